From an optimization exercise on the open Yosys and OpenROAD flow, aimed at small area, a short achievable clock period and few clock cycles; shortcuts taken in it are not production practice.
Function was checked by simulation only, so behaviour that the tests miss may differ from the original.
Runs are listed by start time; runs that overlapped did not see each other's results, and the first one shown may already differ from the original design.
Not every run is shown, and edits may drop behaviour that the tests do not exercise.

File: run.sh
#!/bin/bash
# synth_recipe.tcl (not shown) runs the flow's synth.tcl, then flattens the netlist and writes it again
# the make line also repeats each setting of config.mk as NAME=value (left out here)
make -C /OpenROAD-flow-scripts/flow DESIGN_CONFIG=/design/flow/config.mk WORK_HOME=/design/flow/orfs CLKGATE_MAP_FILE= SYNTH_SCRIPT=/design/flow/synth_recipe.tcl finish
File: config.mk
export PLATFORM = sky130hd
export DESIGN_NAME = y86_cpu
export DESIGN_NICKNAME = y86_cpu
export VERILOG_FILES = /design/flow/design.v
export SDC_FILE = /design/flow/constraint.sdc
export NUM_CORES = 4
export LEC_CHECK = 0
export CAP_MARGIN = 20
export CORE_MARGIN = 2
export CORE_UTILIZATION = 40
export PLACE_DENSITY = 0.6
export SLEW_MARGIN = 20
File: constraint.sdc
create_clock -name core_clock -period 60.0 [get_ports {clk}]
set_input_delay 12.0000 -clock core_clock [delete_from_list [all_inputs] [get_ports {clk}]]
set_output_delay 12.0000 -clock core_clock [all_outputs]
set_load 0.01 [all_outputs]
File: design.v
module halfadder(input a,input b, output sum,output carry);  
xor xor1(sum,a,b); 
and and1(carry,a,b); 
endmodule
module full_adder(output sum, output cout, input a, b, c_in);
wire w1;
wire w2;
halfadder h1(a, b, w1, w2);
wire w3;
halfadder h2(w1, c_in, sum, w3);
or o1(cout, w2, w3);
endmodule
module add64(S,overflow,A,B,control);
output signed [63:0] S;
input [1:0] control;
input signed [63:0] A;
input signed [63:0] B;
output overflow;
wire signed [63:0] tempA;
wire signed [63:0] tempB;
wire signed [63:0] tempS;
wire tempC;
wire x;
wire y;
reg temp;
xor(x,A[63],B[63]);
wire carry[64:0];
assign carry[0]=1'b0;
genvar i;
for(i=0;i<64;i=i+1)
begin
    assign tempA[i] = A[i];
    assign tempB[i] = B[i];
    full_adder f(tempS[i], carry[i+1],tempA[i] ,tempB[i],carry[i]);
    assign S[i] = tempS[i];
end
xor(y,A[63],S[63]);
always@(*)
begin
    if (x==1'b0)
    begin
        if(y==1'b1)
         temp = 1'b1; 
        else 
        temp = 1'b0; 
    end 
    else
      temp = 1'b0;
end 
assign overflow = temp;
endmodule
module sub64(S,overflow,A,B,control);
output signed [63:0] S;
output overflow;
input [1:0] control;
input signed [63:0] A;
input signed [63:0] B;
wire signed [63:0] tempA;
wire signed [63:0] tempB;
wire signed [63:0] tempS;
wire signed [63:0] Bnot;
wire tempC;
wire x;
xor(x,A[63],B[63]);
wire y;
reg temp;
wire [64:0] carry;
assign carry[0]=1'b1;
genvar k;
generate for(k=0;k<64;k=k+1)
        begin
            not(Bnot[k],B[k]);
        end
endgenerate
genvar i;
for(i=0;i<64;i=i+1)
begin
    assign tempA[i] = A[i];
    assign tempB[i] = Bnot[i];
    full_adder f(tempS[i], carry[i+1],tempA[i] ,tempB[i],carry[i]);
    assign S[i] = tempS[i];
end
xor(y,B[63],S[63]);
always@(*)
begin
    if (x==1'b1)
    begin
        if (y==1'b0)
            temp = 1'b1;
        else 
            temp = 1'b0;
    end
    else 
        temp = 1'b0;
end
assign overflow = temp;
endmodule
module and64(output signed [63:0] C ,output overflow ,input signed [63:0] A,input signed [63:0] B,input [1:0] control);
    genvar i;
    for(i = 0; i < 64; i = i + 1) begin
        and(C[i], A[i], B[i]);
    end
    assign overflow = 1'b0;
endmodule
module xor64(output signed [63:0] C ,output overflow,input signed [63:0] A,input signed [63:0] B,input [1:0] control);
    genvar i;
    for(i=0; i<64; i=i+1) begin
        xor(C[i], A[i], B[i]);
    end
    assign overflow = 1'b0;
endmodule
module ALU(control,A,B,C,overflow);
input [1:0] control;
input signed [63:0] A;
input signed [63:0] B;
output signed [63:0] C;
reg signed [63:0] tempC;
wire overflow1;
wire overflow2;
wire overflow3;
wire overflow4;
reg OF1;
output overflow;
wire signed [63:0] out1;
wire signed [63:0] out2;
wire signed [63:0] out3;
wire signed [63:0] out4;
wire signed [63:0] tempA;
wire signed [63:0] tempB;
assign tempA = A;
assign tempB = B;
add64 a(out1,overflow1,tempA,tempB,control);
sub64 s(out2,overflow2,tempA,tempB,control);
and64 a1(out3,overflow3,tempA,tempB,control);
xor64 x(out4,overflow4,tempA,tempB,control);
always@(*)
begin
    case (control)
    2'b00: begin tempC = out1; OF1 = overflow1; end
    2'b01: begin tempC = out2; OF1 = overflow2; end
    2'b10: begin tempC = out3; OF1 = overflow3; end
    default: begin tempC = out4; OF1 = overflow4; end
    endcase
end
assign C = tempC;
assign overflow = OF1;
endmodule
module y86_cpu (
    input             clk,
    input             rst,
    output     [63:0] imem_addr,
    input      [79:0] imem_rdata,
    output     [63:0] dmem_addr,
    output            dmem_we,
    output     [63:0] dmem_wdata,
    input      [63:0] dmem_rdata,
    output     [1:0]  stat,
    input      [3:0]  dbg_reg,
    output     [63:0] dbg_val
);
    localparam S_FETCH = 2'd0, S_EXEC = 2'd1, S_MEM = 2'd2, S_HALT = 2'd3;
    localparam I_HALT = 4'h0, I_NOP = 4'h1, I_RRMOVQ = 4'h2, I_IRMOVQ = 4'h3,
               I_RMMOVQ = 4'h4, I_MRMOVQ = 4'h5, I_OPQ = 4'h6, I_JXX = 4'h7,
               I_CALL = 4'h8, I_RET = 4'h9, I_PUSHQ = 4'hA, I_POPQ = 4'hB;
    localparam RSP = 4'd4, RNONE = 4'hF;
    reg [1:0]  state;
    reg [63:0] pc;
    reg [1:0]  stat_r;
    reg        zf, sf, of;
    reg [63:0] regs [0:14];
    reg [3:0]  m_dst;       
    reg        m_ret;       
    wire [3:0]  icode = imem_rdata[79:76];
    wire [3:0]  ifun  = imem_rdata[75:72];
    wire [3:0]  rA    = imem_rdata[71:68];
    wire [3:0]  rB    = imem_rdata[67:64];
    wire [63:0] valC_r  = imem_rdata[63:0];      
    wire [63:0] valC_j  = imem_rdata[71:8];      
    wire is_rrmov = icode == I_RRMOVQ;
    wire is_irmov = icode == I_IRMOVQ;
    wire is_rmmov = icode == I_RMMOVQ;
    wire is_mrmov = icode == I_MRMOVQ;
    wire is_op    = icode == I_OPQ;
    wire is_jxx   = icode == I_JXX;
    wire is_call  = icode == I_CALL;
    wire is_ret   = icode == I_RET;
    wire is_push  = icode == I_PUSHQ;
    wire is_pop   = icode == I_POPQ;
    wire is_halt  = icode == I_HALT;
    wire instr_valid = (icode <= 4'hB) &&
                       !((is_rrmov || is_jxx) && ifun > 4'd6) &&
                       !(is_op && ifun > 4'd3);
    reg [3:0] ilen;
    always @(*) begin
        case (icode)
            I_RRMOVQ, I_OPQ, I_PUSHQ, I_POPQ: ilen = 4'd2;
            I_IRMOVQ, I_RMMOVQ, I_MRMOVQ:     ilen = 4'd10;
            I_JXX, I_CALL:                    ilen = 4'd9;
            default:                          ilen = 4'd1;
        endcase
    end
    wire [63:0] valP = pc + {60'd0, ilen};
    wire stack_op = is_push || is_pop || is_call || is_ret;
    wire [3:0] srcA = (is_pop || is_ret) ? RSP : rA;
    wire [3:0] srcB = stack_op ? RSP : rB;
    wire [63:0] valA = (srcA == RNONE) ? 64'd0 : regs[srcA];
    wire [63:0] valB = (srcB == RNONE) ? 64'd0 : regs[srcB];
    reg cnd;
    always @(*) begin
        case (ifun)
            4'd0:    cnd = 1'b1;
            4'd1:    cnd = (sf ^ of) | zf;
            4'd2:    cnd = sf ^ of;
            4'd3:    cnd = zf;
            4'd4:    cnd = ~zf;
            4'd5:    cnd = ~(sf ^ of);
            4'd6:    cnd = ~(sf ^ of) & ~zf;
            default: cnd = 1'b0;
        endcase
    end
    reg [1:0]  alu_ctl;
    reg [63:0] alu_a, alu_b;
    always @(*) begin
        alu_a   = valB;
        alu_b   = valA;
        alu_ctl = 2'b00;
        if (is_op) begin
            alu_ctl = ifun[1:0];
        end else if (is_rmmov || is_mrmov) begin
            alu_b = valC_r;
        end else if (is_push || is_call) begin
            alu_b   = 64'd8;
            alu_ctl = 2'b01;
        end else if (is_pop || is_ret) begin
            alu_b = 64'd8;
        end
    end
    wire [63:0] alu_out;
    wire        alu_of;
    ALU alu (alu_ctl, alu_a, alu_b, alu_out, alu_of);
    wire [63:0] valE = is_irmov ? valC_r : is_rrmov ? valA : alu_out;
    reg [3:0] dstE;
    always @(*) begin
        if (is_rrmov)      dstE = cnd ? rB : RNONE;
        else if (is_irmov || is_op) dstE = rB;
        else if (stack_op) dstE = RSP;
        else               dstE = RNONE;
    end
    wire exec = state == S_EXEC;
    assign dmem_addr  = (is_pop || is_ret) ? valA : alu_out;
    assign dmem_we    = exec && instr_valid && (is_rmmov || is_push || is_call);
    assign dmem_wdata = is_call ? valP : valA;
    reg        rf_we;
    reg [3:0]  rf_wa;
    reg [63:0] rf_wd;
    always @(*) begin
        rf_we = 1'b0;
        rf_wa = dstE;
        rf_wd = valE;
        if (exec && instr_valid && !is_halt && dstE != RNONE)
            rf_we = 1'b1;
        if (state == S_MEM && !m_ret && m_dst != RNONE) begin
            rf_we = 1'b1;
            rf_wa = m_dst;
            rf_wd = dmem_rdata;
        end
    end
    integer i;
    always @(posedge clk) begin
        if (rst) begin
            for (i = 0; i < 15; i = i + 1)
                regs[i] <= 64'd0;
        end else if (rf_we) begin
            regs[rf_wa] <= rf_wd;
        end
    end
    always @(posedge clk) begin
        if (rst) begin
            state  <= S_FETCH;
            pc     <= 64'd0;
            stat_r <= 2'd0;
            zf     <= 1'b1;
            sf     <= 1'b0;
            of     <= 1'b0;
            m_dst  <= RNONE;
            m_ret  <= 1'b0;
        end else begin
            case (state)
                S_FETCH: state <= S_EXEC;
                S_EXEC: begin
                    if (!instr_valid) begin
                        state  <= S_HALT;
                        stat_r <= 2'd2;
                    end else if (is_halt) begin
                        state  <= S_HALT;
                        stat_r <= 2'd1;
                    end else begin
                        if (is_op) begin
                            zf <= alu_out == 64'd0;
                            sf <= alu_out[63];
                            of <= alu_of;
                        end
                        if (is_jxx)
                            pc <= cnd ? valC_j : valP;
                        else if (is_call)
                            pc <= valC_j;
                        else
                            pc <= valP;
                        if (is_mrmov || is_pop || is_ret) begin
                            state <= S_MEM;
                            m_dst <= is_ret ? RNONE : rA;
                            m_ret <= is_ret;
                        end else begin
                            state <= S_FETCH;
                        end
                    end
                end
                S_MEM: begin
                    if (m_ret)
                        pc <= dmem_rdata;
                    state <= S_FETCH;
                end
                default: state <= S_HALT;
            endcase
        end
    end
    assign imem_addr = pc;
    assign stat      = stat_r;
    assign dbg_val   = (dbg_reg == RNONE) ? 64'd0 : regs[dbg_reg];
endmodule
==> out/metrics.json, run 1 <==
{
  "run_status": "complete, no violations",
  "synthMostInstantiatedCell": "edfxtp_1",
  "grt_start_max_net_pins": 107,
  "ys_warn_count": 4,
  "clock_tree.root_cell": "clkbuf_16",
  "synth.lib_cells_used.distinct": 92,
  "wirelength_mm": 430.7,
  "netlist_top_cells_area": "edfxtp_1, mux4_2, nor3_1",
  "critical_path.most_common_cell": "fa_1",
  "synth_area_leader_cell": "edfxtp_1",
  "required_ns": 48.00,
  "max_cap_viol_count": 0,
  "placementRows": 163,
  "share_of_flip_flops_with_an_asynchronous_set_or_reset_pct": 0,
  "worst_hold_path.num_cells": 2,
  "post-route-cell-area_mm2": 0.09078,
  "cts-htree-levels": 4,
  "drc": 0,
  "timing_hold_violations_final": 0,
  "syn_avg_cell_area_um2": 10.27,
  "wl_per_cell_um": 40.63,
  "tightestPinTransition_ns": 1.391,
  "achievable-frequency_ghz": 0.01704,
  "ant_nets": 0,
  "overflow": 0,
  "core_area_mm2": 0.1976,
  "grt_pass1_vias": 73200,
  "maxSlewViolCount": 0,
  "drt_first_pass_iters": 8,
  "slew_headroom_pct": 7.297,
  "area_delta_synth_final_pct": 13.95,
  "ctsHoldBuffers": 0,
  "vias_per_cell": 7.367,
  "critical_path.reg2reg.startpoint": "regs[5][0]",
  "design.final.nets": 8174,
  "period_utilization_post_route_pct": 97.81,
  "critical_path.max_stage_delay_ns": 0.83,
  "start_util_pct": 40.31,
  "tritoncts": "built",
  "synth-edff-count": 1024,
  "die_height_um": 450.3,
  "hpwl_mm": 279.7,
  "post_route_cells_drive_above_1_share_pct": 15.81,
  "cp_data_arrival_time_ns": 46.69,
  "timing.critical_path.slowest_stage_cell": "clkdlybuf4s50_1",
  "floorplan.io_pins": 409,
  "cp-start-kind": "input port",
  "crit_start": "imem_rdata[78]",
  "groute.usage.overall_pct": 41.26,
  "cts.repair.resized": 0,
  "tritoncts.num_buffers": 130,
  "worst_clock_skew_ns": 0.06046,
  "first_iter_violations": 15600,
  "synthCells": 7754,
  "place.port_buffers": 408,
  "hp_class": "reg2reg",
  "criticalPathCategory": "in2out",
  "synth.cells.most_frequent": "edfxtp_1, nor2_1, nor3_1",
  "placed_cell_area_mm2": 0.08653,
  "critical_path.endpoint_type": "output pin",
  "rsz0062_at_grt": "false",
  "synthDominantCellAreaShare_pct": 38.60,
  "clock_sinks": 1100,
  "share_of_synthesized_area_occupied_by_flip_flops_and_latches_pct": 40.51,
  "synthesis.area_mm2": 0.07966,
  "floorplan.die_area_mm2": 0.2027,
  "hold_path.startpoint": "stat_r[1]",
  "grt_pass1_wl_mm": 591.4,
  "vias": 78100,
  "antenna_violations_before_repair": 34,
  "max-clock-path-buffers": 3,
  "worstPathMaxFanout": 22,
  "layout_min_cycle_time_ns": 58.69,
  "holdWs_ns": 0.4972,
  "finalSetupViolCount": 0,
  "ys_dominant_reg_cell": "edfxtp_1",
  "place.gp.congestion": 1.014,
  "worst_skew_pair.late_latency_ns": 0.86,
  "cts_setup_buffers": 0,
  "die_width_um": 450.3,
  "ff2ff_path_depth": 79,
  "timing.setup.tns_ns": 0,
  "ys_seq_elements": 1100,
  "cts.reportedPaths.clkPinSlew_ns": 0.06
}
## sequential cells by signal, indices dropped and copies added, names as in the netlist
signal  count
m_ret       1
regs     1024
state       2
pc         64
sf          1
of          1
zf          1
stat_r      2
m_dst       4
## final cells by class
class,count,area [um^2]
Tap cell,2640,3303
Timing Repair Buffer,695,6394
Clock inverter,67,609.3
Multi-Input combinational cell,5674,43830
Inverter,230,865.8
Clock buffer,161,3422
Fill cell,18380,106800
Sequential cell,1100,32270
Antenna cell,34,85.08
## critical path: cells and delay by family
kind,cells,cell delay [ns]
adder cells (fa/ha/maj),62,29.39
buffers and inverters,5,2.40
AND/OR/NAND/NOR,4,1.55
AO/OA/AOI/OAI,4,1.11
multiplexers,1,0.15
## cell families (layout without fill, tap and decap cells)
kind of cell | Yosys count | count (layout) | synth area share [%]
DFF | 1100 | 1100 | 40.51
buffers and inverters | 1043 | 1153 | 5.489
AOI/OAI and AO/OA | 1863 | 1863 | 16.10
xor gates and xnor gates | 66 | 66 | 0.7256
and+or+nand+nor | 2629 | 2629 | 15.33
adders and majority gates | 193 | 193 | 4.209
muxes | 859 | 859 | 17.64
other | 1 | 98 | 0.004707
## layout by cell type (no fill, tap or decap), types with 47 or more instances in the layout
cell type	Yosys	routed
conb_1	1	64
mux4_2	417	417
fa_1	125	125
o21ai_1	57	57
nand3_1	285	281
nor3_1	673	667
a22o_1	67	67
nand2_1	502	491
inv_1	226	226
mux2i_1	255	255
a31oi_1	100	97
a311oi_1	93	93
a22oi_1	47	47
a21oi_1	267	261
a211oi_1	163	163
dfxtp_1	76	76
buf_4	32	277
clkbuf_16	0	132
nor2_1	798	793
o22ai_1	94	94
o211ai_1	70	70
nor2b_1	129	125
ha_1	68	68
clkdlybuf4s50_1	0	397
o21ai_0	441	441
edfxtp_1	1024	1024
o221ai_1	47	47
mux2_2	187	187
a221o_1	72	72
o21a_1	64	64
## layer usage
layer  global-route usage [%]  routed length (um)
met5                        0                  72
met4                    37.35               48130
met3                    14.60               65070
met2                    57.38              176200
met1                    49.93              141200
## worst paths after layout
check	endpoint	slack, ns
setup / recovery	dmem_addr[63]	1.31
hold / removal	stat_r[1]	0.50
setup reg to reg	regs[4][63]	26.68
hold reg to reg	stat_r[1]	0.50
## stage by stage
step	setup WS (ns)	instances	utilization, %
floorplan	5.016	7817	-
global placement	1.327	10330	43.77
detailed placement	1.472	10330	43.79
CTS	1.368	10560	45.83
global route	0.4986	10580	45.91
finish	1.314	10600	45.93
Testbench counts, summed over its fixed seeds: cycles 44,355.
Power of run 1 is not shown: the default activity estimate is doubtful for this run.
==> inputs of run 2 (changes only) <==
==> design.v (replaced) <==
module add64 (
    input  [63:0] a,
    input  [63:0] b,
    input         ci,
    output [63:0] s
);
    reg [63:0] G, P, c;
    integer l, i;
    always @(*) begin
        P = a ^ b;
        G = a & b;
        G[0] = G[0] | (P[0] & ci);
        for (l = 0; l < 6; l = l + 1)
            for (i = 0; i < 64; i = i + 1)
                if (((i + 1) % (2 << l)) == 0) begin
                    G[i] = G[i] | (P[i] & G[i - (1 << l)]);
                    P[i] = P[i] & P[i - (1 << l)];
                end
        for (l = 4; l >= 0; l = l - 1)
            for (i = 0; i < 64; i = i + 1)
                if (((i + 1) % (2 << l)) == (1 << l) && i > (1 << l)) begin
                    G[i] = G[i] | (P[i] & G[i - (1 << l)]);
                    P[i] = P[i] & P[i - (1 << l)];
                end
        c = {G[62:0], ci};
    end
    assign s = a ^ b ^ c;
endmodule
module inc60 (
    input  [59:0] a,
    output [59:0] s
);
    reg [63:0] P;
    integer l, i;
    always @(*) begin
        P = {4'b0, a};
        for (l = 0; l < 6; l = l + 1)
            for (i = 0; i < 64; i = i + 1)
                if (((i + 1) % (2 << l)) == 0)
                    P[i] = P[i] & P[i - (1 << l)];
        for (l = 4; l >= 0; l = l - 1)
            for (i = 0; i < 64; i = i + 1)
                if (((i + 1) % (2 << l)) == (1 << l) && i > (1 << l))
                    P[i] = P[i] & P[i - (1 << l)];
    end
    assign s = a ^ {P[58:0], 1'b1};
endmodule
module y86_cpu (
    input             clk,
    input             rst,
    output     [63:0] imem_addr,
    input      [79:0] imem_rdata,
    output     [63:0] dmem_addr,
    output            dmem_we,
    output     [63:0] dmem_wdata,
    input      [63:0] dmem_rdata,
    output     [1:0]  stat,
    input      [3:0]  dbg_reg,
    output     [63:0] dbg_val
);
    localparam I_HALT = 4'h0, I_NOP = 4'h1, I_RRMOVQ = 4'h2, I_IRMOVQ = 4'h3,
               I_RMMOVQ = 4'h4, I_MRMOVQ = 4'h5, I_OPQ = 4'h6, I_JXX = 4'h7,
               I_CALL = 4'h8, I_RET = 4'h9, I_PUSHQ = 4'hA, I_POPQ = 4'hB;
    localparam RSP = 4'd4, RNONE = 4'hF;
    reg [1:0]  stat_r;
    reg        zf, sf, of;
    reg        boot;           
    reg [63:0] fpc;            
    reg        f_valid;        
    reg        e_valid;
    reg [3:0]  e_icode, e_ifun;
    reg [3:0]  e_srcA, e_srcB, e_rA, e_rB;
    reg        e_bad;          
    reg [63:0] e_valC;         
    reg        w_we;           
    reg        w_load;         
    reg [3:0]  w_dst;
    reg [63:0] w_val;
    reg        w_ret;          
    wire halted = stat_r != 2'd0;
    wire [63:0] rf [0:15];
    assign rf[15] = 64'd0;
    wire [63:0] w_data = w_load ? dmem_rdata : w_val;
    wire        sp_we;         
    wire [63:0] sp_new;
    genvar g;
    generate
        for (g = 0; g < 15; g = g + 1) begin : R
            reg [63:0] q;
            assign rf[g] = q;
            if (g == 4) begin : SP
                always @(posedge clk)
                    if (rst)                       q <= 64'd0;
                    else if (sp_we)                q <= sp_new;
                    else if (w_we && w_dst == g)   q <= w_data;
            end else begin : GP
                always @(posedge clk)
                    if (rst)                       q <= 64'd0;
                    else if (w_we && w_dst == g)   q <= w_data;
            end
        end
    endgenerate
    wire [3:0]  rb_addr = halted ? dbg_reg : e_srcB;
    wire [63:0] rb_raw  = rf[rb_addr];
    wire [63:0] ra_raw  = rf[e_srcA];
    assign dbg_val = rb_raw;
    wire bypA = w_we && !w_load && w_dst == e_srcA;
    wire bypB = w_we && !w_load && w_dst == e_srcB;
    wire [63:0] valA = bypA ? w_val : ra_raw;
    wire [63:0] valB = bypB ? w_val : rb_raw;
    wire e_rrmov = e_icode == I_RRMOVQ;
    wire e_irmov = e_icode == I_IRMOVQ;
    wire e_rmmov = e_icode == I_RMMOVQ;
    wire e_mrmov = e_icode == I_MRMOVQ;
    wire e_op    = e_icode == I_OPQ;
    wire e_call  = e_icode == I_CALL;
    wire e_ret   = e_icode == I_RET;
    wire e_push  = e_icode == I_PUSHQ;
    wire e_pop   = e_icode == I_POPQ;
    wire e_halt  = e_icode == I_HALT;
    wire stall = e_valid && w_we && w_load &&
                 (w_dst == e_srcA || w_dst == e_srcB);
    wire e_live = e_valid && !halted;
    wire e_go   = e_live && !stall && !e_bad && !e_halt;
    reg e_cnd;
    always @(*) begin
        case (e_ifun)
            4'd0:    e_cnd = 1'b1;
            4'd1:    e_cnd = (sf ^ of) | zf;
            4'd2:    e_cnd = sf ^ of;
            4'd3:    e_cnd = zf;
            4'd4:    e_cnd = ~zf;
            4'd5:    e_cnd = ~(sf ^ of);
            4'd6:    e_cnd = ~(sf ^ of) & ~zf;
            default: e_cnd = 1'b0;
        endcase
    end
    wire        e_sub = e_op && e_ifun[1:0] == 2'd1;
    wire [63:0] opB   = e_op ? valA :
                        (e_rmmov || e_mrmov) ? e_valC :
                        (e_push || e_call) ? 64'hFFFF_FFFF_FFFF_FFF8 :
                        64'd8;
    wire [63:0] sum;
    add64 adder (.a(valB), .b(e_sub ? ~opB : opB), .ci(e_sub), .s(sum));
    reg  [63:0] alu_out;
    always @(*) begin
        case (e_ifun[1:0])
            2'd2:    alu_out = valB & valA;
            2'd3:    alu_out = valB ^ valA;
            default: alu_out = sum;
        endcase
        if (!e_op) alu_out = sum;
    end
    wire alu_of = (e_ifun[1:0] == 2'd0) ? (valA[63] == valB[63]) && (sum[63] != valB[63]) :
                  (e_ifun[1:0] == 2'd1) ? (valA[63] != valB[63]) && (sum[63] != valB[63]) :
                  1'b0;
    wire alu_zf = alu_out == 64'd0;
    wire alu_sf = alu_out[63];
    wire n_zf = (e_go && e_op) ? alu_zf : zf;
    wire n_sf = (e_go && e_op) ? alu_sf : sf;
    wire n_of = (e_go && e_op) ? alu_of : of;
    assign sp_we  = e_go && (e_push || e_pop || e_call || e_ret);
    assign sp_new = sum;
    assign dmem_addr  = (e_pop || e_ret) ? valB : sum;
    assign dmem_we    = e_go && (e_rmmov || e_push || e_call);
    assign dmem_wdata = e_call ? e_valC : valA;
    wire [3:0] e_dst = (e_op || e_irmov)    ? e_rB :
                       e_rrmov              ? (e_cnd ? e_rB : RNONE) :
                       (e_mrmov || e_pop)   ? e_rA :
                       RNONE;
    wire [63:0] e_res = e_irmov ? e_valC : e_rrmov ? valA : alu_out;
    wire [3:0]  f_icode = imem_rdata[79:76];
    wire [3:0]  f_ifun  = imem_rdata[75:72];
    wire [3:0]  f_rA    = imem_rdata[71:68];
    wire [3:0]  f_rB    = imem_rdata[67:64];
    wire [63:0] f_valC  = imem_rdata[63:0];
    wire [63:0] f_dest  = imem_rdata[71:8];
    wire f_jxx  = f_icode == I_JXX;
    wire f_call = f_icode == I_CALL;
    wire f_ret  = f_icode == I_RET;
    wire [4:0]  lo1  = {1'b0, fpc[3:0]} + 5'd1;
    wire [4:0]  lo2  = {1'b0, fpc[3:0]} + 5'd2;
    wire [4:0]  lo9  = {1'b0, fpc[3:0]} + 5'd9;
    wire [4:0]  lo10 = {1'b0, fpc[3:0]} + 5'd10;
    reg  [4:0]  f_lo;
    always @(*) begin
        case (f_icode)
            I_RRMOVQ, I_OPQ, I_PUSHQ, I_POPQ: f_lo = lo2;
            I_IRMOVQ, I_RMMOVQ, I_MRMOVQ:     f_lo = lo10;
            I_JXX, I_CALL:                    f_lo = lo9;
            default:                          f_lo = lo1;
        endcase
    end
    wire [59:0] fpc_hi1;
    inc60 pcinc (.a(fpc[63:4]), .s(fpc_hi1));
    wire [63:0] f_valP  = {f_lo[4] ? fpc_hi1 : fpc[63:4], f_lo[3:0]};
    reg f_cnd;
    always @(*) begin
        case (f_ifun)
            4'd0:    f_cnd = 1'b1;
            4'd1:    f_cnd = (n_sf ^ n_of) | n_zf;
            4'd2:    f_cnd = n_sf ^ n_of;
            4'd3:    f_cnd = n_zf;
            4'd4:    f_cnd = ~n_zf;
            4'd5:    f_cnd = ~(n_sf ^ n_of);
            4'd6:    f_cnd = ~(n_sf ^ n_of) & ~n_zf;
            default: f_cnd = 1'b0;
        endcase
    end
    wire f_bad = (f_icode > 4'hB) ||
                 ((f_icode == I_RRMOVQ || f_jxx) && f_ifun > 4'd6) ||
                 (f_icode == I_OPQ && f_ifun > 4'd3);
    reg [3:0] f_srcA, f_srcB;
    always @(*) begin
        f_srcA = RNONE;
        f_srcB = RNONE;
        case (f_icode)
            I_RRMOVQ:          f_srcA = f_rA;
            I_RMMOVQ, I_OPQ: begin f_srcA = f_rA; f_srcB = f_rB; end
            I_MRMOVQ:          f_srcB = f_rB;
            I_PUSHQ: begin     f_srcA = f_rA; f_srcB = RSP; end
            I_POPQ, I_CALL, I_RET: f_srcB = RSP;
            default: ;
        endcase
    end
    reg [63:0] next_pc;
    always @(*) begin
        if (w_ret)
            next_pc = dmem_rdata;
        else if (stall || !f_valid)
            next_pc = fpc;
        else if (f_call || (f_jxx && f_cnd))
            next_pc = f_dest;
        else
            next_pc = f_valP;
    end
    assign imem_addr = next_pc;
    always @(posedge clk) begin
        if (rst) begin
            stat_r  <= 2'd0;
            zf      <= 1'b1;
            sf      <= 1'b0;
            of      <= 1'b0;
            boot    <= 1'b1;
            fpc     <= 64'd0;
            f_valid <= 1'b0;
            e_valid <= 1'b0;
            w_we    <= 1'b0;
            w_load  <= 1'b0;
            w_ret   <= 1'b0;
        end else begin
            boot <= 1'b0;
            fpc  <= next_pc;
            if (boot || w_ret)
                f_valid <= 1'b1;
            else if (!stall && f_valid && f_ret)
                f_valid <= 1'b0;
            if (!stall) begin
                e_valid <= f_valid && !boot && !w_ret;
                e_icode <= f_icode;
                e_ifun  <= f_ifun;
                e_rA    <= f_rA;
                e_rB    <= f_rB;
                e_srcA  <= f_srcA;
                e_srcB  <= f_srcB;
                e_bad   <= f_bad;
                e_valC  <= f_call ? f_valP : f_valC;
            end
            if (e_live && !stall && e_bad)
                stat_r <= 2'd2;
            else if (e_live && !stall && e_halt)
                stat_r <= 2'd1;
            if (e_go && e_op) begin
                zf <= alu_zf;
                sf <= alu_sf;
                of <= alu_of;
            end
            w_we   <= e_go && e_dst != RNONE;
            w_load <= e_mrmov || e_pop;
            w_dst  <= e_dst;
            w_val  <= e_res;
            w_ret  <= e_go && e_ret;
        end
    end
    assign stat = stat_r;
endmodule
==> out/metrics.json, run 2 <==
{
  "tritoncts": "built",
  "synth-edff-count": 157,
  "clock_sinks": 1192,
  "netlist_top_cells_area": "dfxtp_1, a211oi_1, nor2_1",
  "critical_path.reg2reg.startpoint": "e_srcA[0]",
  "slew_headroom_pct": 10.40,
  "cts_setup_buffers": 0,
  "max_cap_viol_count": 0,
  "post_route_cells_drive_above_1_share_pct": 7.993,
  "rsz0062_at_grt": "false",
  "worst_hold_path.endpoint": "f_valid",
  "worst_skew_pair.late_latency_ns": 0.82,
  "wl_per_cell_um": 33.88,
  "critical_path.endpoint_type": "output pin",
  "synthCells": 8017,
  "ctsHoldBuffers": 0,
  "die_width_um": 411.8,
  "vias_per_cell": 6.869,
  "critical_path.n_buffers_inverters": 6,
  "ys_warn_count": 3,
  "first_iter_violations": 11490,
  "timing.setup.tns_ns": 0,
  "worst_hold_path.num_cells": 2,
  "cts.repair.resized": 0,
  "ys_seq_elements": 1192,
  "cp_data_arrival_time_ns": 25.59,
  "synth_area_leader_cell": "dfxtp_1",
  "critical_path.max_stage_delay_ns": 1.05,
  "wirelength_mm": 347.5,
  "share_of_flip_flops_with_an_asynchronous_set_or_reset_pct": 0,
  "reg2reg_to": "fpc[23]",
  "grt_start_max_net_pins": 207,
  "timing.critical_path.slowest_stage_cell": "a311oi_1",
  "commonest_cells_after_routing_fill_and_taps_aside": "nor2_1, a211oi_1, dfxtp_1, nand2_1, a21oi_1",
  "largest-register": "R.q",
  "design.final.nets": 8288,
  "grt_pass1_wl_mm": 483.2,
  "criticalPathCategory": "in2out",
  "maxSlewViolCount": 0,
  "synthMostInstantiatedCell": "nor2_1",
  "synth.cells.most_frequent": "nor2_1, a211oi_1, dfxtp_1",
  "cts-htree-levels": 4,
  "cp-start-kind": "input port",
  "reg2reg_setup_slack_ns": 46.14,
  "grt_pass1_vias": 64020,
  "layout_min_cycle_time_ns": 37.59,
  "clock_tree.root_cell": "clkbuf_16",
  "worst_clock_skew_ns": 0.03053,
  "cpLargestDelayFamily": "compound AO/OA/AOI/OAI gates",
  "start_util_pct": 40.32,
  "synthDominantCellAreaShare_pct": 31.14,
  "core_area_mm2": 0.1650,
  "place.gp.congestion": 1.009,
  "largest_reg_flops": 960,
  "hpwl_mm": 231.2,
  "syn_avg_cell_area_um2": 8.299,
  "synth.lib_cells_used.distinct": 87,
  "die_height_um": 411.8,
  "drt_first_pass_iters": 14,
  "tritoncts.num_buffers": 135,
  "timing_hold_violations_final": 0,
  "placementRows": 149,
  "layout_commonest_cell": "nor2_1",
  "floorplan.io_pins": 409,
  "place.port_buffers": 408,
  "overflow": 0,
  "vias": 70460,
  "ys_dominant_reg_cell": "dfxtp_1",
  "antenna_violations_before_repair": 26,
  "cts.reportedPaths.clkPinSlew_ns": 0.06,
  "max-clock-path-buffers": 3,
  "drc": 0,
  "area_delta_synth_final_pct": 15.81,
  "synthesis.area_mm2": 0.06653,
  "floorplan.die_area_mm2": 0.1696,
  "ant_nets": 0,
  "hp_class": "reg2reg",
  "required_ns": 48.00,
  "worstPathMaxFanout": 62,
  "ff2ff_path_depth": 41,
  "tightestPinTransition_ns": 1.339,
  "run_status": "complete, no violations",
  "finalSetupViolCount": 0,
  "period_utilization_post_route_pct": 62.65,
  "hold_path.startpoint": "boot",
  "achievable-frequency_ghz": 0.02660,
  "groute.usage.overall_pct": 39.18,
  "share_of_synthesized_area_occupied_by_flip_flops_and_latches_pct": 38.23,
  "layout.filler_cells": 16000,
  "crit_start": "dbg_reg[0]"
}
run 2: changes by cell type after synthesis, sizes merged, moves of 241 or more:
cell and delta:
nor3 -665, a22oi +344, o21ai -264, mux4 -417
edfxtp -867, buf -241, dfxtp +959, a211oi +853
clkbuf +264, nor2 +602
run 2: kinds of logic (layout without fill, tap and decap cells):
logic type,Yosys count,after routing,synth area share (%)
adder cells (fa/ha/maj),191,191,3.949
XOR/XNOR,76,76,1.001
multiplexers,269,269,4.250
other,0,12,0
AO/OA/AOI/OAI,2999,2999,32.26
buffers and inverters,931,971,5.318
AND/OR/NAND/NOR,2359,2359,14.99
flip-flops,1192,1192,38.23
run 2: layout make-up:
| type | count | area (um^2) | area share (%) |
|---|---|---|---|
| Multi-Input combinational cell | 5894 | 38090 | 49.44 |
| Timing Repair Buffer | 630 | 5922 | 7.686 |
| Clock inverter | 50 | 523.0 | 0.6788 |
| Inverter | 95 | 357.8 | 0.4645 |
| Sequential cell | 1192 | 25440 | 33.02 |
| Tap cell | 2189 | 2739 | 3.555 |
| Clock buffer | 196 | 3944 | 5.119 |
| Antenna cell | 12 | 30.03 | 0.03897 |
run 2: worst max-delay path by stage:
stage | to | slack, ns | cells after the start
after floorplan | imem_addr[2] | 27.40 | 41
after global placement | imem_addr[20] | 23.18 | 43
after detailed placement | imem_addr[14] | 23.15 | 43
after CTS | imem_addr[14] | 23.09 | 43
after global routing | imem_addr[14] | 22.30 | 43
final | imem_addr[14] | 22.41 | 43
run 2: routing by layer:
| metal | GRT usage [%] | vias to the layer above | share of wire, % |
|---|---|---|---|
| li1 | - | 30290 | - |
| met1 | 50.97 | 33440 | 39 |
| met2 | 54.83 | 5501 | 40 |
| met3 | 15.01 | 1221 | 15 |
| met4 | 22.54 | 14 | 6.7 |
| met5 | 0 | - | 0.025 |
run 2: stage by stage:
| stage | hold WS, ns | worst slack (ns) | utilization, % | std cells | area, um^2 |
|---|---|---|---|---|---|
| finish | 0.4908 | 22.41 | 46.70 | 10260 | 77050 |
| global route | 0.5236 | 22.30 | 46.68 | 10250 | 77020 |
| CTS | 0.4922 | 23.09 | 46.63 | 10240 | 76940 |
| detailed placement | 0.4771 | 23.15 | 43.93 | 9996 | 72470 |
| global placement | 0.4735 | 23.18 | 43.92 | 9996 | 72460 |
| floorplan | 0.4564 | 27.40 | - | 8017 | 66530 |
run 2: tightest hold or removal path, cell delays in order (launching register included):
cell     delay [ns]
dfxtp_1        0.30
nor2_1         0.05
a21oi_1        0.10
Testbench counts for the RTL of run 2, summed over its fixed seeds: cycles 22,423.
Power of run 2 is not shown: the default activity estimate is doubtful for this run.
==> inputs of run 3 (changes only) <==
--- a/design.v
+++ b/design.v
@@ -74,2 +74,3 @@
     reg [63:0] e_valC;         
+    reg [63:0] opA;            
     reg        w_we;           
@@ -80,4 +81,6 @@
     wire halted = stat_r != 2'd0;
+    reg  [3:0] f_srcA, f_srcB;
     wire [63:0] rf [0:15];
     assign rf[15] = 64'd0;
+    wire [15:0] rv = {1'b0, rvalid};
     wire [63:0] w_data = w_load ? dmem_rdata : w_val;
@@ -85,2 +88,3 @@
     wire [63:0] sp_new;
+    reg [14:0] rvalid;
     genvar g;
@@ -89,2 +93,3 @@
             reg [63:0] q;
+            wire wr_w = w_we && w_dst == g;
             assign rf[g] = q;
@@ -92,9 +97,13 @@
                 always @(posedge clk)
-                    if (rst)                       q <= 64'd0;
-                    else if (sp_we)                q <= sp_new;
-                    else if (w_we && w_dst == g)   q <= w_data;
+                    if (sp_we)      q <= sp_new;
+                    else if (wr_w)  q <= w_data;
+                always @(posedge clk)
+                    if (rst)                 rvalid[g] <= 1'b0;
+                    else if (sp_we || wr_w)  rvalid[g] <= 1'b1;
             end else begin : GP
                 always @(posedge clk)
-                    if (rst)                       q <= 64'd0;
-                    else if (w_we && w_dst == g)   q <= w_data;
+                    if (wr_w)       q <= w_data;
+                always @(posedge clk)
+                    if (rst)        rvalid[g] <= 1'b0;
+                    else if (wr_w)  rvalid[g] <= 1'b1;
             end
@@ -102,9 +111,8 @@
     endgenerate
-    wire [3:0]  rb_addr = halted ? dbg_reg : e_srcB;
-    wire [63:0] rb_raw  = rf[rb_addr];
-    wire [63:0] ra_raw  = rf[e_srcA];
-    assign dbg_val = rb_raw;
-    wire bypA = w_we && !w_load && w_dst == e_srcA;
+    wire [3:0]  ra_addr = halted ? dbg_reg : f_srcA;
+    wire [63:0] ra_raw  = rf[ra_addr] & {64{rv[ra_addr]}};
+    assign dbg_val = ra_raw;
+    wire [63:0] rb_raw  = rf[e_srcB] & {64{rv[e_srcB]}};
     wire bypB = w_we && !w_load && w_dst == e_srcB;
-    wire [63:0] valA = bypA ? w_val : ra_raw;
+    wire [63:0] valA = opA;
     wire [63:0] valB = bypB ? w_val : rb_raw;
@@ -212,3 +220,2 @@
                  (f_icode == I_OPQ && f_ifun > 4'd3);
-    reg [3:0] f_srcA, f_srcB;
     always @(*) begin
@@ -225,2 +232,9 @@
     end
+    wire e_wr_dst = e_go && e_dst != RNONE && e_dst == f_srcA;
+    wire e_wr_sp  = e_go && (e_push || e_pop || e_call || e_ret) && f_srcA == RSP;
+    wire w_wr_a   = w_we && w_dst == f_srcA;
+    wire [63:0] f_opA = e_wr_dst ? e_res :
+                        e_wr_sp  ? sum :
+                        w_wr_a   ? w_data :
+                        ra_raw;
     reg [63:0] next_pc;
@@ -267,2 +281,5 @@
                 e_valC  <= f_call ? f_valP : f_valC;
+                opA     <= f_opA;
+            end else if (w_dst == e_srcA) begin
+                opA     <= dmem_rdata;
             end
==> out/metrics.json, run 3 <==
{
  "tritoncts.num_buffers": 139,
  "worst_hold_path.num_cells": 2,
  "wirelength_mm": 336.7,
  "period_utilization_post_route_pct": 50.33,
  "synth-edff-count": 1181,
  "synthCells": 6375,
  "critical_path.max_stage_delay_ns": 0.91,
  "place.gp.congestion": 1.008,
  "synthDominantCellAreaShare_pct": 51.07,
  "wl_per_cell_um": 37.33,
  "ctsHoldBuffers": 0,
  "grt_start_max_net_pins": 129,
  "drt_first_pass_iters": 13,
  "design.final.nets": 6927,
  "worstPathMaxFanout": 42,
  "ys_dominant_reg_cell": "edfxtp_1",
  "layout_min_cycle_time_ns": 30.20,
  "cts.repair.resized": 0,
  "post-route-util_pct": 47.02,
  "synth.lib_cells_used.distinct": 93,
  "share_of_flip_flops_with_an_asynchronous_set_or_reset_pct": 0,
  "syn_avg_cell_area_um2": 10.89,
  "cts-htree-levels": 4,
  "tritoncts": "built",
  "worst_clock_skew_ns": 0.03474,
  "die_height_um": 420.6,
  "synth.cells.most_frequent": "edfxtp_1, a22oi_1, nand2_1",
  "worst_skew_pair.late_latency_ns": 0.83,
  "clock_tree.root_cell": "clkbuf_16",
  "floorplan.io_pins": 409,
  "run_status": "complete, no violations",
  "cp-start-kind": "input port",
  "post-route-cell-area_mm2": 0.08093,
  "synthesis.area_mm2": 0.06944,
  "ys_seq_elements": 1271,
  "timing.setup.tns_ns": 0,
  "area_delta_synth_final_pct": 16.55,
  "vias": 63590,
  "criticalPathCategory": "in2out",
  "slew_headroom_pct": 17.90,
  "achievable-frequency_ghz": 0.03312,
  "synth_area_leader_cell": "edfxtp_1",
  "max-clock-path-buffers": 3,
  "antenna_violations_before_repair": 9,
  "layout_commonest_cell": "edfxtp_1",
  "timing_hold_violations_final": 0,
  "ys_warn_count": 3,
  "placementRows": 152,
  "critical_path.n_buffers_inverters": 4,
  "core_area_mm2": 0.1721,
  "share_of_synthesized_area_occupied_by_flip_flops_and_latches_pct": 53.67,
  "first_iter_violations": 12180,
  "path_cells": "clkdlybuf4s50_1, nand2b_1, a211oi_2, inv_2, o21ai_1, and3_2, buf_4, a22oi_1, nand3_1, nor3_1, nor3_1, clkdlybuf4s50_1",
  "timing.critical_path.depth": 12,
  "groute.usage.overall_pct": 37.01,
  "vias_per_cell": 7.050,
  "clock_sinks": 1271,
  "overflow": 0,
  "netlist_top_cells_area": "edfxtp_1, a22oi_1, nand2_1",
  "maxSlewViolCount": 0,
  "commonest_cells_after_routing_fill_and_taps_aside": "edfxtp_1, a22oi_1, nand2_1, clkdlybuf4s50_1, a21oi_1",
  "start_util_pct": 40.34,
  "cts.reportedPaths.clkPinSlew_ns": 0.06,
  "place.port_buffers": 408,
  "grt_pass1_vias": 59820,
  "rsz0062_at_grt": "false",
  "hpwl_mm": 223.8,
  "max_cap_viol_count": 0,
  "synthMostInstantiatedCell": "edfxtp_1",
  "grt_pass1_wl_mm": 462.2,
  "ant_nets": 0,
  "finalSetupViolCount": 0,
  "placed_cell_area_mm2": 0.07630,
  "critical_path.endpoint_type": "output pin",
  "cpLargestDelayFamily": "buffers and inverters",
  "hp_class": "reg2reg",
  "largest_reg_flops": 960,
  "ff2ff_path_depth": 34,
  "required_ns": 48.00,
  "drc": 0,
  "tightestPinTransition_ns": 1.220,
  "floorplan.die_area_mm2": 0.1769,
  "post_route_cells_drive_above_1_share_pct": 10.33,
  "cts_setup_buffers": 0,
  "timing.critical_path.slowest_stage_cell": "nor3_1",
  "die_width_um": 420.6,
  "largest-register": "R.q",
  "cp_data_arrival_time_ns": 18.20
}
run 3: changes by cell type after synthesis, moves of 84 or more:
| cell | delta |
|---|---|
| a31oi_1 | -84 |
| o31ai_1 | +117 |
| nor2_1 | -1041 |
| a211oi_1 | -915 |
| mux2i_1 | -86 |
| clkbuf_1 | -319 |
| nand2_1 | +106 |
| a22o_1 | -123 |
| o21ai_0 | +97 |
| edfxtp_1 | +1024 |
| dfxtp_1 | -945 |
| a221oi_1 | -208 |
| a22oi_1 | +248 |
run 3: worst reg2reg max path: cells and delay by family, from the launching register on:
kind            cells  cell delay (ns)
simple gates       12             5.71
compound gates     16             5.36
buf+inv             4             1.81
fa+ha+maj           2             0.76
flops               1             0.39
run 3: final timing paths:
path / slack (ns) / start / to
worst max register to register: 45.82 / e_srcB[1] / fpc[16]
worst max-delay path: 29.80 / imem_rdata[78] / dbg_val[57]
worst min register to register: 0.47 / sf / sf
worst min-delay path: 0.47 / sf / sf
run 3: layout make-up:
cell class	count	area, um^2
Antenna cell	10	25.02
Sequential cell	1271	37270
Inverter	107	402.9
Tap cell	2310	2890
Clock inverter	87	890.9
Timing Repair Buffer	612	5672
Fill cell	15700	91190
Multi-Input combinational cell	4456	30110
Clock buffer	167	3667
run 3: per-stage QoR:
stage / cells / setup slack [ns] / hold WS (ns)
floorplan: 6375 / 32.92 / 0.4403
global route: 9010 / 29.92 / 0.5030
detailed placement: 8755 / 30.21 / 0.4581
global placement: 8754 / 30.25 / 0.4522
CTS: 9009 / 30.20 / 0.4660
finish: 9020 / 29.80 / 0.4660
run 3: logic make-up (layout without fill, tap and decap cells):
logic type,Yosys count,count (layout),share of synthesized area (%)
compound gates,2209,2209,22.04
xor+xnor,111,111,1.420
fa+ha+maj,192,192,3.800
buf+inv,648,973,3.672
flops,1271,1271,53.67
mux,193,193,3.076
other cells,0,10,0
simple gates,1751,1751,12.32
run 3: metal layers:
metal | GRT usage, % | routed length (um) | vias to the layer above
met5 | 0 | 98 | -
met4 | 23.02 | 25770 | 10
met3 | 14.20 | 54510 | 1352
met2 | 52.63 | 137400 | 5948
met1 | 47.16 | 118900 | 30620
li1 | - | - | 25660
Testbench counts for the RTL of run 3, summed over its fixed seeds: cycles 22,423.
Power of run 3 is not shown: the default activity estimate is doubtful for this run.
==> inputs of run 4 (changes only) <==
--- a/design.v
+++ b/design.v
@@ -111,3 +111,3 @@
     endgenerate
-    wire [3:0]  ra_addr = halted ? dbg_reg : f_srcA;
+    wire [3:0]  ra_addr = halted ? dbg_reg : imem_rdata[71:68];
     wire [63:0] ra_raw  = rf[ra_addr] & {64{rv[ra_addr]}};
@@ -188,18 +188,20 @@
     wire f_ret  = f_icode == I_RET;
-    wire [4:0]  lo1  = {1'b0, fpc[3:0]} + 5'd1;
-    wire [4:0]  lo2  = {1'b0, fpc[3:0]} + 5'd2;
-    wire [4:0]  lo9  = {1'b0, fpc[3:0]} + 5'd9;
-    wire [4:0]  lo10 = {1'b0, fpc[3:0]} + 5'd10;
-    reg  [4:0]  f_lo;
-    always @(*) begin
-        case (f_icode)
-            I_RRMOVQ, I_OPQ, I_PUSHQ, I_POPQ: f_lo = lo2;
-            I_IRMOVQ, I_RMMOVQ, I_MRMOVQ:     f_lo = lo10;
-            I_JXX, I_CALL:                    f_lo = lo9;
-            default:                          f_lo = lo1;
-        endcase
-    end
+    wire [3:0] x = fpc[3:0];
+    wire [3:0] lo1  = {x[3] ^ (x[2] & x[1] & x[0]), x[2] ^ (x[1] & x[0]), x[1] ^ x[0], ~x[0]};
+    wire [3:0] lo2  = {x[3] ^ (x[2] & x[1]), x[2] ^ x[1], ~x[1], x[0]};
+    wire [3:0] lo9  = {~lo1[3], lo1[2:0]};
+    wire [3:0] lo10 = {~lo2[3], lo2[2:0]};
+    wire k1  = &x;
+    wire k2  = x[3] & x[2] & x[1];
+    wire k9  = x[3] | (x[2] & x[1] & x[0]);
+    wire k10 = x[3] | (x[2] & x[1]);
+    wire c2  = f_icode == I_RRMOVQ || f_icode == I_OPQ || f_icode == I_PUSHQ || f_icode == I_POPQ;
+    wire c10 = f_icode == I_IRMOVQ || f_icode == I_RMMOVQ || f_icode == I_MRMOVQ;
+    wire c9  = f_jxx || f_call;
+    wire c1  = !(c2 || c10 || c9);
+    wire [3:0] f_lo = ({4{c1}} & lo1) | ({4{c2}} & lo2) | ({4{c9}} & lo9) | ({4{c10}} & lo10);
+    wire f_carry = (c1 & k1) | (c2 & k2) | (c9 & k9) | (c10 & k10);
     wire [59:0] fpc_hi1;
     inc60 pcinc (.a(fpc[63:4]), .s(fpc_hi1));
-    wire [63:0] f_valP  = {f_lo[4] ? fpc_hi1 : fpc[63:4], f_lo[3:0]};
+    wire [63:0] f_valP  = {f_carry ? fpc_hi1 : fpc[63:4], f_lo};
     reg f_cnd;
@@ -239,13 +241,12 @@
                         ra_raw;
-    reg [63:0] next_pc;
-    always @(*) begin
-        if (w_ret)
-            next_pc = dmem_rdata;
-        else if (stall || !f_valid)
-            next_pc = fpc;
-        else if (f_call || (f_jxx && f_cnd))
-            next_pc = f_dest;
-        else
-            next_pc = f_valP;
-    end
+    wire hold  = stall || !f_valid;        
+    wire f_tgt = f_call || (f_jxx && f_cnd);
+    wire s_ret = w_ret;
+    wire s_fpc = !w_ret && hold;
+    wire s_tgt = !hold && f_tgt;
+    wire s_seq = !hold && !f_tgt;
+    wire [63:0] next_pc = ({64{s_ret}} & dmem_rdata) |
+                          ({64{s_fpc}} & fpc) |
+                          ({64{s_tgt}} & f_dest) |
+                          ({64{s_seq}} & f_valP);
     assign imem_addr = next_pc;
==> out/metrics.json, run 4 <==
{
  "layout_min_cycle_time_ns": 29.04,
  "grt_pass1_vias": 59220,
  "placementRows": 153,
  "grt.met3_usage_pct": 16.14,
  "layout_commonest_cell": "edfxtp_1",
  "ys_warn_count": 3,
  "worstPathMaxFanout": 35,
  "layout.filler_cells": 15650,
  "use_met2_pct": 51.90,
  "synthMostInstantiatedCell": "edfxtp_1",
  "synth_area_leader_cell": "edfxtp_1",
  "period_utilization_post_route_pct": 48.40,
  "synth-edff-count": 1181,
  "floorplan.io_pins": 409,
  "timing_hold_violations_final": 0,
  "synth.cells.most_frequent": "edfxtp_1, a22oi_1, a21oi_1",
  "run_status": "complete, no violations",
  "synthCells": 6182,
  "largest_reg_flops": 960,
  "die_width_um": 422.0,
  "clock_sinks": 1271,
  "grtUsageMet1_pct": 46.39,
  "start_util_pct": 40.24,
  "die_height_um": 422.0,
  "cts.reportedPaths.clkPinSlew_ns": 0.06,
  "synthesis.area_mm2": 0.06988,
  "criticalPathCategory": "in2out",
  "required_ns": 48.00,
  "synth.lib_cells_used.distinct": 95,
  "design.final.nets": 6727,
  "groute.usage.overall_pct": 36.90,
  "antenna_violations_before_repair": 14,
  "drt_first_pass_iters": 14,
  "ys_dominant_reg_cell": "edfxtp_1",
  "critical_path.endpoint_type": "output pin",
  "share_of_synthesized_area_occupied_by_flip_flops_and_latches_pct": 53.33,
  "max-clock-path-buffers": 3,
  "cts-htree-levels": 4,
  "max_cap_viol_count": 0,
  "timing.setup.tns_ns": 0,
  "multi_input_comb_area_mm2": 0.03062,
  "largest-register": "R.q",
  "overflow": 0,
  "synthDominantCellAreaShare_pct": 50.75,
  "cp-start-kind": "input port",
  "hp_class": "reg2reg",
  "slew_headroom_pct": 8.918,
  "place.gp.congestion": 1.027,
  "floorplan.die_area_mm2": 0.1781,
  "share_of_flip_flops_with_an_asynchronous_set_or_reset_pct": 0,
  "holdWs_ns": 0.4848,
  "vias_per_cell": 7.130,
  "global_route.peak_usage_layer": "met2",
  "drc": 0,
  "syn_avg_cell_area_um2": 11.30,
  "post_route_cells_drive_above_1_share_pct": 11.60,
  "commonest_cells_after_routing_fill_and_taps_aside": "edfxtp_1, a22oi_1, a21oi_1, nand2_1, clkdlybuf4s50_1",
  "grt_pass1_wl_mm": 467.8,
  "place.port_buffers": 408,
  "achievable-frequency_ghz": 0.03443,
  "synthSimpleGateAreaFrac_pct": 10.50,
  "worst_skew_pair.late_latency_ns": 0.83,
  "register_area_mm2": 0.03727,
  "ys_seq_elements": 1271,
  "synth_mux_area_share_pct": 5.950,
  "worst_clock_skew_ns": 0.03271,
  "reg2reg_setup_slack_ns": 46.79,
  "ctsHoldBuffers": 0,
  "cp_data_arrival_time_ns": 17.04,
  "synthXorXnorAreaFrac_pct": 1.266,
  "final_instance_count_without_filler_cells": 8838,
  "tightestPinTransition_ns": 1.328,
  "ant_nets": 0,
  "finalSetupViolCount": 0,
  "synth_top_family_by_area": "compound AO/OA/AOI/OAI gates",
  "hpwl_mm": 220.9,
  "wl_per_cell_um": 38.55,
  "vias": 63010,
  "tritoncts": "built",
  "cts_setup_buffers": 0,
  "tritoncts.num_buffers": 140,
  "clock_tree.root_cell": "clkbuf_16",
  "core_area_mm2": 0.1736,
  "maxSlewViolCount": 0,
  "first_iter_violations": 12140,
  "synth_fa_ha_area_share_pct": 3.746,
  "placed_cells": 8568,
  "area_delta_synth_final_pct": 16.23,
  "rsz0062_at_grt": "false",
  "wirelength_mm": 340.7,
  "cts.repair.resized": 0,
  "grt_start_max_net_pins": 97,
  "netlist_top_cells_area": "edfxtp_1, a22oi_1, mux2i_1",
  "synth_compound_gate_area_share_pct": 21.72
}
==> run 4: cell count changes in the layout (fill, tap and decap cells not counted), sizes merged, moves of 55 or more <==
cell,previous run,this run
o221a,0,63
nand4,110,178
a21oi,377,432
a22o,3,77
or4,9,73
o31ai,125,65
nand2,614,421
o21ai,357,265
mux2i,75,232
==> run 4: cells by family (layout without fill, tap and decap cells) <==
kind of cell	count (synthesis)	after routing
fa+ha+maj	190	190
xor+xnor	101	101
buf+inv	595	919
compound gates	2143	2143
flops	1271	1271
simple gates	1494	1494
mux	388	388
other cells	0	7
==> run 4: worst paths after layout <==
kind / to / from / cells after the start
setup / recovery: dbg_val[16] / imem_rdata[71] / 10
hold reg to reg: rvalid[13] / rvalid[13] / 2
setup reg to reg: fpc[25] / e_srcB[1] / 32
hold / removal: rvalid[13] / rvalid[13] / 2
==> run 4: worst max-delay path, stage by stage <==
cell	delay (ns)
clkdlybuf4s50_1	0.78
or3b_2	0.55
a221oi_2	0.24
buf_4	0.32
and2_2	0.91
buf_4	0.82
a22oi_1	0.17
nand4_1	0.16
o221a_2	0.40
clkdlybuf4s50_1	0.61
==> run 4: layout make-up <==
type | count | area share [%]
Timing Repair Buffer | 589 | 6.775
Multi-Input combinational cell | 4316 | 37.70
Tap cell | 2325 | 3.582
Clock buffer | 170 | 4.591
Inverter | 69 | 0.3204
Clock inverter | 91 | 1.123
Sequential cell | 1271 | 45.89
Antenna cell | 7 | 0.02157
==> run 4: stage by stage <==
step           cell area (um^2)  setup slack, ns  utilization (%)
5_1_grt                   81210            31.06            46.77
3_3_place_gp              76550            31.29            44.09
4_1_cts                   81190            31.26            46.76
2_1_floorplan             69880            33.47                -
3_5_place_dp              76550            31.26            44.09
6_report                  81220            30.96            46.78
==> run 4: metal layers <==
layer / share of wire [%] / vias to the layer above / wire (um)
li1: - / 25220 / -
met1: 35 / 30480 / 119500
met2: 40 / 5957 / 137700
met3: 17 / 1342 / 57250
met4: 7.6 / 14 / 26040
met5: 0.075 / - / 256
Testbench counts for the RTL of run 4, summed over its fixed seeds: cycles 22,423.
Power of run 4 is not shown: the default activity estimate is doubtful for this run.
==> inputs of run 5 (changes only) <==
--- a/design.v
+++ b/design.v
@@ -80,2 +80,8 @@
     reg        w_ret;          
+    reg        w_pred;         
+    reg [63:0] ras;            
+    reg        ras_v;
+    reg        e_pred;         
+    wire mis      = w_ret && w_pred && (dmem_rdata != ras);
+    wire redirect = w_ret && (!w_pred || mis);
     wire halted = stat_r != 2'd0;
@@ -128,2 +134,3 @@
     wire e_halt  = e_icode == I_HALT;
+    wire e_store = e_rmmov || e_push || e_call;
     wire stall = e_valid && w_we && w_load &&
@@ -132,2 +139,3 @@
     wire e_go   = e_live && !stall && !e_bad && !e_halt;
+    wire e_commit = e_go && !mis;
     reg e_cnd;
@@ -169,6 +177,6 @@
     wire n_of = (e_go && e_op) ? alu_of : of;
-    assign sp_we  = e_go && (e_push || e_pop || e_call || e_ret);
+    assign sp_we  = e_commit && (e_push || e_pop || e_call || e_ret);
     assign sp_new = sum;
     assign dmem_addr  = (e_pop || e_ret) ? valB : sum;
-    assign dmem_we    = e_go && (e_rmmov || e_push || e_call);
+    assign dmem_we    = e_commit && e_store;
     assign dmem_wdata = e_call ? e_valC : valA;
@@ -241,10 +249,13 @@
                         ra_raw;
-    wire hold  = stall || !f_valid;        
+    wire hold  = stall || !f_valid;
     wire f_tgt = f_call || (f_jxx && f_cnd);
-    wire s_ret = w_ret;
-    wire s_fpc = !w_ret && hold;
-    wire s_tgt = !hold && f_tgt;
-    wire s_seq = !hold && !f_tgt;
+    wire f_pret = f_ret && ras_v;          
+    wire s_ret = redirect;
+    wire s_fpc = !redirect && hold;
+    wire s_ras = !redirect && !hold && f_pret;
+    wire s_tgt = !redirect && !hold && f_tgt;
+    wire s_seq = !redirect && !hold && !f_tgt && !f_pret;
     wire [63:0] next_pc = ({64{s_ret}} & dmem_rdata) |
                           ({64{s_fpc}} & fpc) |
+                          ({64{s_ras}} & ras) |
                           ({64{s_tgt}} & f_dest) |
@@ -265,2 +276,5 @@
             w_ret   <= 1'b0;
+            w_pred  <= 1'b0;
+            ras_v   <= 1'b0;
+            e_pred  <= 1'b0;
         end else begin
@@ -268,8 +282,17 @@
             fpc  <= next_pc;
-            if (boot || w_ret)
+            if (boot || redirect)
                 f_valid <= 1'b1;
-            else if (!stall && f_valid && f_ret)
+            else if (!stall && f_valid && f_ret && !ras_v)
                 f_valid <= 1'b0;
+            if (f_valid && !stall && !redirect) begin
+                if (f_call && !(e_valid && e_ret && e_pred)) begin
+                    ras   <= f_valP;
+                    ras_v <= 1'b1;
+                end else if (f_pret) begin
+                    ras_v <= 1'b0;
+                end
+            end
             if (!stall) begin
-                e_valid <= f_valid && !boot && !w_ret;
+                e_valid <= f_valid && !boot && !redirect;
+                e_pred  <= f_pret;
                 e_icode <= f_icode;
@@ -283,10 +306,12 @@
                 opA     <= f_opA;
-            end else if (w_dst == e_srcA) begin
+            end else if (w_we && w_load && w_dst == e_srcA) begin
                 opA     <= dmem_rdata;
             end
-            if (e_live && !stall && e_bad)
+            if (mis)
+                e_valid <= 1'b0;
+            if (e_live && !stall && !mis && e_bad)
                 stat_r <= 2'd2;
-            else if (e_live && !stall && e_halt)
+            else if (e_live && !stall && !mis && e_halt)
                 stat_r <= 2'd1;
-            if (e_go && e_op) begin
+            if (e_commit && e_op) begin
                 zf <= alu_zf;
@@ -295,3 +320,3 @@
             end
-            w_we   <= e_go && e_dst != RNONE;
+            w_we   <= e_commit && e_dst != RNONE;
             w_load <= e_mrmov || e_pop;
@@ -299,3 +324,4 @@
             w_val  <= e_res;
-            w_ret  <= e_go && e_ret;
+            w_ret  <= e_commit && e_ret;
+            w_pred <= e_pred;
         end
==> flow/run.sh (new file) <==
#!/bin/bash
# The standard layout (standard.sh: standard synthesis, floorplan,
# power grid, placement, CTS, routing), with one change: the buffers that
# placement puts on every input and output port are sky130_fd_sc_hd__buf_1
# instead of the cell buffer_ports picks by default.
set -uo pipefail
bash standard.sh "BUFFER_PORTS_ARGS=-buffer_cell sky130_fd_sc_hd__buf_1" finish > make_finish.log 2>&1
rc=$?
tail -40 make_finish.log
exit $rc
==> standard.sh (new file) <==
#!/bin/bash
# synth_recipe.tcl (not shown) runs the flow's synth.tcl, then flattens the netlist and writes it again
# the make line also repeats each setting of config.mk as NAME=value (left out here)
make -C /OpenROAD-flow-scripts/flow DESIGN_CONFIG=/design/flow/config.mk WORK_HOME=/design/flow/orfs CLKGATE_MAP_FILE= SYNTH_SCRIPT=/design/flow/synth_recipe.tcl "${@:-finish}"
removed: run.sh
==> out/metrics.json, run 5 <==
{
  "wl_per_cell_um": 40.88,
  "groute.usage.overall_pct": 39.62,
  "synthesis.area_mm2": 0.07269,
  "vias": 66720,
  "synth_area_leader_cell": "edfxtp_1",
  "period_utilization_post_route_pct": 47.42,
  "placed_cell_area_mm2": 0.07716,
  "worst_clock_skew_ns": 0.03122,
  "clock_sinks": 1338,
  "synth.cells.most_frequent": "edfxtp_1, a22oi_1, nand2_1",
  "design.final.nets": 7156,
  "layout_min_cycle_time_ns": 28.45,
  "post-route-cell-area_mm2": 0.08197,
  "commonest_cells_after_routing_fill_and_taps_aside": "edfxtp_1, a22oi_1, nand2_1, o21ai_0, buf_1",
  "placementRows": 156,
  "register_area_mm2": 0.03925,
  "drc": 0,
  "floorplan.die_area_mm2": 0.1852,
  "overflow": 0,
  "cp_data_arrival_time_ns": 16.45,
  "ys_warn_count": 3,
  "achievable-frequency_ghz": 0.03515,
  "run_status": "complete, no violations",
  "post_route_cells_drive_above_1_share_pct": 11.17,
  "grt_pass1_vias": 61630,
  "holdWs_ns": 0.4776,
  "vias_per_cell": 7.162,
  "cts_setup_buffers": 0,
  "largest_reg_flops": 960,
  "ys_dominant_reg_cell": "edfxtp_1",
  "cts-htree-levels": 4,
  "cts.reportedPaths.clkPinSlew_ns": 0.06,
  "largest-register": "R.q",
  "clock_tree.root_cell": "clkbuf_16",
  "synthMostInstantiatedCell": "edfxtp_1",
  "rsz0062_at_grt": "false",
  "floorplan.io_pins": 409,
  "grt.met3_usage_pct": 13.73,
  "share_of_synthesized_area_occupied_by_flip_flops_and_latches_pct": 53.99,
  "synthCells": 6602,
  "global_route.peak_usage_layer": "met2",
  "synthDominantCellAreaShare_pct": 51.43,
  "grt_pass1_wl_mm": 512.7,
  "reg2reg_setup_slack_ns": 48.03,
  "start_util_pct": 40.22,
  "tritoncts": "built",
  "antenna_violations_before_repair": 27,
  "synth-edff-count": 1245,
  "tightestPinTransition_ns": 1.370,
  "required_ns": 48.00,
  "place.gp.congestion": 1.032,
  "die_height_um": 430.3,
  "max-clock-path-buffers": 3,
  "drt_first_pass_iters": 10,
  "core_area_mm2": 0.1807,
  "grtUsageMet1_pct": 50.00,
  "share_of_flip_flops_with_an_asynchronous_set_or_reset_pct": 0,
  "slew_headroom_pct": 7.692,
  "first_iter_violations": 13880,
  "syn_avg_cell_area_um2": 11.01,
  "finalSetupViolCount": 0,
  "worstPathMaxFanout": 33,
  "cts.repair.resized": 0,
  "hp_class": "reg2reg",
  "criticalPathCategory": "in2out",
  "netlist_top_cells_area": "edfxtp_1, a22oi_1, o21ai_0",
  "dpl_worst_slack_ns": 31.85,
  "ys_seq_elements": 1338,
  "cp-start-kind": "input port",
  "wirelength_mm": 380.8,
  "ant_nets": 0,
  "grt_start_max_net_pins": 88,
  "ctsHoldBuffers": 0,
  "place.port_buffers": 408,
  "multi_input_comb_area_mm2": 0.03112,
  "critical_path.endpoint_type": "output pin",
  "timing.setup.tns_ns": 0,
  "worst_setup_slack_final_ns": 31.55,
  "die_width_um": 430.3,
  "area_delta_synth_final_pct": 12.76,
  "worst_skew_pair.late_latency_ns": 0.86,
  "maxSlewViolCount": 0,
  "max_cap_viol_count": 0,
  "tritoncts.num_buffers": 146,
  "layout_commonest_cell": "edfxtp_1",
  "synth.lib_cells_used.distinct": 89,
  "layout.filler_cells": 16770,
  "use_met2_pct": 57.14,
  "hpwl_mm": 250.0,
  "timing_hold_violations_final": 0
}
==> run 5: changes by cell type in the layout (fill, tap and decap cells not counted), sizes merged, moves of 64 or more <==
cell	previous run	this run
or4	73	7
o21ai	265	457
o2111ai	1	67
xor2	51	119
edfxtp	1181	1245
nand2	421	498
buf	181	610
mux2i	232	113
inv	79	184
clkdlybuf4s50	407	0
==> run 5: worst paths after layout <==
check | from | cells after the start | endpoint
worst min-delay path | e_pred | 2 | e_pred
worst min register to register | e_pred | 2 | e_pred
worst max register to register | e_srcB[2] | 34 | fpc[40]
worst max-delay path | imem_rdata[70] | 11 | dbg_val[42]
==> run 5: area by class of cell <==
cell class	instances	area share [%]
sequential	1338	47.89
multi-input combinational	4544	37.97
clock buffer	184	4.757
timing repair buffer	611	3.870
tap	2370	3.618
clock inverter	79	1.052
inverter	175	0.8060
antenna	15	0.04579
==> run 5: cells by family (layout without fill, tap and decap cells) <==
logic type | after synthesis | count (layout) | synth area share [%]
fa+ha+maj | 190 | 190 | 3.601
xor+xnor | 210 | 210 | 2.530
simple gates | 1548 | 1548 | 10.01
buf+inv | 720 | 1049 | 3.864
other cells | 0 | 15 | 0
flops | 1338 | 1338 | 53.99
compound gates | 2299 | 2299 | 21.48
mux | 297 | 297 | 4.515
==> run 5: critical path, cell delays in order <==
cell and delay (ns):
buf_1 0.08, buf_4 0.19, or4b_2 0.68, o21ai_1 0.65, and2_4 0.81, buf_4 0.69
a22oi_1 0.19, nand4_1 0.17, o22ai_1 0.13, nor2_1 0.59, buf_1 0.23
==> run 5: stage by stage <==
stage / util, % / instances
global placement: 42.67 / 9036
detailed placement: 42.69 / 9037
CTS: 45.32 / 9300
floorplan: - / 6602
global route: 45.33 / 9302
finish: 45.35 / 9316
==> run 5: layer usage <==
| layer | part of all wire (%) | vias up |
|---|---|---|
| met5 | 0.084 | - |
| met4 | 8.8 | 18 |
| met3 | 15 | 1415 |
| met2 | 41 | 6529 |
| met1 | 35 | 32350 |
| li1 | - | 26410 |
Testbench counts for the RTL of run 5, summed over its fixed seeds: cycles 21,099.
Power of run 5 is not shown: the default activity estimate is doubtful for this run.
==> inputs of run 6 (changes only) <==
--- a/design.v
+++ b/design.v
@@ -84,4 +84,5 @@
     reg        e_pred;         
+    reg        mis_r;          
     wire mis      = w_ret && w_pred && (dmem_rdata != ras);
-    wire redirect = w_ret && (!w_pred || mis);
+    wire redirect = w_ret && !w_pred;
     wire halted = stat_r != 2'd0;
@@ -139,3 +140,3 @@
     wire e_go   = e_live && !stall && !e_bad && !e_halt;
-    wire e_commit = e_go && !mis;
+    wire e_commit = e_go && !mis && !mis_r;
     reg e_cnd;
@@ -252,7 +253,8 @@
     wire f_pret = f_ret && ras_v;          
+    wire jump  = redirect || mis_r;
     wire s_ret = redirect;
-    wire s_fpc = !redirect && hold;
-    wire s_ras = !redirect && !hold && f_pret;
-    wire s_tgt = !redirect && !hold && f_tgt;
-    wire s_seq = !redirect && !hold && !f_tgt && !f_pret;
+    wire s_fpc = !jump && hold && !boot;    
+    wire s_ras = mis_r || (!jump && !hold && f_pret);
+    wire s_tgt = !jump && !hold && f_tgt;
+    wire s_seq = !jump && !hold && !f_tgt && !f_pret;
     wire [63:0] next_pc = ({64{s_ret}} & dmem_rdata) |
@@ -270,3 +272,2 @@
             boot    <= 1'b1;
-            fpc     <= 64'd0;
             f_valid <= 1'b0;
@@ -274,11 +275,9 @@
             w_we    <= 1'b0;
-            w_load  <= 1'b0;
             w_ret   <= 1'b0;
-            w_pred  <= 1'b0;
             ras_v   <= 1'b0;
-            e_pred  <= 1'b0;
+            mis_r   <= 1'b0;
         end else begin
-            boot <= 1'b0;
-            fpc  <= next_pc;
-            if (boot || redirect)
+            boot  <= 1'b0;
+            mis_r <= mis;
+            if (boot || jump)
                 f_valid <= 1'b1;
@@ -286,30 +285,15 @@
                 f_valid <= 1'b0;
-            if (f_valid && !stall && !redirect) begin
-                if (f_call && !(e_valid && e_ret && e_pred)) begin
-                    ras   <= f_valP;
+            if (!mis && f_valid && !stall && !jump) begin
+                if (f_call && !(e_valid && e_ret && e_pred))
                     ras_v <= 1'b1;
-                end else if (f_pret) begin
+                else if (f_pret)
                     ras_v <= 1'b0;
-                end
             end
-            if (!stall) begin
-                e_valid <= f_valid && !boot && !redirect;
-                e_pred  <= f_pret;
-                e_icode <= f_icode;
-                e_ifun  <= f_ifun;
-                e_rA    <= f_rA;
-                e_rB    <= f_rB;
-                e_srcA  <= f_srcA;
-                e_srcB  <= f_srcB;
-                e_bad   <= f_bad;
-                e_valC  <= f_call ? f_valP : f_valC;
-                opA     <= f_opA;
-            end else if (w_we && w_load && w_dst == e_srcA) begin
-                opA     <= dmem_rdata;
-            end
-            if (mis)
+            if (!stall)
+                e_valid <= f_valid && !boot && !jump;
+            if (mis_r)
                 e_valid <= 1'b0;
-            if (e_live && !stall && !mis && e_bad)
+            if (e_live && !stall && !mis && !mis_r && e_bad)
                 stat_r <= 2'd2;
-            else if (e_live && !stall && !mis && e_halt)
+            else if (e_live && !stall && !mis && !mis_r && e_halt)
                 stat_r <= 2'd1;
@@ -320,9 +304,30 @@
             end
-            w_we   <= e_commit && e_dst != RNONE;
-            w_load <= e_mrmov || e_pop;
-            w_dst  <= e_dst;
-            w_val  <= e_res;
-            w_ret  <= e_commit && e_ret;
-            w_pred <= e_pred;
+            w_we  <= e_commit && e_dst != RNONE;
+            w_ret <= e_commit && e_ret;
+        end
+    end
+    always @(posedge clk) begin
+        fpc <= next_pc;
+        if (mis)
+            ras <= dmem_rdata;
+        else if (f_valid && !stall && !jump && f_call && !(e_valid && e_ret && e_pred))
+            ras <= f_valP;
+        if (!stall) begin
+            e_pred  <= f_pret;
+            e_icode <= f_icode;
+            e_ifun  <= f_ifun;
+            e_rA    <= f_rA;
+            e_rB    <= f_rB;
+            e_srcA  <= f_srcA;
+            e_srcB  <= f_srcB;
+            e_bad   <= f_bad;
+            e_valC  <= f_call ? f_valP : f_valC;
+            opA     <= f_opA;
+        end else if (w_we && w_load && w_dst == e_srcA) begin
+            opA     <= dmem_rdata;
         end
+        w_load <= e_mrmov || e_pop;
+        w_dst  <= e_dst;
+        w_val  <= e_res;
+        w_pred <= e_pred;
     end
==> flow/run.sh (replaced) <==
#!/bin/bash
# The standard layout (standard.sh: standard synthesis, floorplan,
# power grid, placement, CTS, routing) with two changes:
#  - the buffers that placement puts on every input and output port are
#    sky130_fd_sc_hd__buf_1 instead of the cell buffer_ports picks;
#  - repair_timing aims for 33 ns of setup slack instead of 0, so that it
#    also works on the input-to-output paths that set the achieved period.
# The clock period and all constraints are the design's, unchanged.
set -uo pipefail
bash standard.sh "BUFFER_PORTS_ARGS=-buffer_cell sky130_fd_sc_hd__buf_1" \
    SETUP_SLACK_MARGIN=33 finish > make_finish.log 2>&1
rc=$?
tail -40 make_finish.log
exit $rc
==> out/metrics.json, run 6 <==
{
  "criticalPathCategory": "in2out",
  "largest_reg_flops": 960,
  "cts-htree-levels": 4,
  "synthMostInstantiatedCell": "edfxtp_1",
  "cts.reportedPaths.clkPinSlew_ns": 0.06,
  "antenna_violations_before_repair": 14,
  "hpwl_mm": 224.6,
  "netlist_top_cells_area": "edfxtp_1, a22oi_1, mux2i_1",
  "area_delta_synth_final_pct": 14.78,
  "floorplan.io_pins": 409,
  "worst_setup_slack_final_ns": 32.91,
  "tritoncts.num_buffers": 144,
  "rsz0062_at_grt": "true",
  "wl_per_cell_um": 37.64,
  "timing.setup.tns_ns": 0,
  "ys_seq_elements": 1339,
  "achievable-frequency_ghz": 0.03692,
  "ys_warn_count": 3,
  "place.port_buffers": 408,
  "vias_per_cell": 6.963,
  "synth-edff-count": 1178,
  "timing_hold_violations_final": 0,
  "groute.usage.overall_pct": 36.80,
  "grt_pass1_vias": 61370,
  "slew_headroom_pct": 14.56,
  "ys_dominant_reg_cell": "edfxtp_1",
  "maxSlewViolCount": 0,
  "first_iter_violations": 12600,
  "holdWs_ns": 0.3983,
  "cp_data_arrival_time_ns": 15.09,
  "design.final.nets": 7249,
  "max-clock-path-buffers": 3,
  "wirelength_mm": 357.7,
  "worstPathMaxFanout": 20,
  "use_met2_pct": 52.94,
  "synth.lib_cells_used.distinct": 93,
  "period_utilization_post_route_pct": 45.15,
  "vias": 66160,
  "ant_nets": 0,
  "cp-start-kind": "input port",
  "core_area_mm2": 0.1829,
  "clock_sinks": 1339,
  "die_height_um": 432.6,
  "place.gp.congestion": 1.014,
  "synthDominantCellAreaShare_pct": 48.13,
  "synth.cells.most_frequent": "edfxtp_1, nand2_1, a22oi_1",
  "share_of_flip_flops_with_an_asynchronous_set_or_reset_pct": 0,
  "hp_class": "reg2reg",
  "grtUsageMet1_pct": 45.62,
  "global_route.peak_usage_layer": "met2",
  "placed_cells": 9183,
  "commonest_cells_after_routing_fill_and_taps_aside": "edfxtp_1, nand2_1, a22oi_1, a21oi_1, buf_1",
  "largest-register": "R.q",
  "layout_commonest_cell": "edfxtp_1",
  "placementRows": 157,
  "grt.met3_usage_pct": 13.47,
  "tightestPinTransition_ns": 1.246,
  "synth_area_leader_cell": "edfxtp_1",
  "drc": 0,
  "worst_clock_skew_ns": 0.02957,
  "post_route_cells_drive_above_1_share_pct": 11.49,
  "start_util_pct": 40.19,
  "run_status": "complete, no violations",
  "drt_first_pass_iters": 13,
  "finalSetupViolCount": 0,
  "worst_skew_pair.late_latency_ns": 0.83,
  "clock_tree.root_cell": "clkbuf_16",
  "critical_path.endpoint_type": "output pin",
  "tritoncts": "built",
  "synthCells": 6665,
  "grt_start_max_net_pins": 102,
  "layout_min_cycle_time_ns": 27.09,
  "floorplan.die_area_mm2": 0.1872,
  "overflow": 0,
  "max_cap_viol_count": 0,
  "grt_pass1_wl_mm": 485.8,
  "syn_avg_cell_area_um2": 11.03,
  "die_width_um": 432.6,
  "layout.filler_cells": 16790,
  "required_ns": 48.00,
  "ctsHoldBuffers": 0,
  "dpl_worst_slack_ns": 31.63,
  "final_instance_count_without_filler_cells": 9501,
  "share_of_synthesized_area_occupied_by_flip_flops_and_latches_pct": 52.52,
  "synthesis.area_mm2": 0.07349
}
run 6: layout make-up:
type	instances	area, um^2	area share, %
flip-flops and latches	1339	38600	45.76
multi-input cells	4650	33250	39.41
repair buffers	633	4001	4.744
clock buffers	172	3835	4.546
well taps	2464	3083	3.655
clock inverters	91	1022	1.212
inverters	141	536.8	0.6363
diodes	11	27.53	0.03263
run 6: cells by family (layout without fill, tap and decap cells):
| kind of cell | after synthesis | in the layout | share of synthesized area, % |
|---|---|---|---|
| adders and majority gates | 190 | 190 | 3.562 |
| AOI/OAI and AO/OA | 1990 | 1991 | 19.02 |
| other | 0 | 11 | 0 |
| xor gates and xnor gates | 218 | 218 | 2.598 |
| muxes | 526 | 526 | 7.564 |
| buffers and inverters | 681 | 1037 | 3.604 |
| and+or+nand+nor | 1721 | 1725 | 11.14 |
| DFF | 1339 | 1339 | 52.52 |
run 6: critical path, stage by stage:
cell	delay (ns)
buf_1	0.07
buf_4	0.19
or4b_2	0.73
o21ai_4	0.19
buf_12	0.23
and2_4	0.24
buf_4	0.19
clkbuf_16	0.26
a222oi_1	0.12
nand3_1	0.09
o22a_1	0.37
and2_1	0.19
buf_1	0.15
run 6: layer usage:
layer  routed length (um)  vias up  share of wire [%]
met2               148300     6223                 41
met5                  142        -              0.040
met3                55100     1358                 15
met1               122700    31920                 34
li1                     -    26650                  -
met4                31440       12                8.8
run 6: worst paths after layout:
check	to	slack (ns)	startpoint	cells past startpoint
min	w_pred	0.40	e_pred	0
max reg2reg	fpc[4]	47.51	e_srcB[0]	30
min reg2reg	w_pred	0.40	e_pred	0
max	dbg_val[23]	32.91	imem_rdata[70]	13
run 6: per-stage QoR:
stage                     utilization [%]  area [um^2]
after floorplan                         -        73490
after global placement              42.67        78040
after detailed placement            42.67        78040
after CTS                           45.89        83920
after global routing                46.11        84330
final                               46.12        84350
run 6: repair_timing:
item	4_1_cts	5_1_grt
endpoints found under the setup margin	129	99
hold endpoints to repair	0	0
resized for setup	142	41
setup buffers	18	10
pin swaps	7	2
gates cloned	12	4
Testbench counts for the RTL of run 6, summed over its fixed seeds: cycles 21,099.
Power of run 6 is not shown: the default activity estimate is doubtful for this run.
==> inputs of run 7 (changes only) <==
--- a/design.v
+++ b/design.v
@@ -155,4 +155,4 @@
     wire        e_sub = e_op && e_ifun[1:0] == 2'd1;
-    wire [63:0] opB   = e_op ? valA :
-                        (e_rmmov || e_mrmov) ? e_valC :
+    wire [63:0] opB   = (e_op || e_rrmov) ? valA :
+                        (e_rmmov || e_mrmov || e_irmov) ? e_valC :
                         (e_push || e_call) ? 64'hFFFF_FFFF_FFFF_FFF8 :
@@ -182,3 +182,3 @@
     assign dmem_we    = e_commit && e_store;
-    assign dmem_wdata = e_call ? e_valC : valA;
+    assign dmem_wdata = valA;           
     wire [3:0] e_dst = (e_op || e_irmov)    ? e_rB :
@@ -187,3 +187,3 @@
                        RNONE;
-    wire [63:0] e_res = e_irmov ? e_valC : e_rrmov ? valA : alu_out;
+    wire [63:0] e_res = alu_out;
     wire [3:0]  f_icode = imem_rdata[79:76];
@@ -246,3 +246,4 @@
     wire w_wr_a   = w_we && w_dst == f_srcA;
-    wire [63:0] f_opA = e_wr_dst ? e_res :
+    wire [63:0] f_opA = f_call   ? f_valP :
+                        e_wr_dst ? e_res :
                         e_wr_sp  ? sum :
@@ -323,3 +324,3 @@
             e_bad   <= f_bad;
-            e_valC  <= f_call ? f_valP : f_valC;
+            e_valC  <= f_valC;
             opA     <= f_opA;
==> flow/run.sh (replaced) <==
#!/bin/bash
# The standard layout (standard.sh: standard synthesis, floorplan,
# power grid, placement, CTS, routing) with these changes:
#  - the buffers that placement puts on every input and output port are
#    sky130_fd_sc_hd__buf_1 instead of the cell buffer_ports picks;
#  - repair_timing aims for 33 ns of setup slack instead of 0, so that it
#    also works on the input-to-output paths that set the achieved period;
#  - the clock tree is built from sky130_fd_sc_hd__clkbuf_8.
# The clock period and all constraints are the design's, unchanged.
set -uo pipefail
bash standard.sh "BUFFER_PORTS_ARGS=-buffer_cell sky130_fd_sc_hd__buf_1" \
    SETUP_SLACK_MARGIN=33 CTS_BUF_LIST=sky130_fd_sc_hd__clkbuf_8 \
    finish > make_finish.log 2>&1
rc=$?
tail -40 make_finish.log
exit $rc
==> out/metrics.json, run 7 <==
{
  "wl_per_cell_um": 39.01,
  "post-route-util_pct": 46.61,
  "synth_area_leader_cell": "edfxtp_1",
  "vias": 61180,
  "grt.met3_usage_pct": 13.76,
  "synthDominantCellAreaShare_pct": 51.38,
  "grt_pass1_wl_mm": 461.8,
  "area_delta_synth_final_pct": 16.02,
  "synthesis.area_mm2": 0.06885,
  "ys_dominant_reg_cell": "edfxtp_1",
  "tightestPinTransition_ns": 1.249,
  "vias_per_cell": 6.962,
  "criticalPathCategory": "in2out",
  "placementRows": 152,
  "timing_hold_violations_final": 0,
  "grt_start_max_net_pins": 108,
  "ys_seq_elements": 1339,
  "critical_path.most_common_cell": "buf_4",
  "ant_nets": 0,
  "global_route.peak_usage_layer": "met2",
  "wirelength_mm": 342.8,
  "synth.lib_cells_used.distinct": 81,
  "die_height_um": 418.9,
  "worst_clock_skew_ns": 0.08799,
  "synthMostInstantiatedCell": "edfxtp_1",
  "tritoncts": "built",
  "largest-register": "R.q",
  "timing.critical_path.slowest_stage_cell": "or3b_2",
  "netlist_top_cells_area": "edfxtp_1, a22oi_1, dfxtp_1",
  "cp_data_arrival_time_ns": 15.06,
  "share_of_flip_flops_with_an_asynchronous_set_or_reset_pct": 0,
  "hp_class": "reg2reg",
  "cts-htree-levels": 4,
  "cp-start-kind": "input port",
  "rsz0062_at_grt": "false",
  "layout_min_cycle_time_ns": 27.06,
  "clock_tree.root_cell": "clkbuf_8",
  "place.gp.congestion": 1.013,
  "synth-edff-count": 1178,
  "layout_commonest_cell": "edfxtp_1",
  "slew_headroom_pct": 15.83,
  "worstPathMaxFanout": 35,
  "period_utilization_post_route_pct": 45.10,
  "floorplan.io_pins": 409,
  "tritoncts.num_buffers": 216,
  "max-clock-path-buffers": 3,
  "antenna_violations_before_repair": 24,
  "syn_avg_cell_area_um2": 11.75,
  "die_width_um": 418.9,
  "drc": 0,
  "overflow": 0,
  "drt_first_pass_iters": 15,
  "use_met2_pct": 54.02,
  "cts.reportedPaths.clkPinSlew_ns": 0.06,
  "first_iter_violations": 12820,
  "floorplan.die_area_mm2": 0.1754,
  "commonest_cells_after_routing_fill_and_taps_aside": "edfxtp_1, nand2_1, a22oi_1, buf_1, nor2_1",
  "ys_warn_count": 3,
  "finalSetupViolCount": 0,
  "clock_sinks": 1339,
  "hpwl_mm": 224.5,
  "critical_path.endpoint_type": "output pin",
  "required_ns": 48.00,
  "run_status": "complete, no violations",
  "achievable-frequency_ghz": 0.03696,
  "layout.filler_cells": 15570,
  "synth.cells.most_frequent": "edfxtp_1, nand2_1, a22oi_1",
  "post_route_cells_drive_above_1_share_pct": 15.09,
  "reg2reg_setup_slack_ns": 47.10,
  "start_util_pct": 40.18,
  "maxSlewViolCount": 0,
  "grt_pass1_vias": 56390,
  "groute.usage.overall_pct": 37.76,
  "share_of_synthesized_area_occupied_by_flip_flops_and_latches_pct": 56.06,
  "worst_skew_pair.late_latency_ns": 1.05,
  "synthCells": 5859,
  "timing.setup.tns_ns": 0,
  "largest_reg_flops": 960,
  "max_cap_viol_count": 0,
  "core_area_mm2": 0.1714,
  "grtUsageMet1_pct": 47.59,
  "place.port_buffers": 408,
  "design.final.nets": 6618,
  "path_cells": "buf_1, buf_4, or3b_2, a22oi_1, buf_4, and2_4, buf_12, a221o_1, a221oi_1, and3_1, a211oi_1, buf_2",
  "critical_path.max_stage_delay_ns": 0.48
}
==> run 7: cell types whose count changed after synthesis, sizes merged, moves of 48 or more <==
| cell | previous run | this run |
|---|---|---|
| nand4 | 183 | 120 |
| a31oi | 62 | 14 |
| nor2 | 357 | 307 |
| mux2i | 345 | 61 |
| nand3 | 199 | 122 |
| o22a | 55 | 0 |
| a221o | 7 | 122 |
| clkbuf | 424 | 350 |
| and3 | 53 | 112 |
| a22oi | 545 | 430 |
| a21oi | 481 | 235 |
| a222oi | 177 | 244 |
| nand2 | 624 | 489 |
==> run 7: worst paths after layout <==
path	endpoint	cells after the start	from
worst max-delay path	dbg_val[22]	12	imem_rdata[70]
worst min-delay path	w_pred	0	e_pred
worst max register to register	fpc[8]	35	e_srcB[0]
worst min register to register	w_pred	0	e_pred
==> run 7: cell families after synthesis <==
| group | count (synthesis) | synth area share (%) |
|---|---|---|
| AOI/OAI and AO/OA | 1788 | 19.46 |
| muxes | 246 | 4.044 |
| xor gates and xnor gates | 218 | 2.773 |
| and+or+nand+nor | 1431 | 10.07 |
| DFF | 1339 | 56.06 |
| adders and majority gates | 190 | 3.802 |
| buffers and inverters | 647 | 3.789 |
==> run 7: area by class of cell <==
cell class	count	area, um^2	area share (%)
clock inverter	178	1315	1.646
antenna	7	17.52	0.02193
clock buffer	232	3193	3.998
sequential	1339	38600	48.33
tap	2310	2890	3.619
inverter	174	666.9	0.8349
multi-input combinational	3883	28850	36.12
timing repair buffer	664	4340	5.434
==> run 7: through the flow <==
step           worst slack (ns)  cell area, um^2  hold slack, ns  std cells
2_1_floorplan             33.48            68850          0.3484       5859
3_3_place_gp              31.36            73270          0.3637       8287
3_5_place_dp              31.28            73270          0.3587       8287
4_1_cts                   32.99            79360          0.3732       8753
5_1_grt                   32.98            79860          0.3921       8781
6_report                  32.94            79870          0.3761       8787
==> run 7: worst max-delay path: cells and delay by family <==
| family | cells | cell delay [ns] |
|---|---|---|
| AO/OA/AOI/OAI | 4 | 0.84 |
| buffers and inverters | 5 | 1.24 |
| AND/OR/NAND/NOR | 3 | 0.91 |
==> run 7: timing repair <==
action | in CTS | in global routing
setup endpoints to repair | 126 | 82
gates resized for setup | 192 | 59
hold buffers | 0 | 0
pin swaps | 16 | 13
gates cloned | 18 | 3
setup buffers | 38 | 24
==> run 7: per-layer routing <==
metal | routed length, um | vias to the layer above
met5 | 145 | -
met4 | 30190 | 22
met3 | 52780 | 1349
met2 | 139700 | 5934
met1 | 120000 | 29580
li1 | - | 24300
Testbench counts for the RTL of run 7, summed over its fixed seeds: cycles 21,099.
Power of run 7 is not shown: the default activity estimate is doubtful for this run.
==> inputs of run 8 (changes only) <==
--- a/config.mk
+++ b/config.mk
@@ -9,4 +9,4 @@
 export CORE_MARGIN = 2
-export CORE_UTILIZATION = 40
-export PLACE_DENSITY = 0.6
+export CORE_UTILIZATION = 50
+export PLACE_DENSITY = 0.65
 export SLEW_MARGIN = 20
==> out/metrics.json, run 8 <==
{
  "run_status": "complete, no violations",
  "grt_start_max_net_pins": 95,
  "groute.usage.overall_pct": 44.64,
  "timing_hold_violations_final": 0,
  "drt_first_pass_iters": 17,
  "synthCells": 5859,
  "worst_skew_pair.late_latency_ns": 1.01,
  "ant_nets": 0,
  "achievable-frequency_ghz": 0.03694,
  "criticalPathCategory": "in2out",
  "clock_tree.root_cell": "clkbuf_8",
  "required_ns": 48.00,
  "cts-htree-levels": 4,
  "cts.reportedPaths.clkPinSlew_ns": 0.06,
  "critical_path.endpoint_type": "output pin",
  "start_util_pct": 50.20,
  "period_utilization_post_route_pct": 45.12,
  "synthMostInstantiatedCell": "edfxtp_1",
  "ctsHoldBuffers": 0,
  "antenna_violations_before_repair": 17,
  "largest_reg_flops": 960,
  "synth.lib_cells_used.distinct": 81,
  "commonest_cells_after_routing_fill_and_taps_aside": "edfxtp_1, nand2_1, a22oi_1, buf_1, nor2_1",
  "multi_input_comb_area_mm2": 0.02877,
  "hp_class": "reg2reg",
  "timing.critical_path.slowest_stage_cell": "or4b_1",
  "rsz0062_at_grt": "false",
  "netlist_top_cells_area": "edfxtp_1, a22oi_1, dfxtp_1",
  "floorplan.die_area_mm2": 0.1407,
  "layout.filler_cells": 11430,
  "core_area_mm2": 0.1372,
  "grt_pass1_wl_mm": 443.0,
  "drc": 0,
  "die_width_um": 375.1,
  "vias": 61400,
  "max_cap_viol_count": 0,
  "register_area_mm2": 0.03860,
  "cpLargestDelayFamily": "buffers and inverters",
  "share_of_synthesized_area_occupied_by_flip_flops_and_latches_pct": 56.06,
  "ys_warn_count": 3,
  "critical_path.max_stage_delay_ns": 0.54,
  "slew_headroom_pct": 11.15,
  "first_iter_violations": 13570,
  "cp_data_arrival_time_ns": 15.07,
  "synthDominantCellAreaShare_pct": 51.38,
  "layout_commonest_cell": "edfxtp_1",
  "ys_seq_elements": 1339,
  "maxSlewViolCount": 0,
  "hpwl_mm": 208.4,
  "worst_clock_skew_ns": 0.05837,
  "ys_dominant_reg_cell": "edfxtp_1",
  "cp-start-kind": "input port",
  "clock_sinks": 1339,
  "synth_area_leader_cell": "edfxtp_1",
  "floorplan.io_pins": 409,
  "placementRows": 136,
  "post_route_cells_drive_above_1_share_pct": 13.97,
  "layout_min_cycle_time_ns": 27.07,
  "synthesis.area_mm2": 0.06885,
  "synth.cells.most_frequent": "edfxtp_1, nand2_1, a22oi_1",
  "vias_per_cell": 7.470,
  "area_delta_synth_final_pct": 13.96,
  "wirelength_mm": 324.6,
  "place.gp.congestion": 1.095,
  "critical_path.n_buffers_inverters": 5,
  "timing.setup.tns_ns": 0,
  "path_cells": "buf_1, buf_6, or4b_1, o21ai_2, buf_6, and2_4, buf_6, a221o_1, a221oi_1, and3_1, a211oi_4, buf_2",
  "holdWs_ns": 0.4090,
  "syn_avg_cell_area_um2": 11.75,
  "tightestPinTransition_ns": 1.316,
  "tritoncts": "built",
  "max-clock-path-buffers": 3,
  "design.final.nets": 6572,
  "wl_per_cell_um": 39.50,
  "place.port_buffers": 408,
  "grt_pass1_vias": 57850,
  "die_height_um": 375.1,
  "largest-register": "R.q",
  "tritoncts.num_buffers": 215,
  "finalSetupViolCount": 0,
  "critical_path.most_common_cell": "buf_6",
  "share_of_flip_flops_with_an_asynchronous_set_or_reset_pct": 0,
  "worstPathMaxFanout": 36,
  "synth-edff-count": 1178,
  "overflow": 0
}
[run 8: kinds of logic (layout without fill, tap and decap cells)]
| group | after synthesis | count (layout) | synth area share (%) |
|---|---|---|---|
| AO/OA/AOI/OAI | 1788 | 1788 | 19.46 |
| XOR/XNOR | 218 | 218 | 2.773 |
| adder cells (fa/ha/maj) | 190 | 190 | 3.802 |
| buffers and inverters | 647 | 1194 | 3.789 |
| flip-flops | 1339 | 1339 | 56.06 |
| multiplexers | 246 | 247 | 4.044 |
| other | 0 | 10 | 0 |
| AND/OR/NAND/NOR | 1431 | 1439 | 10.07 |
[run 8: worst paths after layout]
kind              slack (ns)  cells after the start           to      startpoint
hold reg to reg         0.41                      0       w_pred          e_pred
hold / removal          0.41                      0       w_pred          e_pred
setup reg to reg       47.45                     34      fpc[10]       e_srcB[0]
setup / recovery       32.93                     12  dbg_val[22]  imem_rdata[69]
[run 8: final cells by class]
cell class | instances | share of cell area, %
Timing Repair Buffer | 620 | 4.872
Sequential cell | 1339 | 49.20
Clock buffer | 221 | 3.877
Clock inverter | 179 | 1.632
Inverter | 174 | 0.8500
Multi-Input combinational cell | 3882 | 36.67
Antenna cell | 10 | 0.03190
Tap cell | 1794 | 2.861
[run 8: metrics by stage]
step / cells / utilization (%) / area (um^2) / setup slack (ns)
global placement: 7752 / 52.78 / 72390 / 31.25
global route: 8213 / 57.19 / 78440 / 33.00
finish: 8219 / 57.20 / 78450 / 32.93
floorplan: 5859 / - / 68850 / 33.48
CTS: 8198 / 56.90 / 78040 / 32.99
detailed placement: 7752 / 52.78 / 72390 / 31.24
[run 8: layer usage]
layer	vias up	share of wire (%)	track usage (%)
met3	1548	18	20.54
met5	-	0.098	0.9262
li1	24180	-	-
met2	6418	40	61.21
met1	29230	33	55.49
met4	22	9.0	31.23
[run 8: worst register-to-register path, delay by kind of cell (launching register included)]
kind	cells	cell delay [ns]
AO/OA/AOI/OAI	19	6.03
AND/OR/NAND/NOR	8	2.76
buffers and inverters	5	2.21
flip-flops	1	0.37
adder cells (fa/ha/maj)	2	1.11
[run 8: timing repair]
action,CTS,global route
cloned,14,4
setup buffers,32,7
endpoints found under the setup margin,124,116
pin swaps,15,5
gates resized for setup,168,64
Power of run 8 is not shown: the default activity estimate is doubtful for this run.
==> inputs of run 9 (changes only) <==
--- a/config.mk
+++ b/config.mk
@@ -10,2 +10,4 @@
 export CORE_UTILIZATION = 50
+export CTS_CLUSTER_DIAMETER = 80
+export CTS_CLUSTER_SIZE = 10
 export PLACE_DENSITY = 0.65
==> out/metrics.json, run 9 <==
{
  "run_status": "complete, no violations",
  "synth-edff-count": 1178,
  "tritoncts.num_buffers": 152,
  "cts-htree-levels": 4,
  "slew_headroom_pct": 5.848,
  "synthesis.area_mm2": 0.06885,
  "grt_pass1_vias": 57190,
  "worst_hold_path.endpoint": "w_pred",
  "path_cells": "buf_1, xnor2_1, nand4_1, nor4_1, nand4_1, and3_2, or3_1, a211oi_1, buf_1",
  "grt.met3_usage_pct": 20.55,
  "ys_seq_elements": 1339,
  "largest-register": "R.q",
  "vias": 61070,
  "worst_hold_path.num_cells": 0,
  "reg2reg_to": "fpc[31]",
  "rsz0062_at_grt": "true",
  "max-clock-path-buffers": 3,
  "worst_skew_pair.late_latency_ns": 0.96,
  "dpl_worst_slack_ns": 31.24,
  "max_cap_viol_count": 0,
  "grt_start_max_net_pins": 95,
  "netlist_top_cells_area": "edfxtp_1, a22oi_1, dfxtp_1",
  "hold_path.startpoint": "e_pred",
  "critical_path.reg2reg.startpoint": "e_srcB[0]",
  "grtUsageMet1_pct": 55.51,
  "clock_sinks": 1339,
  "layout.filler_cells": 11620,
  "synth.lib_cells_used.distinct": 81,
  "commonest_cells_after_routing_fill_and_taps_aside": "edfxtp_1, nand2_1, a22oi_1, buf_1, nor2_1",
  "ctsHoldBuffers": 0,
  "multi_input_comb_area_mm2": 0.02881,
  "largest_reg_flops": 960,
  "holdWs_ns": 0.4226,
  "place.port_buffers": 408,
  "worst_setup_slack_final_ns": 32.91,
  "die_height_um": 375.1,
  "crit_start": "dmem_rdata[31]",
  "achievable-frequency_ghz": 0.03691,
  "overflow": 0,
  "tightestPinTransition_ns": 1.394,
  "worst_clock_skew_ns": 0.05666,
  "required_ns": 48.00,
  "cts.reportedPaths.clkPinSlew_ns": 0.09,
  "syn_avg_cell_area_um2": 11.75,
  "finalSetupViolCount": 0,
  "critical_path.max_stage_delay_ns": 0.55,
  "vias_per_cell": 7.583,
  "worstPathMaxFanout": 19,
  "wirelength_mm": 322.7,
  "share_of_flip_flops_with_an_asynchronous_set_or_reset_pct": 0,
  "floorplan.io_pins": 409,
  "ff2ff_path_depth": 34,
  "die_width_um": 375.1,
  "share_of_synthesized_area_occupied_by_flip_flops_and_latches_pct": 56.06,
  "synth.cells.most_frequent": "edfxtp_1, nand2_1, a22oi_1",
  "global_route.peak_usage_layer": "met2",
  "critical_path.endpoint_type": "output pin",
  "synth_area_leader_cell": "edfxtp_1",
  "ys_dominant_reg_cell": "edfxtp_1",
  "placementRows": 136,
  "tritoncts": "built",
  "grt_pass1_wl_mm": 441.0,
  "wl_per_cell_um": 40.07,
  "antenna_violations_before_repair": 22,
  "first_iter_violations": 13650,
  "reg2reg_setup_slack_ns": 47.39,
  "floorplan.die_area_mm2": 0.1407,
  "layout_min_cycle_time_ns": 27.09,
  "cp_data_arrival_time_ns": 15.09,
  "ys_warn_count": 3,
  "drt_first_pass_iters": 14,
  "criticalPathCategory": "in2out",
  "post-route-util_pct": 55.87,
  "clock_tree.root_cell": "clkbuf_8",
  "start_util_pct": 50.20,
  "post_route_cells_drive_above_1_share_pct": 12.40,
  "area_delta_synth_final_pct": 11.31,
  "drc": 0,
  "layout_commonest_cell": "edfxtp_1",
  "cp-start-kind": "input port",
  "period_utilization_post_route_pct": 45.15,
  "register_area_mm2": 0.03860,
  "design.final.nets": 6510,
  "timing_hold_violations_final": 0,
  "hp_class": "reg2reg",
  "hpwl_mm": 208.4,
  "maxSlewViolCount": 0,
  "ant_nets": 0,
  "synthMostInstantiatedCell": "edfxtp_1",
  "place.gp.congestion": 1.095,
  "use_met2_pct": 61.15,
  "timing.critical_path.slowest_stage_cell": "or3_1",
  "groute.usage.overall_pct": 44.46,
  "synthCells": 5859,
  "core_area_mm2": 0.1372,
  "timing.setup.tns_ns": 0,
  "synthDominantCellAreaShare_pct": 51.38
}
run 9: cell counts after synthesis:
Identical to the previous run, type by type.
run 9: worst max-delay path, delay by kind of cell:
| kind | cells | cell delay, ns |
|---|---|---|
| buf+inv | 2 | 0.71 |
| compound gates | 1 | 0.34 |
| simple gates | 5 | 1.75 |
| xor+xnor | 1 | 0.26 |
run 9: per-layer routing:
layer,part of all wire (%),routed length (um)
met5,0.097,314
met4,9.1,29200
met3,18,57950
met2,40,127700
met1,33,107500
run 9: how the worst max path moves through the flow:
stage / endpoint / cells past startpoint
floorplan: dbg_val[16] / 10
global placement: dbg_val[3] / 10
detailed placement: dbg_val[14] / 11
CTS: dbg_val[3] / 12
global route: dmem_we / 9
finish: dmem_we / 9
run 9: cell type report:
type	count	share of cell area, %
Inverter	174	0.8702
Clock buffer	154	2.766
Antenna cell	17	0.05551
Timing Repair Buffer	621	4.954
Sequential cell	1339	50.37
Tap cell	1794	2.929
Clock inverter	72	0.4588
Multi-Input combinational cell	3882	37.60
run 9: timing repair:
action / in CTS / in global routing
setup endpoints to repair: 124 / 114
gates cloned: 15 / 2
setup buffers: 32 / 9
resized for setup: 172 / 51
pin swaps: 15 / 3
run 9: kinds of logic after synthesis:
logic type,Yosys count,synth area share (%)
simple gates,1431,10.07
buf+inv,647,3.789
flops,1339,56.06
xor+xnor,218,2.773
mux,246,4.044
fa+ha+maj,190,3.802
compound gates,1788,19.46
run 9: through the flow:
step | cell area (um^2) | cells
after floorplan | 68850 | 5859
after global placement | 72390 | 7752
after detailed placement | 72390 | 7752
after CTS | 76200 | 8025
after global routing | 76610 | 8043
final | 76630 | 8053
Power of run 9 is not shown: the default activity estimate is doubtful for this run.
==> inputs of run 10 (changes only) <==
--- a/design.v
+++ b/design.v
@@ -4,4 +4,8 @@
     input         ci,
-    output [63:0] s
+    output [63:0] s,
+    output [63:0] p,
+    output [63:0] g
 );
+    assign p = a ^ b;
+    assign g = a & b;
     reg [63:0] G, P, c;
@@ -9,4 +13,4 @@
     always @(*) begin
-        P = a ^ b;
-        G = a & b;
+        P = p;
+        G = g;
         G[0] = G[0] | (P[0] & ci);
@@ -26,3 +30,3 @@
     end
-    assign s = a ^ b ^ c;
+    assign s = p ^ c;
 endmodule
@@ -85,2 +89,3 @@
     reg        mis_r;          
+    reg        ras_late;       
     wire mis      = w_ret && w_pred && (dmem_rdata != ras);
@@ -159,4 +164,4 @@
                         64'd8;
-    wire [63:0] sum;
-    add64 adder (.a(valB), .b(e_sub ? ~opB : opB), .ci(e_sub), .s(sum));
+    wire [63:0] sum, alu_p, alu_g;
+    add64 adder (.a(valB), .b(e_sub ? ~opB : opB), .ci(e_sub), .s(sum), .p(alu_p), .g(alu_g));
     reg  [63:0] alu_out;
@@ -164,4 +169,4 @@
         case (e_ifun[1:0])
-            2'd2:    alu_out = valB & valA;
-            2'd3:    alu_out = valB ^ valA;
+            2'd2:    alu_out = alu_g;
+            2'd3:    alu_out = alu_p;
             default: alu_out = sum;
@@ -255,2 +260,5 @@
     wire jump  = redirect || mis_r;
+    wire f_call_go = !mis && f_valid && !stall && !jump && f_call;
+    wire ras_block = e_valid && e_ret && e_pred;
+    wire late_go   = ras_late && !mis && !mis_r && e_valid && e_call;
     wire s_ret = redirect;
@@ -279,2 +287,3 @@
             mis_r   <= 1'b0;
+            ras_late <= 1'b0;
         end else begin
@@ -286,8 +295,9 @@
                 f_valid <= 1'b0;
-            if (!mis && f_valid && !stall && !jump) begin
-                if (f_call && !(e_valid && e_ret && e_pred))
-                    ras_v <= 1'b1;
-                else if (f_pret)
-                    ras_v <= 1'b0;
-            end
+            ras_late <= f_call_go && ras_block;
+            if (f_call_go && !ras_block)
+                ras_v <= 1'b1;
+            else if (!mis && f_valid && !stall && !jump && f_pret)
+                ras_v <= 1'b0;
+            else if (late_go)
+                ras_v <= 1'b1;
             if (!stall)
@@ -313,4 +323,6 @@
             ras <= dmem_rdata;
-        else if (f_valid && !stall && !jump && f_call && !(e_valid && e_ret && e_pred))
+        else if (f_call_go && !ras_block)
             ras <= f_valP;
+        else if (late_go)
+            ras <= opA;                 
         if (!stall) begin
==> out/metrics.json, run 10 <==
{
  "floorplan.die_area_mm2": 0.1396,
  "vias": 61680,
  "place.gp.congestion": 1.044,
  "hp_class": "reg2reg",
  "synth.cells.most_frequent": "edfxtp_1, a22oi_1, nand2_1",
  "groute.usage.overall_pct": 45.25,
  "synthesis.area_mm2": 0.06832,
  "synthCells": 6060,
  "placed_cells": 7924,
  "area_delta_synth_final_pct": 10.24,
  "share_of_synthesized_area_occupied_by_flip_flops_and_latches_pct": 56.52,
  "timing_hold_violations_final": 0,
  "slew_headroom_pct": 13.63,
  "start_util_pct": 50.44,
  "post-route-cell-area_mm2": 0.07532,
  "worst_skew_pair.late_latency_ns": 1.01,
  "place.port_buffers": 408,
  "clock_sinks": 1340,
  "tightestPinTransition_ns": 1.296,
  "maxSlewViolCount": 0,
  "floorplan.io_pins": 409,
  "path_cells": "buf_1, nand2b_1, mux2i_4, buf_6, and2_4, buf_12, a22oi_1, nand3_1, o32ai_1, nor2_2, buf_1",
  "timing.critical_path.slowest_stage_cell": "and2_4",
  "grt_pass1_vias": 57170,
  "timing.setup.tns_ns": 0,
  "critical_path.most_common_cell": "buf_1",
  "reg2reg_setup_slack_ns": 46.59,
  "max-clock-path-buffers": 3,
  "share_of_flip_flops_with_an_asynchronous_set_or_reset_pct": 0,
  "ys_seq_elements": 1340,
  "largest-register": "R.q",
  "cts.reportedPaths.clkPinSlew_ns": 0.08,
  "largest_reg_flops": 960,
  "register_area_mm2": 0.03862,
  "rsz0062_at_grt": "false",
  "antenna_violations_before_repair": 18,
  "finalSetupViolCount": 0,
  "synthDominantCellAreaShare_pct": 51.77,
  "placed_cell_area_mm2": 0.07196,
  "layout_min_cycle_time_ns": 27.09,
  "criticalPathCategory": "in2out",
  "netlist_top_cells_area": "edfxtp_1, a22oi_1, dfxtp_1",
  "drt_first_pass_iters": 17,
  "die_height_um": 373.7,
  "first_iter_violations": 14060,
  "core_area_mm2": 0.1355,
  "tritoncts": "built",
  "required_ns": 48.00,
  "ys_dominant_reg_cell": "edfxtp_1",
  "run_status": "complete, no violations",
  "synthMostInstantiatedCell": "edfxtp_1",
  "layout.filler_cells": 11630,
  "grt_start_max_net_pins": 101,
  "ant_nets": 0,
  "wirelength_mm": 327.1,
  "wl_per_cell_um": 39.98,
  "grt_pass1_wl_mm": 446.0,
  "final_instance_count_without_filler_cells": 8181,
  "worstPathMaxFanout": 48,
  "period_utilization_post_route_pct": 45.14,
  "placementRows": 135,
  "syn_avg_cell_area_um2": 11.27,
  "drc": 0,
  "worst_clock_skew_ns": 0.07260,
  "ctsHoldBuffers": 0,
  "multi_input_comb_area_mm2": 0.02823,
  "tritoncts.num_buffers": 151,
  "hpwl_mm": 212.4,
  "synth-edff-count": 1178,
  "synth.lib_cells_used.distinct": 81,
  "overflow": 0,
  "cp-start-kind": "input port",
  "commonest_cells_after_routing_fill_and_taps_aside": "edfxtp_1, a22oi_1, nand2_1, nor2_1, buf_1",
  "cts-htree-levels": 4,
  "die_width_um": 373.7,
  "layout_commonest_cell": "edfxtp_1",
  "synth_area_leader_cell": "edfxtp_1",
  "cp_data_arrival_time_ns": 15.09,
  "critical_path.max_stage_delay_ns": 0.45,
  "ys_warn_count": 3,
  "clock_tree.root_cell": "clkbuf_8",
  "design.final.nets": 6606,
  "max_cap_viol_count": 0,
  "post_route_cells_drive_above_1_share_pct": 10.20,
  "achievable-frequency_ghz": 0.03692,
  "vias_per_cell": 7.539,
  "critical_path.endpoint_type": "output pin"
}
## run 10: cell types whose count changed after synthesis, sizes merged, moves of 38 or more
| cell | change |
|---|---|
| a21oi | +89 |
| a221o | -58 |
| a221oi | -38 |
| a222oi | -58 |
| a22oi | +183 |
| and3 | -91 |
| buf | -73 |
| clkbuf | +80 |
| ha | -60 |
| mux2 | -59 |
| mux2i | +55 |
| nand2 | +65 |
| nor2 | +165 |
| o22ai | +127 |
## run 10: stage by stage
stage               utilization (%)  hold WS [ns]  setup WS (ns)
finish                        55.60        0.3969          32.91
global route                  55.60        0.3977          33.00
floorplan                         -        0.3477          33.78
CTS                           55.46        0.3968          33.00
global placement              53.12        0.3675          31.55
detailed placement            53.12        0.3707          31.53
## run 10: final timing paths
| path | startpoint | end | cells after the start |
|---|---|---|---|
| setup / recovery | dbg_reg[2] | dbg_val[45] | 11 |
| hold / removal | e_pred | w_pred | 0 |
| setup reg to reg | e_srcB[1] | fpc[15] | 31 |
| hold reg to reg | e_pred | w_pred | 0 |
## run 10: area by class of cell
type	instances	area share, %
Clock inverter	65	0.3804
Inverter	161	0.8023
Timing Repair Buffer	588	4.263
Clock buffer	154	2.814
Multi-Input combinational cell	4084	37.48
Antenna cell	8	0.02658
Tap cell	1781	2.959
Sequential cell	1340	51.27
## run 10: logic make-up (layout without fill, tap and decap cells)
group | count (synthesis) | after routing | share of synthesized area [%]
other | 0 | 8 | 0
adders and majority gates | 131 | 131 | 2.747
buffers and inverters | 641 | 968 | 3.619
and+or+nand+nor | 1533 | 1538 | 10.11
AOI/OAI and AO/OA | 1964 | 1964 | 20.50
muxes | 238 | 238 | 3.776
xor gates and xnor gates | 213 | 213 | 2.730
DFF | 1340 | 1340 | 56.52
## run 10: routing by layer
layer	track usage (%)	vias to the layer above	wire (um)
met1	58.70	29640	112500
met4	27.13	16	24120
met2	62.50	6420	131100
met3	19.30	1278	59140
li1	-	24320	-
met5	0.7204	-	212
## run 10: what timing repair did
| action | CTS | global route |
|---|---|---|
| setup endpoints to repair | 93 | 103 |
| gates resized for setup | 115 | 35 |
| endpoints found under the hold margin | 0 | 0 |
| buffers inserted | 20 | 4 |
| pin swaps | 18 | 3 |
| cloned | 6 | 0 |
## run 10: critical path: cells and delay by family
| kind | cells | cell delay (ns) |
|---|---|---|
| mux | 1 | 0.17 |
| simple gates | 4 | 1.17 |
| compound gates | 2 | 0.27 |
| buf+inv | 4 | 1.30 |
Testbench counts for the RTL of run 10, summed over its fixed seeds: cycles 20,945.
Power of run 10 is not shown: the default activity estimate is doubtful for this run.

-- separate check: timing with driven ports --
Ports are ideal in the flow. The routed layouts listed here were re-timed in OpenROAD.
Step 1: set_driving_cell puts a clkbuf_16 on clk and a buf_2 on each other input, an assumption about the parent block.
Step 2 adds t to the input delays and takes it off the output delays; t is the mean of the earliest and latest rising clock arrival at the registers after step 1. Input paths then give back, and output paths get back, about the clock's delay inside the block.
Three values: ideal, step 1, step 2; two values: the first two.
| run | t, ns | slack for setup (ns) | hold slack, ns | worst register clock-pin slew, ns |
|---|---|---|---|---|
| run 1 | 0.932 | 1.314 / 1.290 / 1.290 | 0.497 / 0.497 / 0.497 | 0.07 / 0.07 |
| run 2 | 0.893 | 22.411 / 22.377 / 22.377 | 0.491 / 0.491 / 0.491 | 0.07 / 0.07 |
| run 3 | 0.903 | 29.802 / 29.776 / 29.776 | 0.466 / 0.466 / 0.466 | 0.07 / 0.07 |
| run 4 | 0.898 | 30.960 / 30.937 / 30.937 | 0.485 / 0.485 / 0.485 | 0.07 / 0.07 |
| run 5 | 0.938 | 31.547 / 31.522 / 31.522 | 0.478 / 0.478 / 0.478 | 0.07 / 0.07 |
| run 6 | 0.907 | 32.913 / 32.888 / 32.888 | 0.398 / 0.398 / 0.398 | 0.07 / 0.07 |
| run 7 | 1.093 | 32.940 / 32.916 / 32.916 | 0.376 / 0.376 / 0.376 | 0.07 / 0.07 |
| run 8 | 1.059 | 32.928 / 32.908 / 32.908 | 0.409 / 0.409 / 0.409 | 0.08 / 0.08 |
| run 9 | 1.021 | 32.908 / 32.879 / 32.879 | 0.423 / 0.423 / 0.423 | 0.10 / 0.10 |
| run 10 | 1.065 | 32.914 / 32.891 / 32.891 | 0.397 / 0.397 / 0.397 | 0.10 / 0.10 |
After both steps every run listed still meets setup and hold. The setup slack of run 2, which loses most, moves by -0.034 ns with the drivers and by -0.034 ns with both steps.
